Background: an optimization exercise with open tools, aiming at small area. Do not read the settings as production practice.
Function was checked by simulation only, so behaviour that the tests miss may differ from the original.
The runs stand in the order in which they began. Some may have run side by side, so a run need not build on the results above it, and the first need not be the original design.
Not every run is shown, and edits may drop behaviour that the tests do not exercise.
The flow treats the clock pin as an ideal source, which a real chip does not have.

## flow/design.v

```verilog
module baud (
    input  wire        clk,           
    input  wire        rst,           
    input  wire [11:0] baud_freq_i,   
    input  wire [15:0] baud_limit_i,
    output reg         ce16_o         
);
    reg [15:0] cnt;
    always @ ( posedge clk ) begin
        if ( rst ) begin
            cnt <= 16'b0;
        end
        else if ( cnt >= baud_limit_i ) begin
            cnt <= cnt - baud_limit_i;
        end
        else begin
            cnt <= cnt + baud_freq_i;
        end
    end
    always @ ( posedge clk ) begin
        if ( rst ) begin
            ce16_o <= 1'b0;
        end
        else if ( cnt >= baud_limit_i ) begin
            ce16_o <= 1'b1;
        end
        else begin
            ce16_o <= 1'b0;
        end
    end
endmodule
module rx (
    input  wire       clk,      
    input  wire       rst,      
    input  wire       ce16_i,   
    input  wire       rx_i,     
    output reg  [7:0] data_o,   
    output reg        next_o    
);
    reg [3:0] cnt;
    reg [1:0] sync;
    reg       rx_busy;
    reg [3:0] bit_cnt;
    reg [7:0] data_buf;
    wire ce1     = (cnt == 4'b1111) & ce16_i;
    wire ce1_mid = (cnt == 4'b0111) & ce16_i;
    always @( posedge clk ) begin
        if ( rst ) begin
            sync <= 2'b11;
        end
        else begin
            sync <= {sync[0], rx_i};
        end
    end
    always @( posedge clk ) begin
        if ( rst ) begin
            cnt <= 4'b0;
        end
        else if ( ce16_i ) begin
            if ( rx_busy | (sync[1] == 1'b0) ) begin
                cnt <= cnt + 4'b1;
            end
            else begin
                cnt <= 4'b0;
            end
        end
    end
    always @ ( posedge clk ) begin
        if ( rst ) begin
            rx_busy <= 1'b0;
        end
        else if ( ~rx_busy & ce1_mid ) begin
            rx_busy <= 1'b1;
        end
        else if ( rx_busy & (bit_cnt == 4'h8) & ce1_mid ) begin
            rx_busy <= 1'b0;
        end
    end
    always @ ( posedge clk ) begin
        if ( rst ) begin
            bit_cnt <= 4'h0;
        end
        else if ( ~rx_busy ) begin
            bit_cnt <= 4'h0;
        end
        else if ( rx_busy & ce1_mid ) begin
            bit_cnt <= bit_cnt + 4'h1;
        end
    end
    always @ ( posedge clk ) begin
        if ( rst ) begin
            data_buf <= 8'h0;
        end
        else if ( rx_busy & ce1_mid ) begin
            data_buf <= {sync[1], data_buf[7:1]};
        end
    end
    always @ ( posedge clk ) begin
        if ( rst ) begin
            data_o <= 8'h0;
            next_o <= 1'b0;
        end
        else if ( rx_busy & (bit_cnt == 4'h8) & ce1 ) begin
            data_o <= data_buf;
            next_o <= 1'b1;
        end
        else begin
            next_o <= 1'b0;
        end
    end
endmodule
module tx (
    input  wire       clk,       
    input  wire       rst,       
    input  wire       ce16_i,    
    input  wire [7:0] data_i,    
    input  wire       next_i,    
    output reg        tx_o,      
    output reg        tx_busy_o  
);
    reg [3:0] cnt;
    reg [3:0] bit_cnt;
    reg [8:0] data_buf;
    wire ce1 = (cnt == 4'b1111) & ce16_i;
    always @ ( posedge clk ) begin
        if ( rst ) begin
            cnt <= 4'b0;
        end
        else if ( tx_busy_o & ce16_i ) begin
            cnt <= cnt + 4'b1;
        end
        else if ( ~tx_busy_o ) begin
            cnt <= 4'b0;
        end
    end
    always @ ( posedge clk ) begin
        if ( rst ) begin
            tx_busy_o <= 1'b0;
        end
        else if ( ~tx_busy_o & next_i ) begin
            tx_busy_o <= 1'b1;
        end
        else if ( tx_busy_o & (bit_cnt == 4'h9) & ce1 ) begin
            tx_busy_o <= 1'b0;
        end
    end
    always @ ( posedge clk ) begin
        if ( rst ) begin
            bit_cnt <= 4'h0;
        end
        else if ( tx_busy_o & ce1 ) begin
            bit_cnt <= bit_cnt + 4'h1;
        end
        else if ( ~tx_busy_o ) begin
            bit_cnt <= 4'h0;
        end
    end
    always @ ( posedge clk ) begin
        if ( rst ) begin
            data_buf <= 9'b0;
        end
        else if ( ~tx_busy_o ) begin
            data_buf <= {data_i, 1'b0};
        end
        else if ( tx_busy_o & ce1 ) begin
            data_buf <= {1'b1, data_buf[8:1]};
        end
    end
    always @ ( posedge clk ) begin
        if ( rst ) begin
            tx_o <= 1'b1;
        end
        else if ( tx_busy_o ) begin
            tx_o <= data_buf[0];
        end
        else begin
            tx_o <= 1'b1;
        end
    end
endmodule
module uart_core (
    input  wire        clk,            
    input  wire        rst,            
    input  wire        rx_i,           
    output wire        tx_o,           
    input  wire [ 7:0] data2tx_i,      
    input  wire        next2tx_i,      
    output wire        tx_busy_o,      
    output wire [ 7:0] rx2data_o,      
    output wire        rx2next_o,      
    input  wire [11:0] baud_freq_i,   
    input  wire [15:0] baud_limit_i,
    output wire        baud_clk
);
    wire ce16;
    assign baud_clk = ce16;
    baud core_baud (
        .clk            ( clk          ),
        .rst            ( rst          ),
        .baud_freq_i    ( baud_freq_i  ),
        .baud_limit_i   ( baud_limit_i ),
        .ce16_o         ( ce16         )
    );
    rx core_rx (
        .clk            ( clk       ),
        .rst            ( rst       ),
        .ce16_i         ( ce16      ),
        .rx_i           ( rx_i      ),
        .data_o         ( rx2data_o ),
        .next_o         ( rx2next_o )
    );
    tx core_tx (
        .clk            ( clk       ),
        .rst            ( rst       ),
        .ce16_i         ( ce16      ),
        .data_i         ( data2tx_i ),
        .next_i         ( next2tx_i ),
        .tx_o           ( tx_o      ),
        .tx_busy_o      ( tx_busy_o )
    );
endmodule
module parser (
    input  wire       clk,          
    input  wire       rst,          
    output reg  [7:0] data2tx_o,    
    output reg        next2tx_o,    
    input  wire       tx_busy_i,    
    input  wire [7:0] rx2data_i,    
    input  wire       rx2next_i,    
    output reg  [7:0] addr_o,       
    output reg  [7:0] wdata_o,      
    output reg        wen_o,        
    output reg        ren_o,        
    input  wire [7:0] rdata_i,      
    output wire       req_o,        
    input  wire       gnt_i         
);
    reg write_req;
    reg read_req;
    reg [ 3:0] main_sm;             
    reg        read_op;             
    reg        write_op;            
    reg        data_in_hex_range;   
    reg [ 7:0] data_param;          
    reg [15:0] addr_param;          
    reg [ 3:0] data_nibble;         
    reg        read_done;           
    reg        read_done_s;         
    reg [ 7:0] read_data_s;         
    reg [ 3:0] tx_nibble;           
    reg [ 7:0] tx_char;             
    reg [ 2:0] tx_sm;               
    reg        s_tx_busy;           
    reg        bin_read_op;         
    reg        bin_write_op;        
    reg        addr_auto_inc;       
    reg        send_stat_flag;      
    reg [ 7:0] bin_byte_count;      
    wire       bin_last_byte;       
    wire       tx_end_p;            
    always @( posedge clk ) begin
        if ( rst ) begin
            main_sm <= 4'b0000;
        end
        else if ( rx2next_i ) begin
            case ( main_sm )
                4'b0000: begin
                    if ( rx2data_i == 8'h0 ) begin
                        main_sm <= 4'b1000;
                    end
                    else if ( (rx2data_i == 8'h72) | (rx2data_i == 8'h52) ) begin
                        main_sm <= 4'b0011;
                    end
                    else if ( (rx2data_i == 8'h77) | (rx2data_i == 8'h57) ) begin
                        main_sm <= 4'b0001;
                    end
                    else if ( (rx2data_i == 8'h0d) | (rx2data_i == 8'h0a) ) begin
                        main_sm <= 4'b0000;
                    end
                    else begin
                        main_sm <= 4'b0101;
                    end
                end
                4'b0001: begin
                    if ( (rx2data_i == 8'h20) | (rx2data_i == 8'h09) ) begin
                        main_sm <= 4'b0001;
                    end
                    else if ( data_in_hex_range ) begin
                        main_sm <= 4'b0010;
                    end
                    else if ( (rx2data_i == 8'h0d) | (rx2data_i == 8'h0a) ) begin
                        main_sm <= 4'b0000;
                    end
                    else begin
                        main_sm <= 4'b0101;
                    end
                end
                4'b0010: begin
                    if ( data_in_hex_range ) begin
                        main_sm <= 4'b0010;
                    end
                    else if ( (rx2data_i == 8'h20) | (rx2data_i == 8'h09) ) begin
                        main_sm <= 4'b0011;
                    end
                    else if ( (rx2data_i == 8'h0d) | (rx2data_i == 8'h0a) ) begin
                        main_sm <= 4'b0000;
                    end
                    else begin
                        main_sm <= 4'b0101;
                    end
                end
                4'b0011: begin
                    if ( (rx2data_i == 8'h20) | (rx2data_i == 8'h09) ) begin
                        main_sm <= 4'b0011;
                    end
                    else if ( data_in_hex_range ) begin
                        main_sm <= 4'b0100;
                    end
                    else if ( (rx2data_i == 8'h0d) | (rx2data_i == 8'h0a) ) begin
                        main_sm <= 4'b0000;
                    end
                    else begin
                        main_sm <= 4'b0101;
                    end
                end
                4'b0100: begin
                    if ( data_in_hex_range ) begin
                        main_sm <= 4'b0100;
                    end
                    else if ( (rx2data_i == 8'h0d) | (rx2data_i == 8'h0a) ) begin
                        main_sm <= 4'b0000;
                    end
                    else begin
                        main_sm <= 4'b0101;
                    end
                end
                4'b0101: begin
                    if ( (rx2data_i == 8'h0d) | (rx2data_i == 8'h0a) ) begin
                        main_sm <= 4'b0000;
                    end
                end
                4'b1000: begin
                    if ( rx2data_i[5:4] == 2'b00 ) begin
                        main_sm <= 4'b0000;
                    end
                    else begin
                        main_sm <= 4'b1001;
                    end
                end
                4'b1001: begin
                    main_sm <= 4'b1010;
                end
                4'b1010: begin
                    main_sm <= 4'b1011;
                end
                4'b1011: begin
                    if ( bin_write_op ) begin
                        main_sm <= 4'b1100;
                    end
                    else begin
                        main_sm <= 4'b0000;
                    end
                end
                4'b1100: begin
                    if ( bin_last_byte ) begin
                        main_sm <= 4'b0000;
                    end
                end
                default: begin
                    main_sm <= 4'b0000;
                end
            endcase
        end
    end
    always @(rx2data_i) begin
        if (( (rx2data_i >= 8'h30   ) && (rx2data_i <= 8'h39   ) ) ||
            ( (rx2data_i >= 8'h41) && (rx2data_i <= 8'h46) ) ||
            ( (rx2data_i >= 8'h61) && (rx2data_i <= 8'h66) )) begin
            data_in_hex_range <= 1'b1;
        end
        else begin
            data_in_hex_range <= 1'b0;
        end
    end
    always @( posedge clk ) begin
        if ( rst ) begin
            read_op <= 1'b0;
        end
        else if ( (main_sm == 4'b0000) && rx2next_i ) begin
            if ( (rx2data_i == 8'h72) | (rx2data_i == 8'h52) ) begin
                read_op <= 1'b1;
            end
            else begin
                read_op <= 1'b0;
            end
        end
    end
    always @( posedge clk ) begin
        if ( rst ) begin
            write_op <= 1'b0;
        end
        else if ( (main_sm == 4'b0000) & rx2next_i ) begin
            if ( (rx2data_i == 8'h77) | (rx2data_i == 8'h57) ) begin
                write_op <= 1'b1;
            end
            else begin
                write_op <= 1'b0;
            end
        end
    end
    always @( posedge clk ) begin
        if ( rst) begin
            bin_read_op <= 1'b0;
        end
        else if ( (main_sm == 4'b1000) && rx2next_i && (rx2data_i[5:4] == 2'b01) ) begin
            bin_read_op <= 1'b1;
        end
        else if ( bin_read_op && tx_end_p && bin_last_byte ) begin
            bin_read_op <= 1'b0;
        end
    end
    always @( posedge clk ) begin
        if ( rst ) begin
            bin_write_op <= 1'b0;
        end
        else if ( (main_sm == 4'b1000) && rx2next_i && (rx2data_i[5:4] == 2'b10) ) begin
            bin_write_op <= 1'b1;
        end
        else if ( (main_sm == 4'b1100) && rx2next_i && bin_last_byte ) begin
            bin_write_op <= 1'b0;
        end
    end
    always @( posedge clk ) begin
        if ( rst ) begin
            send_stat_flag <= 1'b0;
        end
        else if ( (main_sm == 4'b1000) && rx2next_i ) begin
            if ( rx2data_i[0] == 1'b1 ) begin
                send_stat_flag <= 1'b1;
            end
            else begin
                send_stat_flag <= 1'b0;
            end
        end
    end
    always @( posedge clk ) begin
        if ( rst ) begin
            addr_auto_inc <= 1'b0;
        end
        else if ( (main_sm == 4'b1000) && rx2next_i ) begin
            if ( rx2data_i[1] == 1'b0 ) begin
                addr_auto_inc <= 1'b1;
            end
            else begin
                addr_auto_inc <= 1'b0;
            end
        end
    end
    always @( posedge clk ) begin
        if ( rst ) begin
            data_param <= 8'h0;
        end
        else if ( (main_sm == 4'b0001) & rx2next_i & data_in_hex_range ) begin
            data_param <= {4'h0, data_nibble};
        end
        else if ( (main_sm == 4'b0010) & rx2next_i & data_in_hex_range ) begin
            data_param <= {data_param[3:0], data_nibble};
        end
    end
    always @( posedge clk ) begin
        if ( rst ) begin
            addr_param <= 0;
        end
        else if ( (main_sm == 4'b0011) & rx2next_i & data_in_hex_range ) begin
            addr_param <= {12'b0, data_nibble};
        end
        else if ( (main_sm == 4'b0100) & rx2next_i & data_in_hex_range ) begin
            addr_param <= {addr_param[11:0], data_nibble};
        end
        else if ( main_sm == 4'b1001 ) begin
            addr_param[15:8] <= rx2data_i;
        end
        else if ( main_sm == 4'b1010 ) begin
            addr_param[7:0] <= rx2data_i;
        end
    end
    always @( posedge clk ) begin
        if ( rst ) begin
            bin_byte_count <= 8'b0;
        end
        else if ( (main_sm == 4'b1011) && rx2next_i ) begin
            bin_byte_count <= rx2data_i;
        end
        else if (( bin_write_op && (main_sm == 4'b1100) && rx2next_i ) ||
                 ( bin_read_op && tx_end_p )) begin
            bin_byte_count <= bin_byte_count - 1;
        end
    end
    assign bin_last_byte = (bin_byte_count == 8'h01) ? 1'b1 : 1'b0;
    always @( posedge clk ) begin
        if ( rst ) begin
            write_req <= 1'b0;
            wen_o <= 1'b0;
            wdata_o <= 0;
        end
        else if ( write_op && (main_sm == 4'b0100) && rx2next_i && !data_in_hex_range ) begin
            write_req <= 1'b1;
            wdata_o <= data_param;
        end
        else if ( bin_write_op && (main_sm == 4'b1100) && rx2next_i ) begin
            write_req <= 1'b1;
            wdata_o <= rx2data_i;
        end
        else if ( gnt_i && write_req ) begin
            wen_o <= 1'b1;
            write_req <= 1'b0;
        end
        else begin
            wen_o <= 1'b0;
        end
    end
    always @( posedge clk ) begin
        if ( rst ) begin
            ren_o <= 1'b0;
            read_req <= 1'b0;
        end
        else if ( read_op && (main_sm == 4'b0100) && rx2next_i && !data_in_hex_range ) begin
            read_req <= 1'b1;
        end
        else if ( bin_read_op && (main_sm == 4'b1011) && rx2next_i ) begin
            read_req <= 1'b1;
        end
        else if ( bin_read_op && tx_end_p && !bin_last_byte ) begin
            read_req <= 1'b1;
        end
        else if ( gnt_i && read_req ) begin
            ren_o <= 1'b1;
            read_req <= 1'b0;
        end
        else begin
            ren_o <= 1'b0;
        end
    end
    assign req_o = write_req | read_req;
    always @( posedge clk ) begin
        if ( rst ) begin
            addr_o <= 0;
        end
        else if ( (main_sm == 4'b0100) && rx2next_i && !data_in_hex_range ) begin
            addr_o <= addr_param[7:0];
        end
        else if ( (main_sm == 4'b1011) && rx2next_i ) begin
            addr_o <= addr_param[7:0];
        end
        else if ( addr_auto_inc &&
                 (( bin_read_op && tx_end_p && !bin_last_byte ) ||
                  ( bin_write_op && wen_o ))) begin
            addr_o <= addr_o + 1;
        end
    end
    always @( posedge clk ) begin
        if ( rst ) begin
            read_done <= 1'b0;
            read_done_s <= 1'b0;
            read_data_s <= 8'h0;
        end
        else begin
            if ( ren_o ) begin
                read_done <= 1'b1;
            end
            else begin
                read_done <= 1'b0;
            end
            read_done_s <= read_done;
            if ( read_done ) begin
                read_data_s <= rdata_i;
            end
        end
    end
    always @( posedge clk ) begin
        if ( rst ) begin
            tx_sm <= 3'b000;
            data2tx_o <= 8'h0;
            next2tx_o <= 1'b0;
        end
        else
            case ( tx_sm )
                3'b000: begin
                    if ( read_done_s ) begin
                        if ( bin_read_op ) begin
                            data2tx_o <= read_data_s;
                            next2tx_o <= 1'b1;
                        end
                        else begin
                            tx_sm <= 3'b001;
                            data2tx_o <= tx_char;
                            next2tx_o <= 1'b1;
                        end
                    end
                    else if (( send_stat_flag && bin_read_op && tx_end_p && bin_last_byte ) ||     
                             ( send_stat_flag && bin_write_op && rx2next_i && bin_last_byte ) ||     
                             ( (main_sm == 4'b1000) && rx2next_i && (rx2data_i[5:4] == 2'b00) ))     
                        begin
                        data2tx_o <= 8'h5a;
                        next2tx_o <= 1'b1;
                    end
                    else begin
                        next2tx_o <= 1'b0;
                    end
                end
                3'b001: begin
                    if ( tx_end_p ) begin
                        tx_sm <= 3'b100;
                        data2tx_o <= tx_char;
                        next2tx_o <= 1'b1;
                    end
                    else begin
                        next2tx_o <= 1'b0;
                    end
                end
                3'b100: begin
                    if ( tx_end_p ) begin
                        tx_sm <= 3'b101;
                        data2tx_o <= 8'h0d;
                        next2tx_o <= 1'b1;
                    end
                    else begin
                        next2tx_o <= 1'b0;
                    end
                end
                3'b101: begin
                    if ( tx_end_p ) begin
                        tx_sm <= 3'b110;
                        data2tx_o <= 8'h0a;
                        next2tx_o <= 1'b1;
                    end
                    else begin
                        next2tx_o <= 1'b0;
                    end
                end
                3'b110: begin
                    if ( tx_end_p ) begin
                        tx_sm <= 3'b000;
                    end
                    next2tx_o <= 1'b0;
                end
                default: begin
                    tx_sm <= 3'b000;
                end
            endcase
    end
    always @( tx_sm or read_data_s ) begin
        case ( tx_sm )
            3'b000:    tx_nibble = read_data_s[7:4];
            3'b001:  tx_nibble = read_data_s[3:0];
            default:     tx_nibble = read_data_s[7:4];
        endcase
    end
    always @( posedge clk ) begin
        if ( rst ) begin
            s_tx_busy <= 1'b0;
        end
        else begin
            s_tx_busy <= tx_busy_i;
        end
    end
    assign tx_end_p = ~tx_busy_i & s_tx_busy;
    always @( rx2data_i ) begin
        case ( rx2data_i )
            8'h30:                 data_nibble = 4'h0;
            8'h31:                 data_nibble = 4'h1;
            8'h32:                 data_nibble = 4'h2;
            8'h33:                 data_nibble = 4'h3;
            8'h34:                 data_nibble = 4'h4;
            8'h35:                 data_nibble = 4'h5;
            8'h36:                 data_nibble = 4'h6;
            8'h37:                 data_nibble = 4'h7;
            8'h38:                 data_nibble = 4'h8;
            8'h39:                 data_nibble = 4'h9;
            8'h41, 8'h61:  data_nibble = 4'ha;
            8'h42, 8'h62:  data_nibble = 4'hb;
            8'h43, 8'h63:  data_nibble = 4'hc;
            8'h44, 8'h64:  data_nibble = 4'hd;
            8'h45, 8'h65:  data_nibble = 4'he;
            8'h46, 8'h66:  data_nibble = 4'hf;
            default:                 data_nibble = 4'hf;
        endcase
    end
    always @(tx_nibble) begin
        case ( tx_nibble )
            4'h0:    tx_char = 8'h30;
            4'h1:    tx_char = 8'h31;
            4'h2:    tx_char = 8'h32;
            4'h3:    tx_char = 8'h33;
            4'h4:    tx_char = 8'h34;
            4'h5:    tx_char = 8'h35;
            4'h6:    tx_char = 8'h36;
            4'h7:    tx_char = 8'h37;
            4'h8:    tx_char = 8'h38;
            4'h9:    tx_char = 8'h39;
            4'ha:    tx_char = 8'h41;
            4'hb:    tx_char = 8'h42;
            4'hc:    tx_char = 8'h43;
            4'hd:    tx_char = 8'h44;
            4'he:    tx_char = 8'h45;
            default: tx_char = 8'h46;
        endcase
    end
endmodule
module uart_top (
    input  wire          clk,        
    input  wire          rst,        
    input  wire          rx,         
    output wire          tx,         
    output wire [ 7:0]   addr_o,     
    output wire          wen_o,      
    output wire [ 7:0]   wdata_o,    
    output wire          ren_o,      
    input  wire [ 7:0]   rdata_i,    
    output wire          req_o,      
    input  wire          gnt_i       
);
    wire [ 7:0] data2tx;         
    wire        next2tx;     
    wire        tx_busy;         
    wire [ 7:0] rx2data;         
    wire        rx2next;     
    wire [11:0] baud_freq;
    wire [15:0] baud_limit;
    wire        baud_clk;
    uart_core top_core (
        .clk            ( clk           ),
        .rst            ( rst           ),
        .rx_i           ( rx            ),
        .tx_o           ( tx            ),
        .data2tx_i      ( data2tx       ),
        .next2tx_i      ( next2tx       ),
        .tx_busy_o      ( tx_busy       ),
        .rx2data_o      ( rx2data       ),
        .rx2next_o      ( rx2next       ),
        .baud_freq_i    ( 12'd144  ),
        .baud_limit_i   ( 16'd2981 ),
        .baud_clk       ( baud_clk      )
    );
    parser top_parser (
        .clk          ( clk       ),
        .rst          ( rst       ),
        .data2tx_o    ( data2tx   ),
        .next2tx_o    ( next2tx   ),
        .tx_busy_i    ( tx_busy   ),
        .rx2data_i    ( rx2data   ),
        .rx2next_i    ( rx2next   ),
        .addr_o       ( addr_o    ),
        .wdata_o      ( wdata_o   ),
        .wen_o        ( wen_o     ),
        .rdata_i      ( rdata_i   ),
        .ren_o        ( ren_o     ),
        .req_o        ( req_o     ),
        .gnt_i        ( gnt_i     )
    );
endmodule
```

## flow/run.sh

```bash
#!/bin/bash
# synth_recipe.tcl (not shown) runs the flow's synth.tcl, then flattens the netlist and writes it again
# the make line also repeats each setting of config.mk as NAME=value (left out here)
make -C /OpenROAD-flow-scripts/flow DESIGN_CONFIG=/design/flow/config.mk WORK_HOME=/design/flow/orfs CLKGATE_MAP_FILE= SYNTH_SCRIPT=/design/flow/synth_recipe.tcl finish
```

## flow/config.mk

```make
export PLATFORM = sky130hd
export DESIGN_NAME = uart_top
export DESIGN_NICKNAME = uart_top
export VERILOG_FILES = /design/flow/design.v
export SDC_FILE = /design/flow/constraint.sdc
export NUM_CORES = 4
export LEC_CHECK = 0
export CAP_MARGIN = 20
export CORE_MARGIN = 2
export CORE_UTILIZATION = 40
export SLEW_MARGIN = 20
```

## flow/constraint.sdc

```tcl
create_clock -name core_clock -period 10.0 [get_ports {clk}]
set_input_delay 2.0000 -clock core_clock [delete_from_list [all_inputs] [get_ports {clk}]]
set_output_delay 2.0000 -clock core_clock [all_outputs]
set_load 0.01 [all_outputs]
```

==> results of run 1 <==
==> through the flow <==
| stage | std cells | cell area, um2 |
|---|---|---|
| after detailed placement | 1085 | 7650 |
| final | 1117 | 8220 |
| after CTS | 1117 | 8220 |
| after floorplan | 878 | 7280 |
| after global placement | 1085 | 7650 |
| after global routing | 1117 | 8220 |
==> synth_stat cells, types with 7 or more instances <==
cell type	instances	area, um2
xnor2_1	17	149
o21ai_0	24	120
mux2i_1	34	340
inv_1	23	86.3
ha_1	15	188
nor2_1	128	480
nand2_1	86	323
nor2b_1	12	75.1
nand4_1	8	50.1
nand3_1	31	155
buf_1	8	30.0
nand3b_1	10	75.1
a311oi_1	12	105
nor3_1	25	125
nor4_1	9	56.3
dfxtp_1	141	2820
or3_1	7	43.8
or2_2	8	50.1
clkbuf_1	33	124
a211oi_1	35	263
a21oi_1	47	235
nand2b_1	11	68.8
buf_2	10	50.1
xor2_1	22	193
==> worst max path at each step <==
stage,slack (ps),end,cells past startpoint
4_1_cts,6480,req_o,2
3_3_place_gp,6310,top_core.core_baud.cnt[7],4
6_report,6500,req_o,2
5_1_grt,6450,req_o,2
3_5_place_dp,6310,top_core.core_baud.cnt[11],4
2_1_floorplan,7220,top_parser.main_sm[2],3
==> registers in the layout, indices dropped and copies added, names as in the netlist, 8 cells and up <==
name / count
top_core.core_rx.data_buf: 8
top_parser.data_param: 8
top_core.core_tx.data_buf: 9
top_parser.read_data_s: 8
top_parser.data2tx_o: 8
top_parser.bin_byte_count: 8
top_parser.wdata_o: 8
top_parser.addr_o: 8
top_parser.addr_param: 8
top_core.core_rx.data_o: 8
top_core.core_baud.cnt: 16
==> per-layer routing <==
layer / share of wire, % / vias to the layer above / track usage [%]
li1: - / 3141 / -
met1: 51 / 2899 / 25.3
met2: 43 / 136 / 26.0
met3: 4.0 / 24 / 3.73
met4: 1.7 / 0 / 5.90
met5: 0 / - / 0
==> placed cells by master (no fill, tap or decap), types with 4 or more instances in the layout <==
cell,count
nand2_1,86
nor2b_1,12
ha_1,15
a22o_1,5
xnor2_1,17
nand2b_1,11
a21oi_1,47
o31ai_1,4
a311oi_1,12
inv_1,23
mux2i_1,34
or2_2,8
nand4_1,8
nor3b_1,6
a31oi_1,5
clkdlybuf4s50_1,30
nor4_1,9
o22ai_1,5
clkinvlp_4,5
and2_1,6
or3_1,7
nor3_1,25
o211a_1,5
nand3_1,31
a211oi_1,35
nor2_1,128
o211ai_1,6
clkbuf_16,17
nand3b_1,10
xor2_1,22
dfxtp_1,141
o21ai_0,24
and3b_1,4
==> final cells by class <==
type | instances | area (um2) | area share [%]
clock buffer | 19 | 453 | 5.51
sequential | 141 | 2820 | 34.3
multi-input combinational | 659 | 4130 | 50.3
inverter | 24 | 90.1 | 1.10
timing repair buffer | 32 | 315 | 3.84
tap | 229 | 287 | 3.49
clock inverter | 13 | 118 | 1.43
==> cell families (layout without fill, tap and decap cells) <==
logic type      count (synthesis)  count (layout)  synth area share [%]
buf+inv                        78              88                  4.40
fa+ha+maj                      15              15                  2.58
flops                         141             141                  38.8
compound gates                190             190                  18.4
mux                            37              37                  5.19
xor+xnor                       39              39                  4.69
simple gates                  378             378                  25.9
==> worst max-delay path: cells and delay by family, from the launching register on <==
family | cells | cell delay (ps)
buf+inv | 1 | 470
flops | 1 | 320
simple gates | 1 | 280
==> results.tsv, run 1 <==
metric	value	unit
fin_tns_setup	0	ps
crit_type	register to output port	
avgViaCountPerCell	5.55	
initial_core_util	40.6	%
fillers	1781	
async_reset_ff_share	0	%
die_w	139	um
layout_min_cycle_time	3500	ps
drt_iter0_markers	458	
cp.arrival	1500	ps
cts_tree	built	
r2r_cells	6	
drtAntennaViolNets	0	
cts_resized	0	
cp_max_fo	3	
min_to	top_core.core_rx.sync[1]	
tightest_slew	1030	ps
slew_headroom	31.3	%
die-area	19300	um2
ys.flop_type	dfxtp_1	
clock_sinks	141	
whs_path_depth	1	
clkTransAtPathRegs	60	ps
dpl_worst_slack	6310	ps
area_growth	12.9	%
num_vias	6200	
clk_latency	430	ps
place.gp.congestion	0.815	
syn-cell-area	7280	um2
worstHoldStart	top_core.core_rx.sync[0]	
worst_clock_skew	9.68	ps
period_share	35.0	%
hold_buffers	0	
hpwl	10800	um
antenna_found_initial	0	
crit-reg2reg-capture	top_parser.data_param[4]	
ys_seq_area_share	38.8	%
slowest_stage	clkdlybuf4s50_1	
cp-end-kind	output port	
antenna_cells	0	
maxSlewViolCount	0	
required	8000	ps
grt_max_degree	92	
wl	16700	um
rows	49	
avgSynthCellArea	8.29	um2
hold_path_class	register to register	
r2r-start	top_core.core_rx.data_o[5]	
start_kind	register	
max-cap-violations	0	
synth_edf_count	0	
worst_hold_slack	408	ps
wire_per_inst	14.9	um
fin_nets	902	
grtUsageTotal	17.5	%
io_pins	32	
fmax	285	MHz
r2r_slack	6930	ps
h-tree-depth	4	
drc	0	
ys_types	87	
synth_cells	878	
report.final.hold_viol_count	0	
overflow	0	
clockBufferDepth	2	
grt_pass1_wl	28200	um
setup_ws	6500	ps
syn-num-nets	905	
core_area	17900	um2
ys_warn_count	4	
grt_pass1_vias	5597	
final_util	45.9	%
yosys_register_bits	141	
status	timing/DRC/antenna clean	
cts-root-buf	clkbuf_16	
startpoint	top_parser.read_req	
drive_above_1_share	7.43	%
drt-pass1-iter-count	7	
die_h	139	um
cts_inserted_buffers	17	
rsz0062_at_grt	no	
setup_viol	0	
post_cts_buffers	0	
worstPathCellList	or2_2 > clkdlybuf4s50_1	
io_buffers	31	
max_stage_delay	470	ps
Power of run 1 is not shown: the default activity estimate is doubtful for this run.
==> run 2, diff against run 1 <==
==> flow/design.v (replaced) <==
module uart_top (
    input  wire          clk,
    input  wire          rst,
    input  wire          rx,
    output reg           tx,
    output reg  [ 7:0]   addr_o,
    output reg           wen_o,
    output reg  [ 7:0]   wdata_o,
    output reg           ren_o,
    input  wire [ 7:0]   rdata_i,
    output wire          req_o,
    input  wire          gnt_i
);
    reg [11:0] bcnt;
    reg        ce16;
    wire       bwrap = (bcnt >= 12'd2981);
    always @(posedge clk) begin
        if (rst) begin
            bcnt <= 12'd0;
            ce16 <= 1'b0;
        end else begin
            bcnt <= bwrap ? bcnt - 12'd2981 : bcnt + 12'd144;
            ce16 <= bwrap;
        end
    end
    reg [1:0] sync;
    reg [3:0] rcnt;
    reg [3:0] rs;
    reg [7:0] rbuf;
    reg       rnext;
    wire      rbusy   = ~(rs[3] & rs[0]);
    wire      rlast   = rs[3] & ~rs[0];
    wire      ce1_mid = (rcnt == 4'd7) & ce16;
    wire      ce1     = (rcnt == 4'd15) & ce16;
    always @(posedge clk) sync <= {sync[0], rx};
    always @(posedge clk) begin
        if (rst) begin
            rcnt <= 4'd0;
        end else if (ce16) begin
            if (rbusy | ~sync[1]) rcnt <= rcnt + 4'd1;
            else                  rcnt <= 4'd0;
        end
    end
    always @(posedge clk) begin
        if (rst)          rs <= 4'd9;
        else if (ce1_mid) rs <= rbusy ? rs + 4'd1 : 4'd0;
    end
    always @(posedge clk) begin
        if (rbusy & ce1_mid) rbuf <= {sync[1], rbuf[7:1]};
    end
    always @(posedge clk) begin
        if (rst) rnext <= 1'b0;
        else     rnext <= rlast & ce1;
    end
    wire [7:0] rxd = rbuf;
    reg [3:0] ts;
    reg [3:0] tcnt;
    reg [7:0] tbuf;
    reg       next2tx;
    wire      t_idle   = ~ts[3] & ~ts[2] & (ts[1] ^ ts[0]);
    wire      tx_end_p = ~ts[3] & ~ts[2] & ~ts[1] & ts[0];
    wire      tce1     = (tcnt == 4'd15) & ce16;
    wire      t_stop   = (ts == 4'd0);
    wire      t_idle_n = t_idle ? ~next2tx : (t_stop & tce1);
    always @(posedge clk) begin
        if (rst)         ts <= 4'd2;
        else if (t_idle) ts <= next2tx ? 4'd7 : 4'd2;
        else if (tce1)   ts <= ts + 4'd1;
    end
    always @(posedge clk) begin
        if (t_idle)    tcnt <= 4'd0;
        else if (ce16) tcnt <= tcnt + 4'd1;
    end
    always @(posedge clk) begin
        if (rst)         tx <= 1'b1;
        else if (ts[3])  tx <= tbuf[ts[2:0]];
        else             tx <= ~ts[2];
    end
    localparam [3:0] M_IDLE  = 4'b0000,
                     M_WH1   = 4'b0001,
                     M_DATA  = 4'b0010,
                     M_EOL   = 4'b0011,
                     M_WH2R  = 4'b0100,
                     M_WH2W  = 4'b0101,
                     M_ADDRR = 4'b0110,
                     M_ADDRW = 4'b0111,
                     M_CMD   = 4'b1000,
                     M_ADRHX = 4'b1001,
                     M_ADRLX = 4'b1010,
                     M_LENX  = 4'b1011,
                     M_BDATA = 4'b1100,
                     M_ADRHW = 4'b1101,
                     M_ADRLW = 4'b1110,
                     M_LENW  = 4'b1111;
    localparam [2:0] T_IDLE = 3'd0,
                     T_HI   = 3'd1,
                     T_LO   = 3'd2,
                     T_CR   = 3'd3,
                     T_LF   = 3'd4;
    reg [3:0] m;
    reg [7:0] data_param;
    reg [7:0] addr_param;
    reg [7:0] cnt;
    reg       bin_read_op;
    reg       auto_inc;
    reg       send_stat;
    reg       write_req;
    reg       read_req;
    reg       read_done;
    reg       read_done_s;
    reg [7:0] read_data_s;
    reg [2:0] tsm;
    wire is_crlf  = (rxd == 8'h0d) | (rxd == 8'h0a);
    wire is_white = (rxd == 8'h20) | (rxd == 8'h09);
    wire is_hex   = ((rxd >= 8'h30) & (rxd <= 8'h39)) |
                    ((rxd >= 8'h41) & (rxd <= 8'h46)) |
                    ((rxd >= 8'h61) & (rxd <= 8'h66));
    wire is_r     = (rxd == 8'h72) | (rxd == 8'h52);
    wire is_w     = (rxd == 8'h77) | (rxd == 8'h57);
    wire [3:0] nib = rxd[6] ? rxd[3:0] + 4'd9 : rxd[3:0];
    wire st_idle = (m == M_IDLE);
    wire st_wh1  = (m == M_WH1);
    wire st_data = (m == M_DATA);
    wire st_wh2  = (m[3:1] == 3'b010);
    wire st_addr = (m[3:1] == 3'b011);
    wire st_cmd  = (m == M_CMD);
    wire st_adrl = m[3] & m[1] & ~m[0];
    wire st_len  = m[3] & m[1] & m[0];
    wire st_bd   = (m == M_BDATA);
    wire wpath   = m[3] & m[2];
    wire last    = (cnt == 8'd1);
    wire addr_end = st_addr & rnext & ~is_hex;
    always @(posedge clk) begin
        if (rst) begin
            m <= M_IDLE;
        end else if (rnext) begin
            case (m)
                M_IDLE:
                    if (rxd == 8'h00)  m <= M_CMD;
                    else if (is_r)     m <= M_WH2R;
                    else if (is_w)     m <= M_WH1;
                    else if (is_crlf)  m <= M_IDLE;
                    else               m <= M_EOL;
                M_WH1:
                    if (is_white)      m <= M_WH1;
                    else if (is_hex)   m <= M_DATA;
                    else if (is_crlf)  m <= M_IDLE;
                    else               m <= M_EOL;
                M_DATA:
                    if (is_hex)        m <= M_DATA;
                    else if (is_white) m <= M_WH2W;
                    else if (is_crlf)  m <= M_IDLE;
                    else               m <= M_EOL;
                M_WH2R, M_WH2W:
                    if (is_white)      m <= m;
                    else if (is_hex)   m <= {3'b011, m[0]};
                    else if (is_crlf)  m <= M_IDLE;
                    else               m <= M_EOL;
                M_ADDRR, M_ADDRW:
                    if (is_hex)        m <= m;
                    else if (is_crlf)  m <= M_IDLE;
                    else               m <= M_EOL;
                M_EOL:
                    if (is_crlf)       m <= M_IDLE;
                M_CMD:
                    if (rxd[5:4] == 2'b00)      m <= M_IDLE;
                    else if (rxd[5:4] == 2'b10) m <= M_ADRHW;
                    else                        m <= M_ADRHX;
                M_ADRHX: m <= M_ADRLX;
                M_ADRLX: m <= M_LENX;
                M_LENX:  m <= M_IDLE;
                M_ADRHW: m <= M_ADRLW;
                M_ADRLW: m <= M_LENW;
                M_LENW:  m <= M_BDATA;
                M_BDATA: if (last) m <= M_IDLE;
            endcase
        end
    end
    always @(posedge clk) begin
        if (rst)
            bin_read_op <= 1'b0;
        else if (st_cmd & rnext & (rxd[5:4] == 2'b01))
            bin_read_op <= 1'b1;
        else if (bin_read_op & tx_end_p & last)
            bin_read_op <= 1'b0;
    end
    always @(posedge clk) begin
        if (st_cmd & rnext) begin
            send_stat <= rxd[0];
            auto_inc  <= ~rxd[1];
        end
    end
    always @(posedge clk) begin
        if (st_wh1 & rnext & is_hex)
            data_param <= {4'h0, nib};
        else if (st_data & rnext & is_hex)
            data_param <= {data_param[3:0], nib};
    end
    always @(posedge clk) begin
        if (st_wh2 & rnext & is_hex)
            addr_param <= {4'h0, nib};
        else if (st_addr & rnext & is_hex)
            addr_param <= {addr_param[3:0], nib};
        else if (st_adrl & rnext)
            addr_param <= rxd;
    end
    always @(posedge clk) begin
        if (rst)
            cnt <= 8'd0;
        else if (st_len & rnext)
            cnt <= rxd;
        else if ((st_bd & rnext) | (bin_read_op & tx_end_p))
            cnt <= cnt - 8'd1;
    end
    always @(posedge clk) begin
        if (rst) begin
            write_req <= 1'b0;
            wen_o     <= 1'b0;
            wdata_o   <= 8'h00;
        end else if (addr_end & m[0]) begin
            write_req <= 1'b1;
            wdata_o   <= data_param;
        end else if (st_bd & rnext) begin
            write_req <= 1'b1;
            wdata_o   <= rxd;
        end else if (gnt_i & write_req) begin
            wen_o     <= 1'b1;
            write_req <= 1'b0;
        end else begin
            wen_o     <= 1'b0;
        end
    end
    wire rd_next = bin_read_op & tx_end_p & ~last;
    always @(posedge clk) begin
        if (rst) begin
            ren_o    <= 1'b0;
            read_req <= 1'b0;
        end else if ((addr_end & ~m[0]) | (bin_read_op & st_len & rnext) | rd_next) begin
            read_req <= 1'b1;
        end else if (gnt_i & read_req) begin
            ren_o    <= 1'b1;
            read_req <= 1'b0;
        end else begin
            ren_o    <= 1'b0;
        end
    end
    assign req_o = write_req | read_req;
    always @(posedge clk) begin
        if (rst)
            addr_o <= 8'h00;
        else if (addr_end | (st_len & rnext))
            addr_o <= addr_param;
        else if (auto_inc & (rd_next | (wpath & wen_o)))
            addr_o <= addr_o + 8'd1;
    end
    always @(posedge clk) begin
        if (rst) begin
            read_done   <= 1'b0;
            read_done_s <= 1'b0;
        end else begin
            read_done   <= ren_o;
            read_done_s <= read_done;
        end
    end
    always @(posedge clk) begin
        if (read_done) read_data_s <= rdata_i;
    end
    wire [3:0] tx_nib  = (tsm == T_HI) ? read_data_s[3:0] : read_data_s[7:4];
    wire [7:0] tx_char = (tx_nib < 4'd10) ? {4'h3, tx_nib} : {4'h3, tx_nib} + 8'd7;
    wire stat_send = (send_stat & bin_read_op & tx_end_p & last) |
                     (send_stat & wpath & rnext & last) |
                     (st_cmd & rnext & (rxd[5:4] == 2'b00));
    reg       send;
    reg [7:0] sdata;
    always @(*) begin
        send  = 1'b0;
        sdata = 8'h5a;
        case (tsm)
            T_IDLE:
                if (read_done_s) begin
                    send  = 1'b1;
                    sdata = bin_read_op ? read_data_s : tx_char;
                end else if (stat_send) begin
                    send  = 1'b1;
                    sdata = 8'h5a;
                end
            T_HI: begin
                send  = tx_end_p;
                sdata = tx_char;
            end
            T_LO: begin
                send  = tx_end_p;
                sdata = 8'h0d;
            end
            T_CR: begin
                send  = tx_end_p;
                sdata = 8'h0a;
            end
            default: ;
        endcase
    end
    always @(posedge clk) begin
        if (rst) begin
            tsm     <= T_IDLE;
            next2tx <= 1'b0;
        end else begin
            next2tx <= send;
            case (tsm)
                T_IDLE: if (read_done_s & ~bin_read_op) tsm <= T_HI;
                T_HI:   if (tx_end_p) tsm <= T_LO;
                T_LO:   if (tx_end_p) tsm <= T_CR;
                T_CR:   if (tx_end_p) tsm <= T_LF;
                default: if (tx_end_p) tsm <= T_IDLE;
            endcase
        end
    end
    always @(posedge clk) begin
        if (send & t_idle_n) tbuf <= sdata;
    end
endmodule
==> run 2 against run 1 <==
Net effect: still clean; cell area is 18% lower; global-route usage is 0.64 points higher; clock skew is 2.8 ps lower; sequential share of layout area is 4.4 points higher; synthesized area is 20% lower; critical path depth stayed put; final cell count is 23% lower; count of clock-buffer cells in the layout is 5 higher; via count is 24% lower; die area is 19% lower; sequential cell count is 27 lower.
==> results.tsv, run 2 <==
metric	value	unit	change
die_h	125	um	was 139 um
drt_iter0_markers	354		was 458
clock_sinks	114		was 141
final-seq-area	2620	um2	was 2820 um2
grt_pass1_vias	4563		was 5597
r2r_cells	6		unchanged
synth_top_area_cell	dfxtp_1		unchanged
cts_resized	0		unchanged
hold_buffers	0		unchanged
status	timing/DRC/antenna clean		unchanged
antenna_cells	0		unchanged
max-cap-violations	0		unchanged
clockBufferDepth	2		unchanged
antenna_found_initial	0		unchanged
die_w	125	um	was 139 um
grt_pass1_wl	22800	um	was 28200 um
ys_types	70		was 87
synth_cells	644		was 878
min_to	sync[1]		was top_core.core_rx.sync[1]
required	8000	ps	about the same
yosysMostFrequentCell	nor2_1		was dfxtp_1
layout_commonest_cell	nor2_1		was dfxtp_1
hold_path_class	register to register		unchanged
worstHoldStart	sync[0]		was top_core.core_rx.sync[0]
max_stage_delay	480	ps	was 470 ps
cts_tree	built		unchanged
drtAntennaViolNets	0		unchanged
most-common-layout-cells	81 x nor2_1, 80 x dfxtp_1, 60 x nand2_1, 44 x a21oi_1, 34 x edfxtp_1		was 141 x dfxtp_1, 128 x nor2_1, 86 x nand2_1, 47 x a21oi_1, 35 x a211oi_1
ys_warn_count	1		was 4
fin_tns_setup	0	ps	unchanged
synth.area.top_cells	dfxtp_1 27%, edfxtp_1 17%, nor2_1 5.2%		was dfxtp_1 39%, nor2_1 6.6%, mux2i_1 4.7%
syn-cell-area	5840	um2	was 7280 um2
rows	44		was 49
period_share	35.1	%	was 35.0%
multiInputGateArea	2980	um2	was 4130 um2
fmax	285	MHz	about the same
wl	13600	um	was 16700 um
grtUsageTotal	18.2	%	was 17.5%
slowest_stage	clkdlybuf4s50_1		unchanged
ys_seq_area_share	44.9	%	was 38.8%
cp-end-kind	output port		unchanged
report.final.hold_viol_count	0		unchanged
crit_type	register to output port		unchanged
yosysTopAreaCellShare	27.4	%	was 38.8%
start_kind	register		unchanged
regMostFlops	bcnt		was top_core.core_baud.cnt
async_reset_ff_share	0	%	unchanged
setup_viol	0		unchanged
syn-num-nets	673		was 905
cp_top_family	buffers and inverters		unchanged
worstPathCellList	or2_2 > clkdlybuf4s50_1		unchanged
wire_per_inst	15.9	um	was 14.9 um
post_cts_buffers	0		unchanged
drive_above_1_share	6.56	%	was 7.43%
cp.arrival	1510	ps	was 1500 ps
num_vias	4693		was 6200
ys.flop_type	dfxtp_1		unchanged
clk_latency	420	ps	was 430 ps
area_growth	15.9	%	was 12.9%
layout_min_cycle_time	3510	ps	was 3500 ps
worst_clock_skew	6.88	ps	was 9.68 ps
h-tree-depth	4		unchanged
core_area	14400	um2	was 17900 um2
yosys-top-cells-count	81 x nor2_1, 80 x dfxtp_1, 60 x nand2_1, 44 x a21oi_1, 34 x edfxtp_1		was 141 x dfxtp_1, 128 x nor2_1, 86 x nand2_1, 47 x a21oi_1, 35 x a211oi_1
overflow	0		unchanged
hpwl	9460	um	was 10800 um
r2r-start	rbuf[1]		was top_core.core_rx.data_o[5]
tightest_slew	862	ps	was 1030 ps
synth_edf_count	34		was 0
drt-pass1-iter-count	4		was 7
cts_inserted_buffers	17		unchanged
yosys_register_bits	114		was 141
avgSynthCellArea	9.07	um2	was 8.29 um2
whs_path_depth	0		was 1
drc	0		unchanged
die-area	15600	um2	was 19300 um2
fillers	1319		was 1781
clkTransAtPathRegs	50	ps	was 60 ps
crit-reg2reg-capture	data_param[0]		was top_parser.data_param[4]
avgViaCountPerCell	5.49		was 5.55
grt_max_degree	60		was 92
io_buffers	31		unchanged
r2r_slack	6920	ps	was 6930 ps
maxSlewViolCount	0		unchanged
cp_max_fo	3		unchanged
largest_reg_flops	12		was 16
initial_core_util	40.6	%	about the same
io_pins	32		unchanged
worst-path-buf-inv	1		unchanged
cts-root-buf	clkbuf_16		unchanged
rsz0062_at_grt	no		unchanged
place.gp.congestion	0.911		was 0.815
fin_nets	687		was 902
slew_headroom	42.3	%	was 31.3%
## run 2: cell types whose count changed after synthesis, sizes merged, moves of 15 or more
cell,change
nor2,-48
mux2i,-15
dfxtp,-61
nor3,-16
edfxtp,+34
nand2,-26
## run 2: area by class of cell
class	count	share of cell area, %
timing repair buffer	32	4.62
multi-input combinational	472	44.1
clock inverter	8	0.869
tap	184	3.40
sequential	114	38.7
clock buffer	24	7.12
inverter	21	1.16
## run 2: worst max-delay path by stage
stage | from | endpoint | slack (ps) | cells past startpoint
after global routing | write_req | req_o | 6440 | 2
final | write_req | req_o | 6490 | 2
after detailed placement | rst | ts[0] | 6680 | 5
after floorplan | rst | bcnt[5] | 7220 | 3
after CTS | write_req | req_o | 6460 | 2
after global placement | rst | rcnt[3] | 6730 | 5
## run 2: cell families after synthesis
kind of cell,synth area share [%]
AOI/OAI and AO/OA,17.2
buffers and inverters,3.96
muxes,4.61
and+or+nand+nor,20.4
xor gates and xnor gates,5.25
DFF,44.9
adders and majority gates,3.64
## run 2: per-layer routing
| layer | part of all wire (%) | vias to the layer above | global-route usage, % |
|---|---|---|---|
| li1 | - | 2347 | - |
| met1 | 46 | 2229 | 23.3 |
| met2 | 48 | 95 | 28.8 |
| met3 | 4.2 | 22 | 4.94 |
| met4 | 1.8 | 0 | 7.84 |
| met5 | 0 | - | 0 |
## run 2: metrics by stage
step	hold WS (ps)	setup slack (ps)	utilization (%)	cells	instance area [um2]
floorplan	310	7220	-	644	5840
global placement	314	6730	43.3	823	6230
detailed placement	316	6680	43.3	823	6230
CTS	328	6460	47.1	855	6770
global route	341	6440	47.1	855	6770
finish	324	6490	47.1	855	6770
## run 2: worst reg2reg max path, delay by kind of cell (launching register included)
kind	cells	cell delay, ps
adders and majority gates	1	280
and+or+nand+nor	1	570
buffers and inverters	1	210
AOI/OAI and AO/OA	3	1210
DFF	1	450
Power of run 2 is not shown: the default activity estimate is doubtful for this run.
==> run 3, diff against run 2 <==
--- a/flow/config.mk
+++ b/flow/config.mk
@@ -8,4 +8,7 @@
 export CAP_MARGIN = 20
 export CORE_MARGIN = 2
 export CORE_UTILIZATION = 40
+export CTS_BUF_LIST = sky130_fd_sc_hd__clkbuf_4
+export CTS_CLUSTER_DIAMETER = 100
+export CTS_CLUSTER_SIZE = 30
 export SLEW_MARGIN = 20
==> run 3 against run 2 <==
Net effect: global-route usage down 0.24 points; highest routed layer unchanged; fmax decreased by 3.7%; non-clock buffer count is the same; count of clock-buffer cells in the layout fell by 3; final cell count is the same; cell area shrank 4.6%; sequential share of layout area is 1.9 points higher; largest cell class unchanged; worst setup slack got worse by 140 ps; critical path depth did not move; register-to-register slack is essentially flat; hold slack improved by 9.6 ps; sequential cell count unchanged.
==> results.tsv, run 3 <==
metric	value	unit	change
status	timing/DRC/antenna clean		unchanged
r2r_cells	6		unchanged
yosys-top-cells-count	81 x nor2_1, 80 x dfxtp_1, 60 x nand2_1, 44 x a21oi_1, 34 x edfxtp_1		unchanged
antenna_cells	0		unchanged
synth_top_area_cell	dfxtp_1		unchanged
avgViaCountPerCell	5.52		was 5.49
whs_path_depth	0		unchanged
wire_per_inst	15.7	um	was 15.9 um
core_area	14400	um2	unchanged
cts-root-buf	clkbuf_4		was clkbuf_16
async_reset_ff_share	0	%	unchanged
die_w	125	um	unchanged
slew_headroom	42.6	%	was 42.3%
yosysMostFrequentCell	nor2_1		unchanged
max-cap-violations	0		unchanged
r2r_slack	6920	ps	about the same
regMostFlops	bcnt		unchanged
most-common-layout-cells	81 x nor2_1, 80 x dfxtp_1, 60 x nand2_1, 44 x a21oi_1, 34 x edfxtp_1		unchanged
area_growth	10.6	%	was 15.9%
ys_seq_area_share	44.9	%	unchanged
post_cts_buffers	0		unchanged
synth.area.top_cells	dfxtp_1 27%, edfxtp_1 17%, nor2_1 5.2%		unchanged
hpwl	9460	um	unchanged
cp_max_fo	3		unchanged
grt_pass1_wl	22600	um	was 22800 um
yosysTopAreaCellShare	27.4	%	unchanged
initial_core_util	40.6	%	unchanged
worstPathCellList	or2_2 > clkdlybuf4s50_1		unchanged
antenna_found_initial	0		unchanged
hold_path_class	register to register		unchanged
drive_above_1_share	6.71	%	was 6.56%
grtUsageTotal	17.9	%	was 18.2%
start_kind	register		unchanged
grt_pass1_vias	4559		was 4563
synth_edf_count	34		unchanged
tightest_slew	859	ps	was 862 ps
synth_cells	644		unchanged
maxSlewViolCount	0		unchanged
required	8000	ps	about the same
place.gp.congestion	0.911		unchanged
die-area	15600	um2	unchanged
fin_nets	687		unchanged
clkTransAtPathRegs	90	ps	was 50 ps
clock_sinks	114		unchanged
drc	0		unchanged
period_share	36.5	%	was 35.1%
die_h	125	um	unchanged
max_stage_delay	480	ps	about the same
cts_tree	built		unchanged
min_to	sync[1]		unchanged
cp.arrival	1650	ps	was 1510 ps
num_vias	4721		was 4693
ys_warn_count	1		unchanged
cts_inserted_buffers	17		unchanged
h-tree-depth	4		unchanged
ys_types	70		unchanged
io_buffers	31		unchanged
rsz0062_at_grt	no		unchanged
rows	44		unchanged
slowest_stage	clkdlybuf4s50_1		unchanged
syn-num-nets	673		unchanged
grt_max_degree	60		unchanged
ys.flop_type	dfxtp_1		unchanged
report.final.hold_viol_count	0		unchanged
hold_buffers	0		unchanged
layout_commonest_cell	nor2_1		unchanged
overflow	0		unchanged
fmax	274	MHz	was 285 MHz
r2r-start	rbuf[1]		unchanged
crit-reg2reg-capture	data_param[3]		was data_param[0]
worst_clock_skew	12.8	ps	was 6.88 ps
layout_min_cycle_time	3650	ps	was 3510 ps
fin_tns_setup	0	ps	unchanged
cts_resized	0		unchanged
drt_iter0_markers	413		was 354
wl	13500	um	was 13600 um
drt-pass1-iter-count	5		was 4
setup_viol	0		unchanged
syn-cell-area	5840	um2	unchanged
largest_reg_flops	12		unchanged
yosys_register_bits	114		unchanged
cp-end-kind	output port		unchanged
clockBufferDepth	2		unchanged
cp_top_family	buffers and inverters		unchanged
clk_latency	540	ps	was 420 ps
drtAntennaViolNets	0		unchanged
io_pins	32		unchanged
worst-path-buf-inv	1		unchanged
worstHoldStart	sync[0]		unchanged
crit_type	register to output port		unchanged
avgSynthCellArea	9.07	um2	unchanged
==> run 3: cell count changes in the layout (fill, tap and decap cells not counted) <==
cell	previous run	this run
clkbuf_8	3	0
clkbuf_4	0	21
clkinv_1	5	8
clkbuf_16	17	0
clkbuf_1	4	0
==> run 3: routing by layer <==
layer	part of all wire [%]	vias up	global-route usage, %
li1	-	2343	-
met1	46	2252	23.1
met2	47	100	28.6
met3	4.1	26	4.64
met4	2.1	0	7.58
met5	0	-	0
==> run 3: worst max path at each step <==
stage | startpoint | to | slack (ps) | cells past startpoint
finish | write_req | req_o | 6350 | 2
global route | write_req | req_o | 6270 | 2
CTS | write_req | req_o | 6300 | 2
detailed placement | rst | ts[0] | 6680 | 5
global placement | rst | rcnt[3] | 6730 | 5
floorplan | rst | bcnt[5] | 7220 | 3
==> run 3: through the flow <==
step                utilization [%]  worst slack (ps)  hold slack [ps]  instances  cell area [um2]
detailed placement             43.3              6680              316        823             6230
finish                         44.9              6350              334        855             6460
global route                   44.9              6270              353        855             6460
CTS                            44.9              6300              340        855             6460
global placement               43.3              6730              314        823             6230
floorplan                         -              7220              310        644             5840
==> run 3: logic make-up (layout without fill, tap and decap cells) <==
logic type,count (synthesis),in the layout,synth area share [%]
simple gates,244,244,20.4
xor+xnor,35,35,5.25
compound gates,152,152,17.2
fa+ha+maj,17,17,3.64
buf+inv,58,85,3.96
flops,114,114,44.9
mux,24,24,4.61
==> run 3: worst reg2reg max path, cell delays in order (launching register included) <==
cell	delay [ps]
edfxtp_1	460
inv_1	210
ha_1	280
o21bai_1	110
a2111oi_0	770
o211ai_1	340
nor3_1	560
==> run 3: cell type report <==
type                       instances  area, um2
multi-input combinational        472       2980
clock inverter                    11       70.1
fill                            1359       7910
inverter                          21       78.8
tap                              184        230
timing repair buffer              32        313
sequential                       114       2620
clock buffer                      21        158
Power of run 3 is not shown: the default activity estimate is doubtful for this run.
==> run 4, diff against run 3 <==
--- a/flow/design.v
+++ b/flow/design.v
@@ -19,7 +19,7 @@
             bcnt <= 12'd0;
             ce16 <= 1'b0;
         end else begin
-            bcnt <= bwrap ? bcnt - 12'd2981 : bcnt + 12'd144;
+            bcnt <= bcnt + (bwrap ? 12'd1115 : 12'd144);
             ce16 <= bwrap;
         end
     end
==> flow/flow/run.sh (new file) <==
#!/bin/bash
# Standard ORFS layout (standard.sh) with two knobs passed through the environment:
#  - port buffers use the smallest buffer cell
#  - clock tree: larger sink clusters and no dummy loads
set -euo pipefail
export BUFFER_PORTS_ARGS="-buffer_cell sky130_fd_sc_hd__buf_1"
export CTS_ARGS="-sink_clustering_enable -repair_clock_nets -dont_use_dummy_load -buf_list sky130_fd_sc_hd__clkbuf_8 -sink_clustering_size 40 -sink_clustering_max_diameter 200"
bash standard.sh > standard.log 2>&1
==> flow/standard.sh (new file) <==
#!/bin/bash
# synth_recipe.tcl (not shown) runs the flow's synth.tcl, then flattens the netlist and writes it again
# the make line also repeats each setting of config.mk as NAME=value (left out here)
make -C /OpenROAD-flow-scripts/flow DESIGN_CONFIG=/design/flow/config.mk WORK_HOME=/design/flow/orfs CLKGATE_MAP_FILE= SYNTH_SCRIPT=/design/flow/synth_recipe.tcl "${@:-finish}"
--- a/flow/config.mk
+++ b/flow/config.mk
@@ -8,7 +8,4 @@
 export CAP_MARGIN = 20
 export CORE_MARGIN = 2
 export CORE_UTILIZATION = 40
-export CTS_BUF_LIST = sky130_fd_sc_hd__clkbuf_4
-export CTS_CLUSTER_DIAMETER = 100
-export CTS_CLUSTER_SIZE = 30
 export SLEW_MARGIN = 20
removed: flow/run.sh
==> run 4 against run 3 <==
Net effect: count of clock-buffer cells in the layout shrank 4; non-clock buffer count grew 1; final cell count shrank 7.4%; critical path type unchanged; wire length shrank 7.5%; register-to-register slack lost 70 ps; via count shrank 6.5%; synthesized cell count shrank 7.5%; global-route usage shrank 0.53 points; cell area shrank 4.1%; die area shrank 1.5%; critical endpoint unchanged; largest cell class unchanged.
==> results.tsv, run 4 <==
metric	value	unit	change
clk_latency	430	ps	was 540 ps
wl	12500	um	was 13500 um
yosys-top-cells-count	80 x dfxtp_1, 59 x nor2_1, 41 x a21oi_1, 39 x nand2_1, 34 x edfxtp_1		was 81 x nor2_1, 80 x dfxtp_1, 60 x nand2_1, 44 x a21oi_1, 34 x edfxtp_1
r2r-start	bcnt[1]		was rbuf[1]
synth.area.top_cells	dfxtp_1 28%, edfxtp_1 18%, ha_1 4.1%		was dfxtp_1 27%, edfxtp_1 17%, nor2_1 5.2%
initial_core_util	41.2	%	was 40.6%
crit_type	register to output port		unchanged
grt_pass1_wl	20600	um	was 22600 um
fin_nets	646		was 687
fmax	317	MHz	was 274 MHz
start_kind	register		unchanged
synth_top_area_cell	dfxtp_1		unchanged
grt_max_degree	53		was 60
yosysMostFrequentCell	dfxtp_1		was nor2_1
use_met1	22.9	%	was 23.1%
r2r_cells	14		was 6
max-cap-violations	0		unchanged
syn-num-nets	628		was 673
drc	0		unchanged
io_buffers	31		unchanged
final-seq-area	2620	um2	unchanged
synth_cells	596		was 644
worstPathCellList	or2_2 > buf_1		was or2_2 > clkdlybuf4s50_1
period_share	31.6	%	was 36.5%
layout_commonest_cell	dfxtp_1		was nor2_1
cp_max_fo	3		unchanged
hold_path_class	register to register		unchanged
wire_per_inst	15.7	um	about the same
crit-reg2reg-capture	bcnt[10]		was data_param[3]
worst_clock_skew	22.5	ps	was 12.8 ps
num_vias	4412		was 4721
overflow	0		unchanged
grtUsageTotal	17.4	%	was 17.9%
yosysTopAreaCellShare	27.9	%	was 27.4%
largest_reg_flops	12		unchanged
tightest_slew	775	ps	was 859 ps
drive_above_1_share	7.35	%	was 6.71%
async_reset_ff_share	0	%	unchanged
whs_path_depth	0		unchanged
die-area	15300	um2	was 15600 um2
drt_iter0_markers	258		was 413
synth_compound_gate_area_share	16.7	%	was 17.2%
min_to	sync[1]		unchanged
ys_types	75		was 70
grt_use_met2	26.3	%	was 28.6%
core_area	13900	um2	was 14400 um2
cp-end-kind	output port		unchanged
die_h	124	um	was 125 um
synthSimpleGateAreaFrac	18.8	%	was 20.4%
clkTransAtPathRegs	60	ps	was 90 ps
clockBufferDepth	2		unchanged
top_usage_layer	met2		unchanged
antenna_cells	0		unchanged
place.gp.congestion	0.892		was 0.911
max_stage_delay	320	ps	was 480 ps
h-tree-depth	4		unchanged
yosys_register_bits	114		unchanged
worstHoldStart	sync[0]		unchanged
cts_inserted_buffers	17		unchanged
post_cts_buffers	0		unchanged
required	8000	ps	about the same
synth_edf_count	34		unchanged
cts-root-buf	clkbuf_8		was clkbuf_4
multiInputGateArea	2920	um2	was 2980 um2
ys_seq_area_share	45.6	%	was 44.9%
grt_pass1_vias	4211		was 4559
fillers	1324		was 1359
setup_viol	0		unchanged
area_growth	7.75	%	was 10.6%
die_w	124	um	was 125 um
regMostFlops	bcnt		unchanged
cts_tree	built		unchanged
hpwl	8330	um	was 9460 um
r2r_slack	6850	ps	was 6920 ps
hold_buffers	0		unchanged
yosys-mux-area-fraction	4.83	%	was 4.61%
drt-pass1-iter-count	5		unchanged
status	timing/DRC/antenna clean		unchanged
dpl-instance-area	5960	um2	was 6230 um2
layout_min_cycle_time	3160	ps	was 3650 ps
avgViaCountPerCell	5.57		was 5.52
fin_tns_setup	0	ps	unchanged
cts_resized	0		unchanged
most-common-layout-cells	80 x dfxtp_1, 59 x nor2_1, 41 x a21oi_1, 39 x nand2_1, 34 x edfxtp_1		was 81 x nor2_1, 80 x dfxtp_1, 60 x nand2_1, 44 x a21oi_1, 34 x edfxtp_1
maxSlewViolCount	0		unchanged
synthAdderAreaFrac	4.48	%	was 3.64%
io_pins	32		unchanged
use_met3	4.99	%	was 4.64%
syn-cell-area	5750	um2	was 5840 um2
slowest_stage	dfxtp_1		was clkdlybuf4s50_1
finish.instance_area	6190	um2	was 6460 um2
drtAntennaViolNets	0		unchanged
slew_headroom	48.3	%	was 42.6%
synth_top_family_by_area	simple AND/OR/NAND/NOR gates		unchanged
clock_sinks	114		unchanged
ys_warn_count	1		unchanged
antenna_found_initial	0		unchanged
synthXorXnorAreaFrac	5.94	%	was 5.25%
cp.arrival	1160	ps	was 1650 ps
rsz0062_at_grt	no		unchanged
rows	43		was 44
ys.flop_type	dfxtp_1		unchanged
report.final.hold_viol_count	0		unchanged
avgSynthCellArea	9.64	um2	was 9.07 um2
## run 4: worst max-delay path, delay by kind of cell (launching register included)
family | cells | cell delay [ps]
buf+inv | 1 | 130
flops | 1 | 320
simple gates | 1 | 290
## run 4: cell families after synthesis
logic type      count (synthesis)
simple gates                  203
compound gates                144
flops                         114
buf+inv                        51
xor+xnor                       39
mux                            25
fa+ha+maj                      20
## run 4: worst max path at each step
stage,slack [ps],cells after the start,from,endpoint
floorplan,6980,5,m[1],tbuf[0]
global placement,6600,5,rst,rcnt[0]
detailed placement,6500,5,rst,rcnt[1]
CTS,6810,2,write_req,req_o
global route,6550,14,bcnt[1],bcnt[10]
finish,6840,2,write_req,req_o
## run 4: metal layers
metal / routed length (um) / part of all wire (%)
met1: 5990 / 48
met2: 5550 / 45
met3: 660 / 5.3
met4: 248 / 2.0
met5: 0 / 0
## run 4: cell type report
class | instances | area share, %
Timing Repair Buffer | 33 | 2.14
Inverter | 17 | 1.03
Sequential cell | 114 | 42.3
Tap cell | 180 | 3.64
Multi-Input combinational cell | 431 | 47.1
Clock buffer | 17 | 3.78
## run 4: stage by stage
| stage | utilization (%) | std cells | hold slack [ps] | setup slack [ps] |
|---|---|---|---|---|
| 2_1_floorplan | - | 596 | 310 | 6980 |
| 3_3_place_gp | 42.8 | 775 | 311 | 6600 |
| 3_5_place_dp | 42.8 | 775 | 315 | 6500 |
| 4_1_cts | 44.4 | 792 | 330 | 6810 |
| 5_1_grt | 44.4 | 792 | 333 | 6550 |
| 6_report | 44.4 | 792 | 330 | 6840 |
Power of run 4 is not shown: the default activity estimate is doubtful for this run.
==> run 5, diff against run 4 <==
==> flow/flow/run.sh (replaced) <==
#!/bin/bash
# The standard ORFS layout (standard.sh), with these changes passed to it through the
# environment:
#  - port buffers use the smallest buffer cell (buf_1);
#  - the clock tree is built by flow/myclk.tcl (run as ORFS's PRE_CTS hook): the clock port
#    drives one root buffer that drives a 2x2 grid of leaf clock buffers, each driving the
#    flip-flops of its region; TritonCTS then finds no net left to buffer.
# The make output goes to standard.log; ORFS's per-step logs are under orfs/logs/.
set -euo pipefail
HERE=$(cd "$(dirname "$0")" && pwd)
export BUFFER_PORTS_ARGS="-buffer_cell sky130_fd_sc_hd__buf_1"
export PRE_CTS_TCL="$HERE/myclk.tcl"
export CTS_ARGS="-clk_nets clk -dont_use_dummy_load"
export MYCLK_NCOL=2 MYCLK_NROW=2 MYCLK_CELL=sky130_fd_sc_hd__clkbuf_16 MYCLK_ROOT=sky130_fd_sc_hd__clkbuf_4
bash standard.sh > standard.log 2>&1
==> flow/flow/myclk.tcl (new file) <==
# Manual clock buffering (run as the PRE_CTS hook): the clock port drives one root buffer,
# which drives NCOL x NROW leaf clock buffers, each driving the flip-flops of one region.
proc envor {name def} { expr {[info exists ::env($name)] ? $::env($name) : $def} }
set ncol [envor MYCLK_NCOL 2]
set nrow [envor MYCLK_NROW 2]
set lcell [envor MYCLK_CELL sky130_fd_sc_hd__clkbuf_16]
set rcell [envor MYCLK_ROOT sky130_fd_sc_hd__clkbuf_4]
set block [ord::get_db_block]
set db [ord::get_db]
set clknet [$block findNet clk]
set sinks {}
foreach it [$clknet getITerms] {
  set loc [[$it getInst] getLocation]
  lappend sinks [list [lindex $loc 0] [lindex $loc 1] $it]
}
set root [odb::dbInst_create $block [$db findMaster $rcell] clkbuf_root]
set rnet [odb::dbNet_create $block clknet_root]
$rnet setSigType CLOCK
[$root findITerm A] connect $clknet
[$root findITerm X] connect $rnet
set sinks [lsort -integer -index 0 $sinks]
set n [llength $sinks]
set percol [expr {int(ceil(double($n) / $ncol))}]
set rx 0; set ry 0; set nl 0
for {set c 0} {$c < $ncol} {incr c} {
  set col [lsort -integer -index 1 [lrange $sinks [expr {$c * $percol}] [expr {($c + 1) * $percol - 1}]]]
  set m [llength $col]
  set perrow [expr {int(ceil(double($m) / $nrow))}]
  for {set r 0} {$r < $nrow} {incr r} {
    set grp [lrange $col [expr {$r * $perrow}] [expr {($r + 1) * $perrow - 1}]]
    if {[llength $grp] == 0} { continue }
    set name "clkbuf_leaf_${c}_${r}"
    set inst [odb::dbInst_create $block [$db findMaster $lcell] $name]
    set net [odb::dbNet_create $block "clknet_leaf_${c}_${r}"]
    $net setSigType CLOCK
    set sx 0; set sy 0
    foreach s $grp {
      set it [lindex $s 2]
      $it disconnect
      $it connect $net
      set sx [expr {$sx + [lindex $s 0]}]; set sy [expr {$sy + [lindex $s 1]}]
    }
    [$inst findITerm A] connect $rnet
    [$inst findITerm X] connect $net
    set cx [expr {$sx / [llength $grp]}]; set cy [expr {$sy / [llength $grp]}]
    $inst setLocation $cx $cy
    $inst setPlacementStatus PLACED
    set rx [expr {$rx + $cx}]; set ry [expr {$ry + $cy}]; incr nl
    puts "clock buffer $name ($lcell) drives [llength $grp] sinks at $cx $cy"
  }
}
$root setLocation [expr {$rx / $nl}] [expr {$ry / $nl}]
$root setPlacementStatus PLACED
--- a/flow/config.mk
+++ b/flow/config.mk
@@ -7,5 +7,5 @@
 export LEC_CHECK = 0
 export CAP_MARGIN = 20
 export CORE_MARGIN = 2
-export CORE_UTILIZATION = 40
+export CORE_UTILIZATION = 65
 export SLEW_MARGIN = 20
==> run 5 against run 4 <==
Net effect: first-iteration DRC count rose by 43%; fmax down 2.6%; synthesized area is the same; register-to-register slack worse by 40 ps; sequential share of layout area grew 1.5 points; critical path depth is the same; die area down 37%; cell area is 3.5% lower; hold slack better by 32 ps; core utilization is 25 points higher; synthesized cell count unchanged; wire length shrank 3.7%; critical path type unchanged; largest cell class unchanged.
==> results.tsv, run 5 <==
metric	value	unit	change
drtAntennaViolNets	0		unchanged
multiInputGateArea	2920	um2	unchanged
die-area	9610	um2	was 15300 um2
worst_clock_skew	11.6	ps	was 22.5 ps
yosys-mux-area-fraction	4.83	%	unchanged
synth_top_family_by_area	simple AND/OR/NAND/NOR gates		unchanged
period_share	32.4	%	was 31.6%
die_h	98.0	um	was 124 um
rows	34		was 43
die_w	98.0	um	was 124 um
wl	12000	um	was 12500 um
io_pins	32		unchanged
max-cap-violations	0		unchanged
avgSynthCellArea	9.64	um2	unchanged
hold_buffers	0		unchanged
rsz0062_at_grt	no		unchanged
num_vias	4383		was 4412
grt_use_met2	40.4	%	was 26.3%
ys_types	75		unchanged
start_kind	register		unchanged
fin_nets	634		was 646
synth_edf_count	34		unchanged
tightest_slew	838	ps	was 775 ps
clk_latency	460	ps	was 430 ps
cp.arrival	1240	ps	was 1160 ps
synth_compound_gate_area_share	16.7	%	unchanged
layout_commonest_cell	dfxtp_1		unchanged
fin_tns_setup	0	ps	unchanged
required	8000	ps	about the same
yosys-top-cells-count	80 x dfxtp_1, 59 x nor2_1, 41 x a21oi_1, 39 x nand2_1, 34 x edfxtp_1		unchanged
yosysTopAreaCellShare	27.9	%	unchanged
setup_viol	0		unchanged
cp-end-kind	output port		unchanged
grt_max_degree	53		unchanged
fillers	684		was 1324
ys.flop_type	dfxtp_1		unchanged
syn-num-nets	628		unchanged
final-seq-area	2620	um2	unchanged
grt_pass1_wl	20200	um	was 20600 um
use_met1	38.1	%	was 22.9%
clkTransAtPathRegs	110	ps	was 60 ps
most-common-layout-cells	80 x dfxtp_1, 59 x nor2_1, 41 x a21oi_1, 39 x nand2_1, 34 x edfxtp_1		unchanged
overflow	0		unchanged
yosys_register_bits	114		unchanged
setup_ws	6760	ps	was 6840 ps
ys_seq_area_share	45.6	%	unchanged
largest_reg_flops	12		unchanged
hold_path_class	register to register		unchanged
area_growth	3.98	%	was 7.75%
synth_top_area_cell	dfxtp_1		unchanged
drt_iter0_markers	370		was 258
async_reset_ff_share	0	%	unchanged
synth_cells	596		unchanged
top_usage_layer	met2		unchanged
drc	0		unchanged
cts_resized	0		unchanged
hpwl	8360	um	was 8330 um
fmax	309	MHz	was 317 MHz
status	timing/DRC/antenna clean		unchanged
synth.area.top_cells	dfxtp_1 28%, edfxtp_1 18%, ha_1 4.1%		unchanged
report.final.hold_viol_count	0		unchanged
post_cts_buffers	0		unchanged
avgViaCountPerCell	6.19		was 5.57
initial_core_util	66.6	%	was 41.2%
core_area	8640	um2	was 13900 um2
ys_warn_count	1		unchanged
syn-cell-area	5750	um2	unchanged
crit_type	register to output port		unchanged
slew_headroom	44.1	%	was 48.3%
drive_above_1_share	5.50	%	was 7.35%
synthAdderAreaFrac	4.48	%	unchanged
grtUsageTotal	24.8	%	was 17.4%
maxSlewViolCount	0		unchanged
synthSimpleGateAreaFrac	18.8	%	unchanged
regMostFlops	bcnt		unchanged
place.gp.congestion	0.947		was 0.892
synthXorXnorAreaFrac	5.94	%	unchanged
dpl_worst_slack	6550	ps	was 6500 ps
layout_min_cycle_time	3240	ps	was 3160 ps
drt-pass1-iter-count	6		was 5
wire_per_inst	16.9	um	was 15.7 um
grt_pass1_vias	4091		was 4211
antenna_cells	0		unchanged
use_met3	1.22	%	was 4.99%
antenna_found_initial	0		unchanged
yosysMostFrequentCell	dfxtp_1		unchanged
io_buffers	31		unchanged
cp_max_fo	3		unchanged
## run 5: final cells by class
| cell class | instances | area share (%) |
|---|---|---|
| Inverter | 17 | 1.07 |
| Sequential cell | 114 | 43.9 |
| Tap cell | 108 | 2.26 |
| Multi-Input combinational cell | 431 | 48.8 |
| Buffer | 5 | 1.80 |
| Timing Repair Buffer | 33 | 2.22 |
## run 5: logic make-up after synthesis
group                      Yosys count
and+or+nand+nor                    203
DFF                                114
adders and majority gates           20
xor gates and xnor gates            39
muxes                               25
buffers and inverters               51
AOI/OAI and AO/OA                  144
## run 5: final timing paths
kind | slack (ps) | depth (start not counted) | from | to
setup / recovery | 6760 | 2 | write_req | req_o
hold reg to reg | 360 | 0 | sync[0] | sync[1]
hold / removal | 360 | 0 | sync[0] | sync[1]
setup reg to reg | 6810 | 14 | bcnt[1] | bcnt[8]
## run 5: metal layers
layer | vias up | share of wire, %
met1 | 2098 | 49
met4 | 0 | 1.2
li1 | 2161 | -
met5 | - | 0
met3 | 13 | 4.6
met2 | 111 | 45
## run 5: worst max-delay path, stage by stage, from the launching register on
cell     delay, ps
dfxtp_1        350
or2_2          300
buf_1          130
## run 5: stage by stage
step	utilization, %	area (um2)	hold WS (ps)	cells
CTS	69.2	5980	346	708
floorplan	-	5750	310	596
global route	69.2	5980	366	708
finish	69.2	5980	362	708
detailed placement	68.0	5870	346	703
global placement	68.0	5870	354	703
Power of run 5 is not shown: the default activity estimate is doubtful for this run.
==> run 6, diff against run 5 <==
==> flow/flow/run.sh (replaced) <==
#!/bin/bash
# The standard ORFS layout (standard.sh), with these changes:
#  - synthesis: flow/synth.tcl, which is synth_recipe.tcl with ABC mapping the combinational
#    logic for area (flow/area.abc) instead of for speed; the flip-flops are mapped as in the
#    standard synthesis;
#  - port buffers use the smallest buffer cell (buf_1);
#  - the clock tree is built by flow/myclk.tcl (run as ORFS's PRE_CTS hook): the clock port
#    drives one root buffer that drives a 2x2 grid of leaf clock buffers, each driving the
#    flip-flops of its region; TritonCTS then finds no net left to buffer.
# The make output goes to standard.log; ORFS's per-step logs are under orfs/logs/.
set -euo pipefail
HERE=$(cd "$(dirname "$0")" && pwd)
export MY_ABC_SCRIPT="$HERE/area.abc"
export BUFFER_PORTS_ARGS="-buffer_cell sky130_fd_sc_hd__buf_1"
export PRE_CTS_TCL="$HERE/myclk.tcl"
export CTS_ARGS="-clk_nets clk -dont_use_dummy_load"
export MYCLK_NCOL=2 MYCLK_NROW=2 MYCLK_CELL=sky130_fd_sc_hd__clkbuf_16 MYCLK_ROOT=sky130_fd_sc_hd__clkbuf_4
bash standard.sh SYNTH_SCRIPT="$HERE/synth.tcl" finish > standard.log 2>&1
==> flow/flow/area.abc (new file) <==
&get -n
&deepsyn -T 60
&dch
&nf -R 1000
&put
topo
==> flow/flow/synth.tcl (new file) <==
# The standard synthesis script (synth_recipe.tcl), except that ABC maps the combinational
# logic with flow/area.abc instead of ORFS's speed script. Everything else, the flip-flop
# mapping included, is unchanged, so the registers keep their names and cell types.
proc synth {args} { yosys synth -nofsm -noshare {*}$args }
proc abc {args} {
  set i [lsearch -exact $args -script]
  if {$i >= 0} { set args [lreplace $args [expr {$i + 1}] [expr {$i + 1}] $::env(MY_ABC_SCRIPT)] }
  yosys abc {*}$args
}
source $::env(SCRIPTS_DIR)/synth.tcl
# left out here: clear keep_hierarchy, flatten, clean up, hide names made inside functions, write 1_2_yosys.v
==> run 6 against run 5 <==
Net effect: via count fell by 4.7%; cell area fell by 7.9%; core utilization rose by 2.4 points; fmax fell by 13%; synthesized area fell by 11%; critical endpoint is now bcnt[10]; highest routed layer unchanged.
==> results.tsv, run 6 <==
metric	value	unit	change
synth.area.top_cells	dfxtp_1 31%, edfxtp_1 20%, nor2_1 5.8%		was dfxtp_1 28%, edfxtp_1 18%, ha_1 4.1%
fillers	619		was 684
initial_core_util	66.9	%	was 66.6%
clkTransAtPathRegs	110	ps	about the same
wire_per_inst	16.0	um	was 16.9 um
period_share	37.1	%	was 32.4%
synth_top_area_cell	dfxtp_1		unchanged
antenna_found_initial	0		unchanged
rsz0062_at_grt	no		unchanged
async_reset_ff_share	0	%	unchanged
r2r_slack	6290	ps	was 6810 ps
worstHoldStart	sync[0]		unchanged
cp_top_family	simple AND/OR/NAND/NOR gates		was flip-flops
r2r-start	bcnt[1]		unchanged
place.gp.congestion	0.884		was 0.947
cts_resized	0		unchanged
min_to	sync[1]		unchanged
io_buffers	31		unchanged
yosys-top-cells-count	80 x dfxtp_1, 80 x nor2_1, 59 x nand2_1, 40 x a21oi_1, 34 x edfxtp_1		was 80 x dfxtp_1, 59 x nor2_1, 41 x a21oi_1, 39 x nand2_1, 34 x edfxtp_1
area_growth	7.11	%	was 3.98%
start_kind	register		unchanged
worst_clock_skew	9.58	ps	was 11.6 ps
clk_latency	440	ps	was 460 ps
hold_path_class	register to register		unchanged
die_h	92.9	um	was 98.0 um
setup_viol	0		unchanged
layout_min_cycle_time	3710	ps	was 3240 ps
status	timing/DRC/antenna clean		unchanged
core_area	7690	um2	was 8640 um2
ys_types	53		was 75
syn-cell-area	5140	um2	was 5750 um2
fmax	270	MHz	was 309 MHz
syn-num-nets	576		was 628
avgSynthCellArea	9.45	um2	was 9.64 um2
rows	32		was 34
post_cts_buffers	0		unchanged
ys.flop_type	dfxtp_1		unchanged
required	10360	ps	was 8000 ps
yosysTopAreaCellShare	31.2	%	was 27.9%
maxSlewViolCount	0		unchanged
cp_max_fo	6		was 3
crit-reg2reg-capture	bcnt[10]		was bcnt[8]
die-area	8640	um2	was 9610 um2
overflow	0		unchanged
wl	10900	um	was 12000 um
synth_edf_count	34		unchanged
fin_nets	615		was 634
max_stage_delay	440	ps	was 350 ps
most-common-layout-cells	80 x nor2_1, 80 x dfxtp_1, 59 x nand2_1, 40 x a21oi_1, 34 x edfxtp_1		was 80 x dfxtp_1, 59 x nor2_1, 41 x a21oi_1, 39 x nand2_1, 34 x edfxtp_1
worstPathCellList	o21ai_0 > nand2_1 > a21oi_1 > nor2_1 > o21ai_0 > clkinv_1 > ha_1 > fa_1 > and3_1 > or3_1 > and3_1 > o21ai_0 > nand2b_1 > and2_0 > and3_1 > nor3_1		was or2_2 > buf_1
ys_warn_count	1		unchanged
drive_above_1_share	1.38	%	was 5.50%
cp-end-kind	register		was output port
drtAntennaViolNets	0		unchanged
synth_cells	544		was 596
hold_buffers	0		unchanged
die_w	92.9	um	was 98.0 um
r2r_cells	16		was 14
io_pins	32		unchanged
drt_iter0_markers	254		was 370
drc	0		unchanged
grt_max_degree	50		was 53
ys_seq_area_share	51.0	%	was 45.6%
max-cap-violations	0		unchanged
grt_pass1_vias	3917		was 4091
crit_type	register to register		was register to output port
slew_headroom	36.2	%	was 44.1%
whs_path_depth	0		unchanged
antenna_cells	0		unchanged
largest_reg_flops	12		unchanged
avgViaCountPerCell	6.11		was 6.19
grtUsageTotal	25.3	%	was 24.8%
grt_pass1_wl	18100	um	was 20200 um
drt-pass1-iter-count	6		unchanged
fin_tns_setup	0	ps	unchanged
hpwl	8020	um	was 8360 um
num_vias	4176		was 4383
regMostFlops	bcnt		unchanged
tightest_slew	949	ps	was 838 ps
yosys_register_bits	114		unchanged
worst-path-buf-inv	1		unchanged
slowest_stage	fa_1		was dfxtp_1
cp.arrival	4070	ps	was 1240 ps
report.final.hold_viol_count	0		unchanged
-- run 6: cell count changes in the layout (fill, tap and decap cells not counted), sizes merged, moves of 16 or more --
cell	previous run	this run
clkinv	0	19
nand2	39	59
inv	17	0
nor2	60	80
nor3	7	23
-- run 6: layout make-up --
| cell class | count | area, um2 | share of cell area, % |
|---|---|---|---|
| Inverter | 19 | 71.3 | 1.30 |
| Sequential cell | 114 | 2620 | 47.6 |
| Multi-Input combinational cell | 411 | 2450 | 44.5 |
| Tap cell | 102 | 128 | 2.32 |
| Buffer | 5 | 108 | 1.95 |
| Timing Repair Buffer | 32 | 125 | 2.27 |
-- run 6: logic make-up (layout without fill, tap and decap cells) --
logic type      Yosys count  after routing  synth area share (%)
simple gates            242            242                  22.5
flops                   114            114                  51.0
fa+ha+maj                20             20                  5.01
mux                       8              8                  1.58
xor+xnor                 13             13                  2.22
buf+inv                  19             56                  1.39
compound gates          128            128                  16.3
-- run 6: per-stage QoR --
step	utilization [%]	cell area, um2	std cells	setup WS (ps)	hold slack [ps]
floorplan	-	5140	544	6700	310
global placement	70.1	5390	678	6390	318
detailed placement	70.2	5400	678	6250	347
CTS	71.6	5510	683	6230	347
global route	71.6	5510	683	6030	367
finish	71.6	5510	683	6290	365
-- run 6: worst max-delay path by stage --
stage                  from        end  slack [ps]  cells past startpoint
floorplan           bcnt[1]   bcnt[10]        6700                     16
global placement        rst  addr_o[7]        6390                      6
detailed placement      rst  addr_o[7]        6250                      6
CTS                     rst  addr_o[7]        6230                      6
global route        bcnt[1]   bcnt[10]        6030                     16
finish              bcnt[1]   bcnt[10]        6290                     16
-- run 6: metal layers --
| metal | track usage (%) | wire [um] |
|---|---|---|
| met4 | 3.80 | 182 |
| met3 | 1.22 | 503 |
| met5 | 0 | 0 |
| met1 | 37.0 | 5120 |
| met2 | 42.9 | 5110 |
Power of run 6 is not shown: the default activity estimate is doubtful for this run.
==> run 7, diff against run 6 <==
--- a/flow/design.v
+++ b/flow/design.v
@@ -12,24 +12,18 @@
     input  wire          gnt_i
 );
     reg [11:0] bcnt;
-    reg        ce16;
     wire       bwrap = (bcnt >= 12'd2981);
+    wire       ce16  = (bcnt < 12'd144);
     always @(posedge clk) begin
-        if (rst) begin
-            bcnt <= 12'd0;
-            ce16 <= 1'b0;
-        end else begin
-            bcnt <= bcnt + (bwrap ? 12'd1115 : 12'd144);
-            ce16 <= bwrap;
-        end
+        if (rst) bcnt <= 12'd3125;
+        else     bcnt <= bcnt + (bwrap ? 12'd1115 : 12'd144);
     end
     reg [1:0] sync;
     reg [3:0] rcnt;
-    reg [3:0] rs;
-    reg [7:0] rbuf;
+    reg       rbusy;
+    reg [8:0] rsr;
     reg       rnext;
-    wire      rbusy   = ~(rs[3] & rs[0]);
-    wire      rlast   = rs[3] & ~rs[0];
+    wire      rlast   = rsr[0];
     wire      ce1_mid = (rcnt == 4'd7) & ce16;
     wire      ce1     = (rcnt == 4'd15) & ce16;
     always @(posedge clk) sync <= {sync[0], rx};
@@ -42,17 +36,19 @@
         end
     end
     always @(posedge clk) begin
-        if (rst)          rs <= 4'd9;
-        else if (ce1_mid) rs <= rbusy ? rs + 4'd1 : 4'd0;
+        if (rst)
+            rbusy <= 1'b0;
+        else if (ce1_mid)
+            rbusy <= ~rbusy | ~rlast;
     end
     always @(posedge clk) begin
-        if (rbusy & ce1_mid) rbuf <= {sync[1], rbuf[7:1]};
+        if (ce1_mid) rsr <= rbusy ? {sync[1], rsr[8:1]} : 9'h100;
     end
     always @(posedge clk) begin
         if (rst) rnext <= 1'b0;
-        else     rnext <= rlast & ce1;
+        else     rnext <= rbusy & rlast & ce1;
     end
-    wire [7:0] rxd = rbuf;
+    wire [7:0] rxd = rsr[8:1];
     reg [3:0] ts;
     reg [3:0] tcnt;
     reg [7:0] tbuf;
--- a/flow/flow/run.sh
+++ b/flow/flow/run.sh
@@ -5,7 +5,7 @@
 #    standard synthesis;
 #  - port buffers use the smallest buffer cell (buf_1);
 #  - the clock tree is built by flow/myclk.tcl (run as ORFS's PRE_CTS hook): the clock port
-#    drives one root buffer that drives a 2x2 grid of leaf clock buffers, each driving the
+#    drives one root buffer that drives a 3x2 grid of leaf clock buffers, each driving the
 #    flip-flops of its region; TritonCTS then finds no net left to buffer.
 # The make output goes to standard.log; ORFS's per-step logs are under orfs/logs/.
 set -euo pipefail
@@ -14,5 +14,5 @@
 export BUFFER_PORTS_ARGS="-buffer_cell sky130_fd_sc_hd__buf_1"
 export PRE_CTS_TCL="$HERE/myclk.tcl"
 export CTS_ARGS="-clk_nets clk -dont_use_dummy_load"
-export MYCLK_NCOL=2 MYCLK_NROW=2 MYCLK_CELL=sky130_fd_sc_hd__clkbuf_16 MYCLK_ROOT=sky130_fd_sc_hd__clkbuf_4
+export MYCLK_NCOL=3 MYCLK_NROW=2 MYCLK_CELL=sky130_fd_sc_hd__clkbuf_8 MYCLK_ROOT=sky130_fd_sc_hd__clkbuf_4
 bash standard.sh SYNTH_SCRIPT="$HERE/synth.tcl" finish > standard.log 2>&1
==> run 7 against run 6 <==
Net effect: still clean; worst setup slack gained 540 ps; cell area shrank 1.3%; global-route usage fell by 0.81 points; highest routed layer unchanged.
==> results.tsv, run 7 <==
metric	value	unit	change
layout_min_cycle_time	3170	ps	was 3710 ps
clk_latency	440	ps	about the same
yosys-top-cells-count	76 x dfxtp_1, 56 x nor2_1, 55 x nand2_1, 43 x a21oi_1, 35 x edfxtp_1		was 80 x dfxtp_1, 80 x nor2_1, 59 x nand2_1, 40 x a21oi_1, 34 x edfxtp_1
fillers	604		was 619
slew_headroom	40.5	%	was 36.2%
use_met1	34.3	%	was 37.0%
grt_use_met2	42.3	%	was 42.9%
yosysTopAreaCellShare	30.0	%	was 31.2%
r2r_cells	12		was 16
synth_top_family_by_area	simple AND/OR/NAND/NOR gates		unchanged
num_vias	4051		was 4176
clkTransAtPathRegs	120	ps	was 110 ps
hpwl	7620	um	was 8020 um
area_growth	7.21	%	was 7.11%
synth.area.top_cells	dfxtp_1 30%, edfxtp_1 21%, ha_1 4.4%		was dfxtp_1 31%, edfxtp_1 20%, nor2_1 5.8%
cts_resized	0		unchanged
maxSlewViolCount	0		unchanged
grt_pass1_wl	17600	um	was 18100 um
cp-end-kind	output port		was register
use_met3	2.12	%	was 1.22%
setup_viol	0		unchanged
synthSimpleGateAreaFrac	22.2	%	was 22.5%
die-area	8520	um2	was 8640 um2
start_kind	register		unchanged
grtUsageTotal	24.5	%	was 25.3%
cp.arrival	1170	ps	was 4070 ps
report.final.hold_viol_count	0		unchanged
layout_commonest_cell	dfxtp_1		
finish.instance_area	5440	um2	was 5510 um2
die_h	92.3	um	was 92.9 um
avgViaCountPerCell	5.97		was 6.11
ys_warn_count	1		unchanged
avgSynthCellArea	9.49	um2	was 9.45 um2
antenna_found_initial	0		unchanged
async_reset_ff_share	0	%	unchanged
post_cts_buffers	0		unchanged
synth_compound_gate_area_share	16.3	%	about the same
wire_per_inst	15.5	um	was 16.0 um
yosysMostFrequentCell	dfxtp_1		
r2r-start	rsr[1]		was bcnt[1]
overflow	0		unchanged
crit_type	register to output port		was register to register
drt_iter0_markers	206		was 254
drtAntennaViolNets	0		unchanged
fin_nets	609		was 615
largest_reg_flops	12		unchanged
rows	32		unchanged
drc	0		unchanged
synthAdderAreaFrac	4.84	%	was 5.01%
endpoint	req_o		was bcnt[10]
synth_cells	534		was 544
status	timing/DRC/antenna clean		unchanged
cp_top_family	flip-flops		was simple AND/OR/NAND/NOR gates
startpoint	write_req		was bcnt[1]
drive_above_1_share	2.08	%	was 1.38%
io_pins	32		unchanged
worstPathCellList	or2_0 > buf_1		was o21ai_0 > nand2_1 > a21oi_1 > nor2_1 > o21ai_0 > clkinv_1 > ha_1 > fa_1 > and3_1 > or3_1 > and3_1 > o21ai_0 > nand2b_1 > and2_0 > and3_1 > nor3_1
hold_buffers	0		unchanged
top_usage_layer	met2		unchanged
place.gp.congestion	0.884		about the same
syn-cell-area	5070	um2	was 5140 um2
initial_core_util	66.3	%	was 66.9%
fmax	316	MHz	was 270 MHz
max_stage_delay	340	ps	was 440 ps
grt_max_degree	42		was 50
hold_path_class	register to register		unchanged
wl	10500	um	was 10900 um
crit-reg2reg-capture	wdata_o[3]		was bcnt[10]
syn-num-nets	565		was 576
core_area	7650	um2	was 7690 um2
period_share	31.7	%	was 37.1%
dpl-instance-area	5350	um2	was 5400 um2
path_depth	2		was 16
reg.largest.list	bcnt (12), rsr (9)		
die_w	92.3	um	was 92.9 um
ys_seq_area_share	50.7	%	was 51.0%
worst-path-buf-inv	1		unchanged
yosys-mux-area-fraction	1.43	%	was 1.58%
synth_edf_count	35		was 34
required	8000	ps	was 10360 ps
worst_hold_slack	338	ps	was 365 ps
tightest_slew	886	ps	was 949 ps
slowest_stage	dfxtp_1		was fa_1
drt-pass1-iter-count	4		was 6
rsz0062_at_grt	no		unchanged
max-cap-violations	0		unchanged
synthXorXnorAreaFrac	2.59	%	was 2.22%
grt_pass1_vias	3802		was 3917
regMostFlops	bcnt		unchanged
synth_top_area_cell	dfxtp_1		unchanged
dpl_worst_slack	6430	ps	was 6250 ps
io_buffers	31		unchanged
ys.flop_type	dfxtp_1		unchanged
worst_clock_skew	17.1	ps	was 9.58 ps
most-common-layout-cells	76 x dfxtp_1, 56 x nor2_1, 55 x nand2_1, 43 x a21oi_1, 35 x edfxtp_1		was 80 x nor2_1, 80 x dfxtp_1, 59 x nand2_1, 40 x a21oi_1, 34 x edfxtp_1
ys_types	49		was 53
setup_ws	6830	ps	was 6290 ps
cp_max_fo	3		was 6
yosys_register_bits	111		was 114
antenna_cells	0		unchanged
r2r_slack	6840	ps	was 6290 ps
fin_tns_setup	0	ps	unchanged
## run 7: cell types whose count changed after synthesis, sizes merged, moves of 6 or more
cell | before | now
a222oi | 0 | 8
and2 | 8 | 14
clkinv | 19 | 25
nand2b | 4 | 14
nor2 | 80 | 56
o21ai | 18 | 25
## run 7: per-stage QoR
step                instances  utilization [%]
global route              678             71.1
global placement          671             69.9
finish                    678             71.1
detailed placement        671             69.9
floorplan                 534                -
CTS                       678             71.1
## run 7: metal layers
| metal | up-vias | share of wire [%] |
|---|---|---|
| li1 | 2039 | - |
| met3 | 11 | 5.6 |
| met1 | 1901 | 45 |
| met4 | 0 | 1.0 |
| met2 | 100 | 49 |
| met5 | - | 0 |
## run 7: cells by family (layout without fill, tap and decap cells)
| family | Yosys count | after routing |
|---|---|---|
| mux | 7 | 7 |
| buf+inv | 25 | 67 |
| flops | 111 | 111 |
| simple gates | 229 | 229 |
| xor+xnor | 15 | 15 |
| compound gates | 128 | 128 |
| fa+ha+maj | 19 | 19 |
## run 7: layout make-up
| class | count | area, um2 | area share, % |
|---|---|---|---|
| Buffer | 7 | 90.1 | 1.66 |
| Tap cell | 102 | 128 | 2.35 |
| Inverter | 25 | 93.8 | 1.73 |
| Timing Repair Buffer | 35 | 148 | 2.72 |
| Multi-Input combinational cell | 398 | 2400 | 44.2 |
| Sequential cell | 111 | 2570 | 47.3 |
## run 7: worst min path at each step
stage,startpoint,depth (start not counted),slack (ps),to
2_1_floorplan,sync[0],0,310,sync[1]
3_3_place_gp,sync[0],0,310,sync[1]
3_5_place_dp,sync[0],0,320,sync[1]
4_1_cts,sync[0],0,320,sync[1]
5_1_grt,sync[0],0,350,sync[1]
6_report,sync[0],0,340,sync[1]
Power of run 7 is not shown: the default activity estimate is doubtful for this run.
==> run 8, diff against run 7 <==
--- a/flow/design.v
+++ b/flow/design.v
@@ -12,11 +12,16 @@
     input  wire          gnt_i
 );
     reg [11:0] bcnt;
+    reg        ce16;
     wire       bwrap = (bcnt >= 12'd2981);
-    wire       ce16  = (bcnt < 12'd144);
     always @(posedge clk) begin
-        if (rst) bcnt <= 12'd3125;
-        else     bcnt <= bcnt + (bwrap ? 12'd1115 : 12'd144);
+        if (rst) begin
+            bcnt <= 12'd0;
+            ce16 <= 1'b0;
+        end else begin
+            bcnt <= bcnt + (bwrap ? 12'd1115 : 12'd144);
+            ce16 <= bwrap;
+        end
     end
     reg [1:0] sync;
     reg [3:0] rcnt;
--- a/flow/flow/run.sh
+++ b/flow/flow/run.sh
@@ -1,8 +1,9 @@
 #!/bin/bash
 # The standard ORFS layout (standard.sh), with these changes:
 #  - synthesis: flow/synth.tcl, which is synth_recipe.tcl with ABC mapping the combinational
-#    logic for area (flow/area.abc) instead of for speed; the flip-flops are mapped as in the
-#    standard synthesis;
+#    logic for area (flow/area.abc) instead of for speed, and with ADDER_MAP_FILE empty, so
+#    that adders go to ABC as plain logic instead of to full/half-adder cells; the
+#    flip-flops are mapped as in the standard synthesis;
 #  - port buffers use the smallest buffer cell (buf_1);
 #  - the clock tree is built by flow/myclk.tcl (run as ORFS's PRE_CTS hook): the clock port
 #    drives one root buffer that drives a 3x2 grid of leaf clock buffers, each driving the
@@ -15,4 +16,4 @@
 export PRE_CTS_TCL="$HERE/myclk.tcl"
 export CTS_ARGS="-clk_nets clk -dont_use_dummy_load"
 export MYCLK_NCOL=3 MYCLK_NROW=2 MYCLK_CELL=sky130_fd_sc_hd__clkbuf_8 MYCLK_ROOT=sky130_fd_sc_hd__clkbuf_4
-bash standard.sh SYNTH_SCRIPT="$HERE/synth.tcl" finish > standard.log 2>&1
+bash standard.sh SYNTH_SCRIPT="$HERE/synth.tcl" ADDER_MAP_FILE= finish > standard.log 2>&1
==> run 8 against run 7 <==
Net effect: die area shrank 6.0%; critical path type is now primary input to register; register-to-register slack better by 190 ps; highest routed layer unchanged; wire length down 5.3%; worst setup slack got worse by 11 ps.
==> results.tsv, run 8 <==
metric	value	unit	change
die_h	89.5	um	was 92.3 um
maxSlewViolCount	0		unchanged
reg.largest.list	bcnt (12), rsr (9)		unchanged
regMostFlops	bcnt		unchanged
worstPathCellList	buf_1 > buf_4 > nor2_1 > nand2_1 > a21oi_1 > o21ai_0 > nand2_1		was or2_0 > buf_1
finish.instance_area	5100	um2	was 5440 um2
grtUsageTotal	25.0	%	was 24.5%
num_vias	3868		was 4051
fillers	576		was 604
drt-pass1-iter-count	5		was 4
crit_type	primary input to register		was register to output port
placed_cells	639		was 671
drive_above_1_share	1.83	%	was 2.08%
tightest_slew	995	ps	was 886 ps
layout_min_cycle_time	3180	ps	was 3170 ps
post_cts_buffers	0		unchanged
crit_top_cell	nand2_1		
place.gp.congestion	0.972		was 0.884
max-cap-violations	0		unchanged
worst_clock_skew	14.7	ps	was 17.1 ps
start_kind	primary input		was register
ys_types	43		was 49
layout_commonest_cell	dfxtp_1		unchanged
avgSynthCellArea	9.37	um2	was 9.49 um2
slew_headroom	33.2	%	was 40.5%
min_to	sync[1]		unchanged
hold_path_class	register to register		unchanged
grt_max_degree	35		was 42
synth.area.top_cells	dfxtp_1 32%, edfxtp_1 22%, nor2_1 6.0%		was dfxtp_1 30%, edfxtp_1 21%, ha_1 4.4%
drt_iter0_markers	262		was 206
clk_latency	450	ps	was 440 ps
fin_cells	646		was 678
rows	31		was 32
synth_edf_count	35		unchanged
cp_max_fo	34		was 3
area_growth	7.27	%	was 7.21%
most-common-layout-cells	77 x dfxtp_1, 76 x nor2_1, 64 x nand2_1, 35 x edfxtp_1, 33 x a21oi_1		was 76 x dfxtp_1, 56 x nor2_1, 55 x nand2_1, 43 x a21oi_1, 35 x edfxtp_1
die-area	8010	um2	was 8520 um2
yosys-top-cells-count	77 x dfxtp_1, 76 x nor2_1, 64 x nand2_1, 35 x edfxtp_1, 33 x a21oi_1		was 76 x dfxtp_1, 56 x nor2_1, 55 x nand2_1, 43 x a21oi_1, 35 x edfxtp_1
grt_pass1_wl	16100	um	was 17600 um
drc	0		unchanged
yosysTopAreaCellShare	32.4	%	was 30.0%
ys_warn_count	1		unchanged
hold_buffers	0		unchanged
io_pins	32		unchanged
antenna_cells	0		unchanged
syn-num-nets	519		was 565
syn-cell-area	4750	um2	was 5070 um2
synth_top_area_cell	dfxtp_1		unchanged
initial_core_util	66.2	%	was 66.3%
max_stage_delay	550	ps	was 340 ps
yosysMostFrequentCell	dfxtp_1		unchanged
fmax	315	MHz	was 316 MHz
io_buffers	31		unchanged
fin_tns_setup	0	ps	unchanged
dpl-instance-area	5010	um2	was 5350 um2
cts_resized	0		unchanged
wire_per_inst	15.4	um	was 15.5 um
avgViaCountPerCell	5.99		was 5.97
largest_reg_flops	12		unchanged
required	10400	ps	was 8000 ps
multiInputGateArea	2110	um2	was 2400 um2
r2r_cells	11		was 12
drtAntennaViolNets	0		unchanged
core_area	7180	um2	was 7650 um2
crit-reg2reg-capture	addr_o[7]		was wdata_o[3]
hpwl	7250	um	was 7620 um
slowest_stage	nor2_1		was dfxtp_1
ys.flop_type	dfxtp_1		unchanged
setup_viol	0		unchanged
rsz0062_at_grt	no		unchanged
final-seq-area	2590	um2	was 2570 um2
period_share	31.8	%	was 31.7%
cp.arrival	3570	ps	was 1170 ps
yosys_register_bits	112		was 111
r2r-start	cnt[2]		was rsr[1]
report.final.hold_viol_count	0		unchanged
cp-end-kind	register		was output port
grt_pass1_vias	3384		was 3802
whs_path_depth	0		unchanged
clkTransAtPathRegs	110	ps	was 120 ps
async_reset_ff_share	0	%	unchanged
antenna_found_initial	0		unchanged
ys_seq_area_share	54.6	%	was 50.7%
synth_cells	507		was 534
r2r_slack	7030	ps	was 6840 ps
wl	9950	um	was 10500 um
overflow	0		unchanged
fin_nets	561		was 609
die_w	89.5	um	was 92.3 um
status	timing/DRC/antenna clean		unchanged
worstHoldStart	sync[0]		unchanged
[run 8: changes by cell type in the layout (fill, tap and decap cells not counted), moves of 4 or more]
cell	delta
nor4_1	+4
clkinv_1	-13
ha_1	-18
a21oi_1	-10
nor3_1	-6
o31ai_1	+5
or2_0	-4
and3_1	+7
nand2b_1	-4
nor2_1	+20
nand2_1	+9
a222oi_1	-8
[run 8: critical path, delay by kind of cell]
| family | cells | cell delay, ps |
|---|---|---|
| AO/OA/AOI/OAI | 2 | 290 |
| buffers and inverters | 2 | 320 |
| AND/OR/NAND/NOR | 3 | 960 |
[run 8: metrics by stage]
stage / worst slack [ps] / hold WS [ps] / utilization (%)
2_1_floorplan: 7080 / 310 / -
3_3_place_gp: 6470 / 317 / 69.8
3_5_place_dp: 6350 / 317 / 69.8
4_1_cts: 6350 / 317 / 71.0
5_1_grt: 6660 / 362 / 71.0
6_report: 6820 / 342 / 71.0
[run 8: cell type report]
type                    count  area share, %
flip-flops and latches    112           50.9
multi-input cells         383           41.5
repair buffers             33           2.58
well taps                  99           2.43
plain buffers               7           1.77
inverters                  12          0.884
[run 8: cells by family after synthesis]
group,Yosys count,synth area share [%]
AOI/OAI and AO/OA,120,16.4
DFF,112,54.6
muxes,3,0.895
buffers and inverters,12,0.948
xor gates and xnor gates,16,2.95
and+or+nand+nor,244,24.3
[run 8: how the worst max path moves through the flow]
stage          start   endpoint  cells after the start
3_5_place_dp     rst  addr_o[2]                      5
5_1_grt          rst  addr_o[3]                      7
2_1_floorplan    rst  addr_o[1]                      5
3_3_place_gp     rst  addr_o[3]                      7
6_report         rst  addr_o[1]                      7
4_1_cts          rst  addr_o[2]                      5
[run 8: per-layer routing]
| layer | up-vias | global-route usage, % | part of all wire [%] | wire length, um |
|---|---|---|---|---|
| met5 | - | 0 | 0 | 0 |
| met4 | 0 | 3.93 | 1.7 | 167 |
| met3 | 16 | 2.68 | 6.5 | 643 |
| met2 | 123 | 39.3 | 45 | 4450 |
| met1 | 1808 | 38.4 | 47 | 4690 |
| li1 | 1921 | - | - | - |
Power of run 8 is not shown: the default activity estimate is doubtful for this run.
==> run 9, diff against run 8 <==
--- a/flow/design.v
+++ b/flow/design.v
@@ -63,14 +63,11 @@
     wire      tce1     = (tcnt == 4'd15) & ce16;
     wire      t_stop   = (ts == 4'd0);
     wire      t_idle_n = t_idle ? ~next2tx : (t_stop & tce1);
+    wire [3:0] ts_n   = rst ? 4'd2 : t_idle ? (next2tx ? 4'd7 : 4'd2) : tce1 ? ts + 4'd1 : ts;
+    wire [3:0] tcnt_n = t_idle ? 4'd0 : ce16 ? tcnt + 4'd1 : tcnt;
     always @(posedge clk) begin
-        if (rst)         ts <= 4'd2;
-        else if (t_idle) ts <= next2tx ? 4'd7 : 4'd2;
-        else if (tce1)   ts <= ts + 4'd1;
-    end
-    always @(posedge clk) begin
-        if (t_idle)    tcnt <= 4'd0;
-        else if (ce16) tcnt <= tcnt + 4'd1;
+        ts   <= ts_n;
+        tcnt <= tcnt_n;
     end
     always @(posedge clk) begin
         if (rst)         tx <= 1'b1;
@@ -109,7 +106,7 @@
     reg       read_req;
     reg       read_done;
     reg       read_done_s;
-    reg [7:0] read_data_s;
+    reg [3:0] read_lo;           
     reg [2:0] tsm;
     wire is_crlf  = (rxd == 8'h0d) | (rxd == 8'h0a);
     wire is_white = (rxd == 8'h20) | (rxd == 8'h09);
@@ -177,14 +174,10 @@
             endcase
         end
     end
-    always @(posedge clk) begin
-        if (rst)
-            bin_read_op <= 1'b0;
-        else if (st_cmd & rnext & (rxd[5:4] == 2'b01))
-            bin_read_op <= 1'b1;
-        else if (bin_read_op & tx_end_p & last)
-            bin_read_op <= 1'b0;
-    end
+    wire bin_read_op_n = rst ? 1'b0 :
+                         (st_cmd & rnext & (rxd[5:4] == 2'b01)) ? 1'b1 :
+                         (bin_read_op & tx_end_p & last) ? 1'b0 : bin_read_op;
+    always @(posedge clk) bin_read_op <= bin_read_op_n;
     always @(posedge clk) begin
         if (st_cmd & rnext) begin
             send_stat <= rxd[0];
@@ -264,30 +257,33 @@
         end
     end
     always @(posedge clk) begin
-        if (read_done) read_data_s <= rdata_i;
+        if (read_done) read_lo <= rdata_i[3:0];
     end
-    wire [3:0] tx_nib  = (tsm == T_HI) ? read_data_s[3:0] : read_data_s[7:4];
-    wire [7:0] tx_char = (tx_nib < 4'd10) ? {4'h3, tx_nib} : {4'h3, tx_nib} + 8'd7;
+    function [7:0] hexchar(input [3:0] n);
+        hexchar = (n < 4'd10) ? {4'h3, n} : {4'h3, n} + 8'd7;
+    endfunction
     wire stat_send = (send_stat & bin_read_op & tx_end_p & last) |
                      (send_stat & wpath & rnext & last) |
                      (st_cmd & rnext & (rxd[5:4] == 2'b00));
     reg       send;
+    reg       send_rd;
     reg [7:0] sdata;
     always @(*) begin
-        send  = 1'b0;
-        sdata = 8'h5a;
+        send    = 1'b0;
+        send_rd = 1'b0;
+        sdata   = 8'h5a;
         case (tsm)
             T_IDLE:
                 if (read_done_s) begin
-                    send  = 1'b1;
-                    sdata = bin_read_op ? read_data_s : tx_char;
+                    send    = 1'b1;
+                    send_rd = 1'b1;
                 end else if (stat_send) begin
                     send  = 1'b1;
                     sdata = 8'h5a;
                 end
             T_HI: begin
                 send  = tx_end_p;
-                sdata = tx_char;
+                sdata = hexchar(read_lo);
             end
             T_LO: begin
                 send  = tx_end_p;
@@ -300,22 +296,30 @@
             default: ;
         endcase
     end
+    reg [2:0] tsm_n;
+    always @(*) begin
+        tsm_n = tsm;
+        case (tsm)
+            T_IDLE: if (read_done_s & ~bin_read_op) tsm_n = T_HI;
+            T_HI:   if (tx_end_p) tsm_n = T_LO;
+            T_LO:   if (tx_end_p) tsm_n = T_CR;
+            T_CR:   if (tx_end_p) tsm_n = T_LF;
+            default: if (tx_end_p) tsm_n = T_IDLE;
+        endcase
+        if (rst) tsm_n = T_IDLE;
+    end
     always @(posedge clk) begin
-        if (rst) begin
-            tsm     <= T_IDLE;
-            next2tx <= 1'b0;
-        end else begin
-            next2tx <= send;
-            case (tsm)
-                T_IDLE: if (read_done_s & ~bin_read_op) tsm <= T_HI;
-                T_HI:   if (tx_end_p) tsm <= T_LO;
-                T_LO:   if (tx_end_p) tsm <= T_CR;
-                T_CR:   if (tx_end_p) tsm <= T_LF;
-                default: if (tx_end_p) tsm <= T_IDLE;
-            endcase
-        end
+        tsm     <= tsm_n;
+        next2tx <= ~rst & send;
     end
+    wire      t_idle_1   = (ts_n == 4'd1) | (ts_n == 4'd2);
+    wire      tce1_1     = (tcnt_n == 4'd15) & ~rst & bwrap;
+    wire      t_idle_n_1 = t_idle_1 ? ~(~rst & send) : ((ts_n == 4'd0) & tce1_1);
+    wire      early      = read_done & ~rst & (tsm_n == T_IDLE) & t_idle_n_1;
     always @(posedge clk) begin
-        if (send & t_idle_n) tbuf <= sdata;
+        if (early)
+            tbuf <= bin_read_op_n ? rdata_i : hexchar(rdata_i[7:4]);
+        else if (send & ~send_rd & t_idle_n)
+            tbuf <= sdata;
     end
 endmodule
==> run 9 against run 8 <==
Net effect: still clean; critical path depth increased by 1; fmax decreased by 16%; final cell count decreased by 0.77%; clock skew decreased by 0.97 ps; critical path type unchanged; highest routed layer unchanged.
==> results.tsv, run 9 <==
metric	value	unit	change
ys_seq_area_share	52.6	%	was 54.6%
ys.flop_type	dfxtp_1		unchanged
async_reset_ff_share	0	%	unchanged
startpoint	rst		unchanged
fin_nets	556		was 561
drt_iter0_markers	249		was 262
yosysMostFrequentCell	dfxtp_1		unchanged
reg.largest.list	bcnt (12), rsr (9)		unchanged
post_cts_buffers	0		unchanged
initial_core_util	65.9	%	was 66.2%
core_area	7140	um2	was 7180 um2
overflow	0		unchanged
die_w	89.1	um	was 89.5 um
r2r_cells	12		was 11
largest_reg_flops	12		unchanged
drive_above_1_share	2.03	%	was 1.83%
layout_commonest_cell	dfxtp_1		unchanged
tightest_slew	877	ps	was 995 ps
grt_pass1_wl	16300	um	was 16100 um
avgViaCountPerCell	6.15		was 5.99
start_kind	primary input		unchanged
drt-pass1-iter-count	5		unchanged
ys_warn_count	1		unchanged
layout_min_cycle_time	3790	ps	was 3180 ps
fin_tns_setup	0	ps	unchanged
whs_path_depth	0		unchanged
wl	10200	um	was 9950 um
die-area	7930	um2	was 8010 um2
cp.arrival	3990	ps	was 3570 ps
cp_max_fo	41		was 34
synth_edf_count	31		was 35
report.final.hold_viol_count	0		unchanged
fmax	264	MHz	was 315 MHz
drc	0		unchanged
die_h	89.1	um	was 89.5 um
rows	31		unchanged
period_share	37.9	%	was 31.8%
drtAntennaViolNets	0		unchanged
yosys-top-cells-count	77 x dfxtp_1, 61 x nor2_1, 54 x nand2_1, 41 x a21oi_1, 31 x edfxtp_1		was 77 x dfxtp_1, 76 x nor2_1, 64 x nand2_1, 35 x edfxtp_1, 33 x a21oi_1
io_buffers	31		unchanged
rsz0062_at_grt	no		unchanged
syn-num-nets	514		was 519
setup_viol	0		unchanged
place.gp.congestion	0.911		was 0.972
clkTransAtPathRegs	110	ps	about the same
ys_types	51		was 43
synth_cells	502		was 507
wire_per_inst	15.9	um	was 15.4 um
regMostFlops	bcnt		unchanged
crit-reg2reg-capture	tbuf[6]		was addr_o[7]
synth_top_area_cell	dfxtp_1		unchanged
grtUsageTotal	25.5	%	was 25.0%
cp-end-kind	register		unchanged
r2r_slack	6470	ps	was 7030 ps
hold_buffers	0		unchanged
area_growth	7.34	%	was 7.27%
cts_resized	0		unchanged
worstHoldStart	sync[0]		unchanged
min_to	sync[1]		unchanged
slew_headroom	41.1	%	was 33.2%
worst_clock_skew	13.7	ps	was 14.7 ps
yosysTopAreaCellShare	32.8	%	was 32.4%
antenna_cells	0		unchanged
synth.area.top_cells	dfxtp_1 33%, edfxtp_1 20%, nor2_1 4.9%		was dfxtp_1 32%, edfxtp_1 22%, nor2_1 6.0%
max-cap-violations	0		unchanged
hold_path_class	register to register		unchanged
status	timing/DRC/antenna clean		unchanged
grt_pass1_vias	3505		was 3384
clk_latency	450	ps	about the same
hpwl	7300	um	was 7250 um
most-common-layout-cells	77 x dfxtp_1, 61 x nor2_1, 54 x nand2_1, 41 x a21oi_1		was 77 x dfxtp_1, 76 x nor2_1, 64 x nand2_1, 35 x edfxtp_1, 33 x a21oi_1
yosys_register_bits	108		was 112
crit_type	primary input to register		unchanged
required	10200	ps	was 10400 ps
io_pins	32		unchanged
r2r-start	m[1]		was cnt[2]
grt_max_degree	42		was 35
syn-cell-area	4700	um2	was 4750 um2
antenna_found_initial	0		unchanged
num_vias	3944		was 3868
maxSlewViolCount	0		unchanged
avgSynthCellArea	9.37	um2	about the same
==> run 9: area by class of cell <==
cell class | instances | area [um2]
fill | 575 | 2090
timing repair buffer | 33 | 131
buffer | 7 | 90.1
tap | 99 | 124
inverter | 19 | 71.3
sequential | 108 | 2470
multi-input combinational | 375 | 2160
==> run 9: worst max-delay path: stages <==
cell	delay (ps)
buf_1	70
buf_4	250
nor2_1	380
a41oi_1	230
nor4_1	540
nand2_1	230
o21ai_0	220
nor3_1	80
==> run 9: cell families after synthesis <==
family          after synthesis  synth area share (%)
simple gates                216                  21.9
compound gates              140                  19.8
flops                       108                  52.6
buf+inv                      19                  1.52
xor+xnor                     17                  3.17
mux                           2                 0.958
==> run 9: how the worst max path moves through the flow <==
stage                     endpoint  slack (ps)  depth (start not counted)
after global routing       tbuf[6]        5920                          8
after floorplan            tbuf[1]        6490                          5
after detailed placement   tbuf[1]        5810                          7
final                      tbuf[6]        6210                          8
after global placement     tbuf[1]        5850                          7
after CTS                  tbuf[6]        5710                          8
==> run 9: metrics by stage <==
| stage | area [um2] | utilization [%] | cells | hold WS, ps | setup WS [ps] |
|---|---|---|---|---|---|
| 6_report | 5050 | 70.7 | 641 | 343 | 6210 |
| 5_1_grt | 5050 | 70.7 | 641 | 357 | 5920 |
| 4_1_cts | 5050 | 70.7 | 641 | 318 | 5710 |
| 3_5_place_dp | 4960 | 69.5 | 634 | 318 | 5810 |
| 3_3_place_gp | 4960 | 69.5 | 634 | 313 | 5850 |
| 2_1_floorplan | 4700 | - | 502 | 310 | 6490 |
==> run 9: routing by layer <==
metal  track usage [%]  share of wire, %  routed length, um
met1              33.6                42               4320
met2              44.0                47               4840
met3              2.77               6.2                633
met4              8.68               3.9                393
met5                 0                 0                  0
Power of run 9 is not shown: the default activity estimate is doubtful for this run.

-- port drivers added, routing unchanged --
Ports are ideal in the flow. The routed layouts listed here were re-timed in OpenROAD.
Step 1, drivers: a clkbuf_16 drives clk and a buf_2 each remaining input, both assumed.
Step 2 moves the port delays by t, midway between the first and last clock arrival at a register: inputs arrive t later, outputs are due t later. That takes back most of the time a late clock gives input paths.
a / b / c = no drivers / after step 1 / after step 2; a / b = the first two.
run | t, ns | slack for setup (ns) | latest minus earliest clock arrival (ns) | worst slew at a driven data input, ns | pins driven straight from the clock port
run 1 | 0.467 | 6.495 / 6.453 / 6.298 | 0.010 / 0.009 | 0.05 | 1
run 2 | 0.456 | 6.486 / 6.443 / 6.687 | 0.007 / 0.007 | 0.04 | 1
run 3 | 0.569 | 6.350 / 6.316 / 6.691 | 0.012 / 0.013 | 0.04 | 1
run 4 | 0.461 | 6.843 / 6.805 / 6.527 | 0.023 / 0.023 | 0.04 | 1
run 5 | 0.480 | 6.760 / 6.730 / 6.543 | 0.013 / 0.012 | 0.03 | 1
run 6 | 0.466 | 6.290 / 6.290 / 6.206 | 0.010 / 0.010 | 0.03 | 1
run 7 | 0.463 | 6.832 / 6.804 / 6.419 | 0.017 / 0.017 | 0.05 | 1
run 8 | 0.470 | 6.822 / 6.830 / 6.361 | 0.015 / 0.015 | 0.03 | 1
run 9 | 0.472 | 6.214 / 6.222 / 5.750 | 0.014 / 0.014 | 0.03 | 1
After both steps setup and hold are still met in every run listed. For run 9, which loses most, drivers alone change the setup slack by +0.008 ns; drivers and shift together by -0.464 ns.
